This design comes from an exercise in tuning for small area on the open sky130 flow, not from production work. Only simulation tests tie the RTL to the original design; equivalence was not proved. Runs are listed by start time; runs that overlapped did not see each other's results, and the first one shown may already differ from the original design. Not every run is shown, and edits may drop behaviour that the tests do not exercise.

--- design/flow/constraint.sdc ---
create_clock -name core_clock -period 10.0 [get_ports {clk}]
set_input_delay 2.0000 -clock core_clock [delete_from_list [all_inputs] [get_ports {clk}]]
set_output_delay 2.0000 -clock core_clock [all_outputs]
set_load 0.01 [all_outputs]
--- design/flow/design.v ---
module wht_1d #(
    parameter  WIDTH0 = 8, 
    parameter  WIDTH1 = 11, 
    parameter  WIDTH2 = 13 
)(
    input   wire                            clk,
    input   wire                            rst_n,
    input   wire    signed  [WIDTH0-1:0]    blk_i0,
    input   wire    signed  [WIDTH0-1:0]    blk_i1,
    input   wire    signed  [WIDTH0-1:0]    blk_i2,
    input   wire    signed  [WIDTH0-1:0]    blk_i3,
    input   wire    signed  [WIDTH0-1:0]    blk_i4,
    input   wire    signed  [WIDTH0-1:0]    blk_i5,
    input   wire    signed  [WIDTH0-1:0]    blk_i6,
    input   wire    signed  [WIDTH0-1:0]    blk_i7,
    input   wire    signed  [WIDTH0-1:0]    blk_i8,
    input   wire    signed  [WIDTH0-1:0]    blk_i9,
    input   wire    signed  [WIDTH0-1:0]    blk_i10,
    input   wire    signed  [WIDTH0-1:0]    blk_i11,
    input   wire    signed  [WIDTH0-1:0]    blk_i12,
    input   wire    signed  [WIDTH0-1:0]    blk_i13,
    input   wire    signed  [WIDTH0-1:0]    blk_i14,
    input   wire    signed  [WIDTH0-1:0]    blk_i15,
    input   wire                            blk_ivalid,
    output  wire            [WIDTH2-1:0]    blk_o0,
    output  wire            [WIDTH2-1:0]    blk_o1,
    output  wire            [WIDTH2-1:0]    blk_o2,
    output  wire            [WIDTH2-1:0]    blk_o3,
    output  wire            [WIDTH2-1:0]    blk_o4,
    output  wire            [WIDTH2-1:0]    blk_o5,
    output  wire            [WIDTH2-1:0]    blk_o6,
    output  wire            [WIDTH2-1:0]    blk_o7,
    output  wire            [WIDTH2-1:0]    blk_o8,
    output  wire            [WIDTH2-1:0]    blk_o9,
    output  wire            [WIDTH2-1:0]    blk_o10,
    output  wire            [WIDTH2-1:0]    blk_o11,
    output  wire            [WIDTH2-1:0]    blk_o12,
    output  wire            [WIDTH2-1:0]    blk_o13,
    output  wire            [WIDTH2-1:0]    blk_o14,
    output  wire            [WIDTH2-1:0]    blk_o15,
    output  reg                             blk_ovalid
);
    reg     signed          [WIDTH1-1:0]    cal_pix00[15:0]; 
    reg     signed          [WIDTH1-1:0]    cal_pix01[15:0]; 
    reg     signed          [WIDTH1-1:0]    cal_pix02[15:0]; 
    reg     signed          [WIDTH1-1:0]    cal_pix03[15:0]; 
    reg     signed          [WIDTH1-1:0]    cal_pix04[15:0]; 
    reg     signed          [WIDTH1-1:0]    cal_pix05[15:0]; 
    reg     signed          [WIDTH1-1:0]    cal_pix06[15:0]; 
    reg     signed          [WIDTH1-1:0]    cal_pix07[15:0];
    reg     signed          [WIDTH1-1:0]    cal_pix10[15:0]; 
    reg     signed          [WIDTH1-1:0]    cal_pix11[15:0]; 
    reg     signed          [WIDTH1-1:0]    cal_pix12[15:0]; 
    reg     signed          [WIDTH1-1:0]    cal_pix13[15:0]; 
    reg     signed          [WIDTH1-1:0]    cal_pix20[15:0]; 
    reg     signed          [WIDTH1-1:0]    cal_pix21[15:0];
    reg     signed          [WIDTH1-1:0]    cal_pix30[15:0]; 
    reg                                     blk_ivalid_s1;
    reg                                     blk_ivalid_s2;
    reg                                     blk_ivalid_s3;
    always @(posedge clk or negedge rst_n) begin:blk0
        if (!rst_n) begin
            cal_pix00[0] <= 0;
            cal_pix01[0] <= 0;
            cal_pix02[0] <= 0;
            cal_pix03[0] <= 0;
            cal_pix04[0] <= 0;
            cal_pix05[0] <= 0;
            cal_pix06[0] <= 0;
            cal_pix07[0] <= 0;
        end
        else if (blk_ivalid) begin
            cal_pix00[0] <= blk_i0 + blk_i1;
            cal_pix01[0] <= blk_i2 + blk_i3;
            cal_pix02[0] <= blk_i4 + blk_i5;
            cal_pix03[0] <= blk_i6 + blk_i7;
            cal_pix04[0] <= blk_i8 + blk_i9;
            cal_pix05[0] <= blk_i10 + blk_i11;
            cal_pix06[0] <= blk_i12 + blk_i13;
            cal_pix07[0] <= blk_i14 + blk_i15;
        end
    end
    always @(posedge clk or negedge rst_n) begin:blk1
        if (!rst_n) begin
            cal_pix00[1] <= 0;
            cal_pix01[1] <= 0;
            cal_pix02[1] <= 0;
            cal_pix03[1] <= 0;
            cal_pix04[1] <= 0;
            cal_pix05[1] <= 0;
            cal_pix06[1] <= 0;
            cal_pix07[1] <= 0;
        end
        else if (blk_ivalid) begin
            cal_pix00[1] <= blk_i0 + blk_i1;
            cal_pix01[1] <= blk_i2 + blk_i3;
            cal_pix02[1] <= blk_i4 + blk_i5;
            cal_pix03[1] <= blk_i6 + blk_i7;
            cal_pix04[1] <= (-blk_i8) + (-blk_i9);
            cal_pix05[1] <= (-blk_i10) + (-blk_i11);
            cal_pix06[1] <= (-blk_i12) + (-blk_i13);
            cal_pix07[1] <= (-blk_i14) + (-blk_i15);
        end
    end
    always @(posedge clk or negedge rst_n) begin:blk2
        if (!rst_n) begin
            cal_pix00[2] <= 0;
            cal_pix01[2] <= 0;
            cal_pix02[2] <= 0;
            cal_pix03[2] <= 0;
            cal_pix04[2] <= 0;
            cal_pix05[2] <= 0;
            cal_pix06[2] <= 0;
            cal_pix07[2] <= 0;
        end
        else if (blk_ivalid) begin
            cal_pix00[2] <= blk_i0 + blk_i1;
            cal_pix01[2] <= blk_i2 + blk_i3;
            cal_pix02[2] <= (-blk_i4) + (-blk_i5);
            cal_pix03[2] <= (-blk_i6) + (-blk_i7);
            cal_pix04[2] <= blk_i8 + blk_i9;
            cal_pix05[2] <= blk_i10 + blk_i11;
            cal_pix06[2] <= (-blk_i12) + (-blk_i13);
            cal_pix07[2] <= (-blk_i14) + (-blk_i15);
        end
    end
    always @(posedge clk or negedge rst_n) begin:blk3
        if (!rst_n) begin
            cal_pix00[3] <= 0;
            cal_pix01[3] <= 0;
            cal_pix02[3] <= 0;
            cal_pix03[3] <= 0;
            cal_pix04[3] <= 0;
            cal_pix05[3] <= 0;
            cal_pix06[3] <= 0;
            cal_pix07[3] <= 0;
        end
        else if (blk_ivalid) begin
            cal_pix00[3] <= blk_i0 + blk_i1;
            cal_pix01[3] <= blk_i2 + blk_i3;
            cal_pix02[3] <= (-blk_i4) + (-blk_i5);
            cal_pix03[3] <= (-blk_i6) + (-blk_i7);
            cal_pix04[3] <= (-blk_i8) + (-blk_i9);
            cal_pix05[3] <= (-blk_i10) + (-blk_i11);
            cal_pix06[3] <= blk_i12 + blk_i13;
            cal_pix07[3] <= blk_i14 + blk_i15;
        end
    end
    always @(posedge clk or negedge rst_n) begin:blk4
        if (!rst_n) begin
            cal_pix00[4] <= 0;
            cal_pix01[4] <= 0;
            cal_pix02[4] <= 0;
            cal_pix03[4] <= 0;
            cal_pix04[4] <= 0;
            cal_pix05[4] <= 0;
            cal_pix06[4] <= 0;
            cal_pix07[4] <= 0;
        end
        else if (blk_ivalid) begin
            cal_pix00[4] <= blk_i0 + blk_i1;
            cal_pix01[4] <= (-blk_i2) + (-blk_i3);
            cal_pix02[4] <= blk_i4 + blk_i5;
            cal_pix03[4] <= (-blk_i6) + (-blk_i7);
            cal_pix04[4] <= blk_i8 + blk_i9;
            cal_pix05[4] <= (-blk_i10) + (-blk_i11);
            cal_pix06[4] <= blk_i12 + blk_i13;
            cal_pix07[4] <= (-blk_i14) + (-blk_i15);
        end
    end
    always @(posedge clk or negedge rst_n) begin:blk5
        if (!rst_n) begin
            cal_pix00[5] <= 0;
            cal_pix01[5] <= 0;
            cal_pix02[5] <= 0;
            cal_pix03[5] <= 0;
            cal_pix04[5] <= 0;
            cal_pix05[5] <= 0;
            cal_pix06[5] <= 0;
            cal_pix07[5] <= 0;
        end
        else if (blk_ivalid) begin
            cal_pix00[5] <= blk_i0 + blk_i1;
            cal_pix01[5] <= (-blk_i2) + (-blk_i3);
            cal_pix02[5] <= blk_i4 + blk_i5;
            cal_pix03[5] <= (-blk_i6) + (-blk_i7);
            cal_pix04[5] <= (-blk_i8) + (-blk_i9);
            cal_pix05[5] <= blk_i10 + blk_i11;
            cal_pix06[5] <= (-blk_i12) + (-blk_i13);
            cal_pix07[5] <= blk_i14 + blk_i15;
        end
    end
    always @(posedge clk or negedge rst_n) begin:blk6
        if (!rst_n) begin
            cal_pix00[6] <= 0;
            cal_pix01[6] <= 0;
            cal_pix02[6] <= 0;
            cal_pix03[6] <= 0;
            cal_pix04[6] <= 0;
            cal_pix05[6] <= 0;
            cal_pix06[6] <= 0;
            cal_pix07[6] <= 0;
        end
        else if (blk_ivalid) begin
            cal_pix00[6] <= blk_i0 + blk_i1;
            cal_pix01[6] <= (-blk_i2) + (-blk_i3);
            cal_pix02[6] <= (-blk_i4) + (-blk_i5);
            cal_pix03[6] <= blk_i6 + blk_i7;
            cal_pix04[6] <= blk_i8 + blk_i9;
            cal_pix05[6] <= (-blk_i10) + (-blk_i11);
            cal_pix06[6] <= (-blk_i12) + (-blk_i13);
            cal_pix07[6] <= blk_i14 + blk_i15;
        end
    end
    always @(posedge clk or negedge rst_n) begin:blk7
        if (!rst_n) begin
            cal_pix00[7] <= 0;
            cal_pix01[7] <= 0;
            cal_pix02[7] <= 0;
            cal_pix03[7] <= 0;
            cal_pix04[7] <= 0;
            cal_pix05[7] <= 0;
            cal_pix06[7] <= 0;
            cal_pix07[7] <= 0;
        end
        else if (blk_ivalid) begin
            cal_pix00[7] <= blk_i0 + blk_i1;
            cal_pix01[7] <= (-blk_i2) + (-blk_i3);
            cal_pix02[7] <= (-blk_i4) + (-blk_i5);
            cal_pix03[7] <= blk_i6 + blk_i7;
            cal_pix04[7] <= (-blk_i8) + (-blk_i9);
            cal_pix05[7] <= blk_i10 + blk_i11;
            cal_pix06[7] <= blk_i12 + blk_i13;
            cal_pix07[7] <= (-blk_i14) + (-blk_i15);
        end
    end
    always @(posedge clk or negedge rst_n) begin:blk8
        if (!rst_n) begin
            cal_pix00[8] <= 0;
            cal_pix01[8] <= 0;
            cal_pix02[8] <= 0;
            cal_pix03[8] <= 0;
            cal_pix04[8] <= 0;
            cal_pix05[8] <= 0;
            cal_pix06[8] <= 0;
            cal_pix07[8] <= 0;
        end
        else if (blk_ivalid) begin
            cal_pix00[8] <= blk_i0 + (-blk_i1);
            cal_pix01[8] <= blk_i2 + (-blk_i3);
            cal_pix02[8] <= blk_i4 + (-blk_i5);
            cal_pix03[8] <= blk_i6 + (-blk_i7);
            cal_pix04[8] <= blk_i8 + (-blk_i9);
            cal_pix05[8] <= blk_i10 + (-blk_i11);
            cal_pix06[8] <= blk_i12 + (-blk_i13);
            cal_pix07[8] <= blk_i14 + (-blk_i15);
        end
    end
    always @(posedge clk or negedge rst_n) begin:blk9
        if (!rst_n) begin
            cal_pix00[9] <= 0;
            cal_pix01[9] <= 0;
            cal_pix02[9] <= 0;
            cal_pix03[9] <= 0;
            cal_pix04[9] <= 0;
            cal_pix05[9] <= 0;
            cal_pix06[9] <= 0;
            cal_pix07[9] <= 0;
        end
        else if (blk_ivalid) begin
            cal_pix00[9] <= blk_i0 + (-blk_i1);
            cal_pix01[9] <= blk_i2 + (-blk_i3);
            cal_pix02[9] <= blk_i4 + (-blk_i5);
            cal_pix03[9] <= blk_i6 + (-blk_i7);
            cal_pix04[9] <= (-blk_i8) + blk_i9;
            cal_pix05[9] <= (-blk_i10) + blk_i11;
            cal_pix06[9] <= (-blk_i12) + blk_i13;
            cal_pix07[9] <= (-blk_i14) + blk_i15;
        end
    end
    always @(posedge clk or negedge rst_n) begin:blk10
        if (!rst_n) begin
            cal_pix00[10] <= 0;
            cal_pix01[10] <= 0;
            cal_pix02[10] <= 0;
            cal_pix03[10] <= 0;
            cal_pix04[10] <= 0;
            cal_pix05[10] <= 0;
            cal_pix06[10] <= 0;
            cal_pix07[10] <= 0;
        end
        else if (blk_ivalid) begin
            cal_pix00[10] <= blk_i0 + (-blk_i1);
            cal_pix01[10] <= blk_i2 + (-blk_i3);
            cal_pix02[10] <= (-blk_i4) + blk_i5;
            cal_pix03[10] <= (-blk_i6) + blk_i7;
            cal_pix04[10] <= blk_i8 + (-blk_i9);
            cal_pix05[10] <= blk_i10 + (-blk_i11);
            cal_pix06[10] <= (-blk_i12) + blk_i13;
            cal_pix07[10] <= (-blk_i14) + blk_i15;
        end
    end
    always @(posedge clk or negedge rst_n) begin:blk11
        if (!rst_n) begin
            cal_pix00[11] <= 0;
            cal_pix01[11] <= 0;
            cal_pix02[11] <= 0;
            cal_pix03[11] <= 0;
            cal_pix04[11] <= 0;
            cal_pix05[11] <= 0;
            cal_pix06[11] <= 0;
            cal_pix07[11] <= 0;
        end
        else if (blk_ivalid) begin
            cal_pix00[11] <= blk_i0 + (-blk_i1);
            cal_pix01[11] <= blk_i2 + (-blk_i3);
            cal_pix02[11] <= (-blk_i4) + blk_i5;
            cal_pix03[11] <= (-blk_i6) + blk_i7;
            cal_pix04[11] <= (-blk_i8) + blk_i9;
            cal_pix05[11] <= (-blk_i10) + blk_i11;
            cal_pix06[11] <= blk_i12 + (-blk_i13);
            cal_pix07[11] <= blk_i14 + (-blk_i15);
        end
    end
    always @(posedge clk or negedge rst_n) begin:blk12
        if (!rst_n) begin
            cal_pix00[12] <= 0;
            cal_pix01[12] <= 0;
            cal_pix02[12] <= 0;
            cal_pix03[12] <= 0;
            cal_pix04[12] <= 0;
            cal_pix05[12] <= 0;
            cal_pix06[12] <= 0;
            cal_pix07[12] <= 0;
        end
        else if (blk_ivalid) begin
            cal_pix00[12] <= blk_i0 + (-blk_i1);
            cal_pix01[12] <= (-blk_i2) + blk_i3;
            cal_pix02[12] <= blk_i4 + (-blk_i5);
            cal_pix03[12] <= (-blk_i6) + blk_i7;
            cal_pix04[12] <= blk_i8 + (-blk_i9);
            cal_pix05[12] <= (-blk_i10) + blk_i11;
            cal_pix06[12] <= blk_i12 + (-blk_i13);
            cal_pix07[12] <= (-blk_i14) + blk_i15;
        end
    end
    always @(posedge clk or negedge rst_n) begin:blk13
        if (!rst_n) begin
            cal_pix00[13] <= 0;
            cal_pix01[13] <= 0;
            cal_pix02[13] <= 0;
            cal_pix03[13] <= 0;
            cal_pix04[13] <= 0;
            cal_pix05[13] <= 0;
            cal_pix06[13] <= 0;
            cal_pix07[13] <= 0;
        end
        else if (blk_ivalid) begin
            cal_pix00[13] <= blk_i0 + (-blk_i1);
            cal_pix01[13] <= (-blk_i2) + blk_i3;
            cal_pix02[13] <= blk_i4 + (-blk_i5);
            cal_pix03[13] <= (-blk_i6) + blk_i7;
            cal_pix04[13] <= (-blk_i8) + blk_i9;
            cal_pix05[13] <= blk_i10 + (-blk_i11);
            cal_pix06[13] <= (-blk_i12) + blk_i13;
            cal_pix07[13] <= blk_i14 + (-blk_i15);
        end
    end
    always @(posedge clk or negedge rst_n) begin:blk14
        if (!rst_n) begin
            cal_pix00[14] <= 0;
            cal_pix01[14] <= 0;
            cal_pix02[14] <= 0;
            cal_pix03[14] <= 0;
            cal_pix04[14] <= 0;
            cal_pix05[14] <= 0;
            cal_pix06[14] <= 0;
            cal_pix07[14] <= 0;
        end
        else if (blk_ivalid) begin
            cal_pix00[14] <= blk_i0 + (-blk_i1);
            cal_pix01[14] <= (-blk_i2) + blk_i3;
            cal_pix02[14] <= (-blk_i4) + blk_i5;
            cal_pix03[14] <= blk_i6 + (-blk_i7);
            cal_pix04[14] <= blk_i8 + (-blk_i9);
            cal_pix05[14] <= (-blk_i10) + blk_i11;
            cal_pix06[14] <= (-blk_i12) + blk_i13;
            cal_pix07[14] <= blk_i14 + (-blk_i15);
        end
    end
    always @(posedge clk or negedge rst_n) begin:blk15
        if (!rst_n) begin
            cal_pix00[15] <= 0;
            cal_pix01[15] <= 0;
            cal_pix02[15] <= 0;
            cal_pix03[15] <= 0;
            cal_pix04[15] <= 0;
            cal_pix05[15] <= 0;
            cal_pix06[15] <= 0;
            cal_pix07[15] <= 0;
        end
        else if (blk_ivalid) begin
            cal_pix00[15] <= blk_i0 + (-blk_i1);
            cal_pix01[15] <= (-blk_i2) + blk_i3;
            cal_pix02[15] <= (-blk_i4) + blk_i5;
            cal_pix03[15] <= blk_i6 + (-blk_i7);
            cal_pix04[15] <= (-blk_i8) + blk_i9;
            cal_pix05[15] <= blk_i10 + (-blk_i11);
            cal_pix06[15] <= blk_i12 + (-blk_i13);
            cal_pix07[15] <= (-blk_i14) + blk_i15;
        end
    end
    always @(posedge clk or negedge rst_n) begin
        if (!rst_n) begin
            blk_ivalid_s1 <= 0;
            blk_ivalid_s2 <= 0;
            blk_ivalid_s3 <= 0;
        end
        else begin
            blk_ivalid_s1 <= blk_ivalid;
            blk_ivalid_s2 <= blk_ivalid_s1;
            blk_ivalid_s3 <= blk_ivalid_s2;
        end
    end
    generate
        genvar i;
        for (i=0; i<16; i=i+1) begin:gen_calpix
            always @(posedge clk or negedge rst_n) begin
                if (!rst_n) begin
                    cal_pix10[i] <= 0;
                    cal_pix11[i] <= 0;
                    cal_pix12[i] <= 0;
                    cal_pix13[i] <= 0;
                end
                else if (blk_ivalid_s1) begin
                    cal_pix10[i] <= cal_pix00[i] + cal_pix01[i];
                    cal_pix11[i] <= cal_pix02[i] + cal_pix03[i];
                    cal_pix12[i] <= cal_pix04[i] + cal_pix05[i];
                    cal_pix13[i] <= cal_pix06[i] + cal_pix07[i];
                end
            end
            always @(posedge clk or negedge rst_n) begin
                if (!rst_n) begin
                    cal_pix20[i] <= 0;
                    cal_pix21[i] <= 0;
                end
                else if (blk_ivalid_s2) begin
                    cal_pix20[i] <= cal_pix10[i] + cal_pix11[i];
                    cal_pix21[i] <= cal_pix12[i] + cal_pix13[i];
                end
            end
            always @(posedge clk or negedge rst_n) begin
                if (!rst_n) begin
                    cal_pix30[i] <= 0;
                end
                else if (blk_ivalid_s3) begin
                    cal_pix30[i] <= cal_pix20[i] + cal_pix21[i];
                end
            end
        end
    endgenerate
    assign blk_o0 = cal_pix30[0];
    assign blk_o1 = cal_pix30[1];
    assign blk_o2 = cal_pix30[2];
    assign blk_o3 = cal_pix30[3];
    assign blk_o4 = cal_pix30[4];
    assign blk_o5 = cal_pix30[5];
    assign blk_o6 = cal_pix30[6];
    assign blk_o7 = cal_pix30[7];
    assign blk_o8 = cal_pix30[8];
    assign blk_o9 = cal_pix30[9];
    assign blk_o10 = cal_pix30[10];
    assign blk_o11 = cal_pix30[11];
    assign blk_o12 = cal_pix30[12];
    assign blk_o13 = cal_pix30[13];
    assign blk_o14 = cal_pix30[14];
    assign blk_o15 = cal_pix30[15];
    always @(posedge clk or negedge rst_n) begin
        if (!rst_n) begin
            blk_ovalid <= 0;
        end
        else begin
            blk_ovalid <= blk_ivalid_s3;
        end
    end
endmodule  
--- design/flow/config.mk ---
export PLATFORM = sky130hd
export DESIGN_NAME = wht_1d
export DESIGN_NICKNAME = wht_1d
export VERILOG_FILES = /design/flow/design.v
export SDC_FILE = /design/flow/constraint.sdc
export NUM_CORES = 8
export LEC_CHECK = 0
export CAP_MARGIN = 20
export CORE_MARGIN = 2
export CORE_UTILIZATION = 50
export PLACE_DENSITY = 0.65
export SLEW_MARGIN = 20
--- design/flow/run.sh ---
#!/bin/bash
# synth_recipe.tcl (not shown) runs the flow's synth.tcl, then flattens the netlist and writes it again
# the make line also repeats each setting of config.mk as NAME=value (left out here)
make -C /OpenROAD-flow-scripts/flow DESIGN_CONFIG=/design/flow/config.mk WORK_HOME=/design/flow/orfs CLKGATE_MAP_FILE= SYNTH_SCRIPT=/design/flow/synth_recipe.tcl finish
==> metrics.cfg, run 1 <==
[die]
num_rows = 147
start_util = 0.502
dieHeight_um = 405
die-area_mm2 = 0.164
core_area_mm2 = 0.160
io_pins = 340
die_x_um = 405

[synthesis]
ys.flop_type = dfrtp_1
syn_inst = 8607
synth_edf_count = 0
ys_seq_area_frac = 0.306
ys_async_sr_fraction = 1.00
ys_warn_count = 16
synth_cell_types = 79
synth_nets = 9755
netlist_area_mm2 = 0.0803
postSynthAreaPerCell_um2 = 9.33
synth-seq-cells = 983

[clock_network]
clock-sinks = 983
cts_resized = 0
cts_tree = yes
cts.path.max_buffers = 3
post_cts.repair.setup_buffers = 0
hold_buffers = 0
cts.clk_slew.worst_paths_ns = 0.06
htree_levels = 3
clk-insertion-delay-late_ns = 0.77
root_buffer = clkbuf_16
cts_buffers = 113

[routing]
met1_length_mm = 125
wl_met3_mm = 19.0
wl_mm = 259
drc_errors = 0
drt_iter0_markers = 5694
drt_first_pass_iters = 7
ant_nets = 0
met2WireLength_mm = 110
avgRoutedWirePerCell_um = 23.6
viasPerCell = 6.06
routed-via-count = 66600
top_layer_used = met5

[global_routing]
grt_pass1_wl_mm = 389
grt_overflow = 0
grt_max_degree = 191
grt_pass1_vias = 62400
grt_usage = 0.311
grt_antenna_before_repair = 15

[place]
dpl_cell_area_mm2 = 0.0853
io_buffers = 339
post-dp-hpwl_mm = 209
post-place-ws_ns = 4.65
place_congestion = 0.978
dp_cells = 10800

[sta]
fin_setup_tns_ns = 0
min_period_over_period = 0.460
period_needed_ns = 4.60
setup_violations = 0
fmax_ghz = 0.217
worst_pin_slew_ns = 1.07
hold_viol = 0
fin_ws_ns = 5.40
final-max-slew-violation-count = 0
fin_skew_ns = 0.0302
rsz0062_at_grt = false
max_slew_margin = 0.286

[critical_path]
end_kind = flip-flop
crit_type = in -> reg
cp_max_fo = 6
worstSetupStartpointType = input pin
critPathRequiredTime_ns = 10.63
arrival_ns = 5.23

[final_layout]
area_growth_pct = 11.3
drive_above_1_share = 0.113
final_cell_mix = dfrtp_1, ha_1, nor2_1, a21oi_1, xnor2_1
final_cell_area_mm2 = 0.0894
stdcell_count = 11000
finalNetCount = 9950
final_common_cell = dfrtp_1

[run_status]
status = no timing/DRC/antenna violations

[min_path]
hold_path.class = reg -> reg

[flow_run]
maxCapViolCount = 0

## per-layer routing
layer / vias to the layer above / global-route usage
met5: - / 0
met4: 10 / 0.0773
met3: 283 / 0.0533
met2: 2096 / 0.462
met1: 32600 / 0.465
li1: 31600 / -
## state kept, by name (all words and copies together), names as in the netlist
| signal | cells |
|---|---|
| cal_pix05 | 39 |
| blk_ivalid_s3 | 1 |
| cal_pix12 | 81 |
| cal_pix02 | 39 |
| blk_ivalid_s1 | 1 |
| cal_pix10 | 41 |
| cal_pix01 | 39 |
| cal_pix03 | 39 |
| cal_pix30 | 161 |
| cal_pix07 | 39 |
| cal_pix11 | 81 |
| cal_pix13 | 81 |
| cal_pix04 | 39 |
| cal_pix06 | 39 |
| cal_pix21 | 161 |
| blk_ivalid_s2 | 1 |
| blk_ovalid | 1 |
| cal_pix20 | 81 |
| cal_pix00 | 19 |
## synthesized netlist by cell type (188+ instances only)
library cell	number	area share
o21ai_0	594	0.037
nand2_1	288	0.013
dfrtp_1	983	0.31
a31oi_1	188	0.015
ha_1	919	0.14
xnor2_1	615	0.067
nor3_1	211	0.013
a21oi_1	620	0.039
nor2_1	727	0.034
a21o_1	224	0.021
clkbuf_1	188	0.0088
mux2_2	592	0.083
inv_1	472	0.022
## area by class of cell
cell class                      count  area [µm²]
Fill cell                       14400       70600
Tap cell                         2086        2610
Clock inverter                     63         848
Inverter                          475        1790
Multi-Input combinational cell   6865       52600
Clock buffer                      148        3150
Sequential cell                   983       24600
Timing Repair Buffer              364        3720
Antenna cell                        5        12.5
## final timing paths
check / from / end / slack [ns] / depth (start not counted)
hold reg to reg: cal_pix30[3][1] / cal_pix30[3][1] / 0.48 / 2
max in group asynchronous: rst_n / blk_ivalid_s3 / 6.44 / 4
setup reg to reg: cal_pix10[10][0] / cal_pix20[11][6] / 6.10 / 9
setup / recovery: blk_i9[3] / cal_pix04[3][9] / 5.40 / 11
hold / removal: cal_pix30[3][1] / cal_pix30[3][1] / 0.48 / 2
min in group asynchronous: rst_n / cal_pix01[3][7] / 1.27 / 1
## cell families (layout without fill, tap and decap cells)
kind of cell	count (synthesis)	count (layout)	share of synthesized area
compound gates	2448	2448	0.192
xor+xnor	754	754	0.0823
fa+ha+maj	1017	1017	0.168
buf+inv	759	1050	0.0384
flops	983	983	0.306
mux	675	675	0.0933
other cells	0	5	0
simple gates	1971	1971	0.120
## metrics by stage
stage | hold slack (ns) | util
5_1_grt | 0.495 | 0.558
3_3_place_gp | 0.462 | 0.533
6_report | 0.481 | 0.559
3_5_place_dp | 0.469 | 0.533
2_1_floorplan | 0.349 | -
4_1_cts | 0.483 | 0.558
## worst max-delay path, cell delays in order
cell and delay, ns:
clkdlybuf4s50_1 0.55, or3_1 0.46, or3_1 0.37, nor3_1 0.29, xnor2_1 0.18, ha_1 0.43, a211oi_1 0.24, o21ai_0 0.14
a31oi_1 0.23, xnor2_1 0.08, mux2_2 0.26
Power of run 1 is not shown: the default activity estimate is doubtful for this run.
## Run 2: large edit since run 1, in outline
design/flow/design.v: 486 -> 2510 lines; modules unchanged: 0
  wht_1d: edited, 486 -> 2510 lines, shown in part
==> module wht_1d as of run 2, first 37 of 2510 lines <==
module wht_1d #(
    parameter  WIDTH0 = 8,
    parameter  WIDTH1 = 11,
    parameter  WIDTH2 = 13
)(
    input   wire                            clk,
    input   wire                            rst_n,
    input   wire    signed  [WIDTH0-1:0]    blk_i0,
    input   wire    signed  [WIDTH0-1:0]    blk_i1,
    input   wire    signed  [WIDTH0-1:0]    blk_i2,
    input   wire    signed  [WIDTH0-1:0]    blk_i3,
    input   wire    signed  [WIDTH0-1:0]    blk_i4,
    input   wire    signed  [WIDTH0-1:0]    blk_i5,
    input   wire    signed  [WIDTH0-1:0]    blk_i6,
    input   wire    signed  [WIDTH0-1:0]    blk_i7,
    input   wire    signed  [WIDTH0-1:0]    blk_i8,
    input   wire    signed  [WIDTH0-1:0]    blk_i9,
    input   wire    signed  [WIDTH0-1:0]    blk_i10,
    input   wire    signed  [WIDTH0-1:0]    blk_i11,
    input   wire    signed  [WIDTH0-1:0]    blk_i12,
    input   wire    signed  [WIDTH0-1:0]    blk_i13,
    input   wire    signed  [WIDTH0-1:0]    blk_i14,
    input   wire    signed  [WIDTH0-1:0]    blk_i15,
    input   wire                            blk_ivalid,
    output  wire            [WIDTH2-1:0]    blk_o0,
    output  wire            [WIDTH2-1:0]    blk_o1,
    output  wire            [WIDTH2-1:0]    blk_o2,
    output  wire            [WIDTH2-1:0]    blk_o3,
    output  wire            [WIDTH2-1:0]    blk_o4,
    output  wire            [WIDTH2-1:0]    blk_o5,
    output  wire            [WIDTH2-1:0]    blk_o6,
    output  wire            [WIDTH2-1:0]    blk_o7,
    output  wire            [WIDTH2-1:0]    blk_o8,
    output  wire            [WIDTH2-1:0]    blk_o9,
    output  wire            [WIDTH2-1:0]    blk_o10,
    output  wire            [WIDTH2-1:0]    blk_o11,
    output  wire            [WIDTH2-1:0]    blk_o12,
==> run 2 against run 1 <==
Global-route usage decreased by 6.3 points. Synthesized cell count decreased by 64%. Largest cell class unchanged. Critical path depth increased by 11. Final area decreased by 60%. Hold slack got worse by 0.17 ns. Via count decreased by 69%. Synthesized area decreased by 62%. Sequential share of layout area increased by 1.5 points.
==> metrics.cfg, run 2 <==
[run_status]
status = no timing/DRC/antenna violations

[clock_network]
hold_buffers = 0  ; unchanged
clk-insertion-delay-late_ns = 0.60  ; -0.17 ns
cts_buffers = 47  ; -58%
cts.clk_slew.worst_paths_ns = 0.06  ; about the same
cts.path.max_buffers = 3  ; unchanged
cts_tree = yes
clock-sinks = 516  ; -48%
htree_levels = 2  ; -1
root_buffer = clkbuf_16

[die]
io_pins = 340  ; unchanged
start_util = 0.503  ; +0.000673
die_x_um = 252  ; -38%
die-area_mm2 = 0.0637  ; -61%
num_rows = 91  ; -38%
dieHeight_um = 252  ; -38%
core_area_mm2 = 0.0614  ; -62%

[synthesis]
synth_top_area_cell = dfxtp_1
syn_inst = 3136  ; -64%
ys_warn_count = 1  ; -15
synth_most_common_cell = dfxtp_1
ys_top_cells_by_count = dfxtp_1, inv_1, xnor2_1
ys_seq_area_frac = 0.336  ; +0.0293
netlist_area_mm2 = 0.0308  ; -62%
synth-seq-cells = 516  ; -48%
synth_nets = 3662  ; -62%
synth_edf_count = 0  ; unchanged
synth_cell_types = 79  ; unchanged
ys_async_sr_fraction = 0.00775  ; -0.992
synthTopCellsByArea = dfxtp_1, fa_1, ha_1
ys.flop_type = dfxtp_1
synth_top_cell_area_share = 0.332  ; +0.0260
postSynthAreaPerCell_um2 = 9.84  ; +5.4%

[place]
post-dp-hpwl_mm = 68.0  ; -68%
dpl_cell_area_mm2 = 0.0337  ; -60%
place_congestion = 0.929  ; -5.0%
io_buffers = 339  ; unchanged
post-place-ws_ns = 0.306  ; -4.34 ns

[final_layout]
num-fill-cells = 5262  ; -63%
final_cell_area_mm2 = 0.0357  ; -60%
finalNetCount = 3851  ; -61%
final_cell_mix = dfxtp_1, inv_1, clkdlybuf4s50_1, xnor2_1, ha_1
n_antenna_cell = 0  ; -5
final_common_cell = dfxtp_1
drive_above_1_share = 0.0647  ; -0.0486
area_growth_pct = 15.7

[critical_path]
crit_type = reg -> out
worstSetupStartpointType = flip-flop
path_cells = inv_1, ha_1, fa_1, fa_1, fa_1, fa_1, fa_1, fa_1, fa_1, nand2_1, nand2_1, o21ai_0, fa_1, inv_1, fa_1, fa_1, inv_1, ha_1, a21o_1, a31oi_1, xor2_2, clkdlybuf4s50_1
crit_slowest_cell = fa_1
end_kind = primary output
cp_max_fo = 4  ; -2
critPathRequiredTime_ns = 8.00  ; -2.63 ns
critPathMostFrequentCell = fa_1
max_stage_delay_ns = 0.60  ; +0.05 ns
arrival_ns = 7.74  ; +2.51 ns

[global_routing]
grt_usage = 0.248  ; -0.0626
grt_max_degree = 17  ; -91%
grt_antenna_before_repair = 0  ; -15
grt_overflow = 0  ; unchanged
grt_pass1_wl_mm = 119  ; -70%
grt_pass1_vias = 21000  ; -66%

[routing]
ant_nets = 0  ; unchanged
routed-via-count = 20900  ; -69%
drt_first_pass_iters = 7  ; unchanged
wl_mm = 79.6  ; -69%
viasPerCell = 5.05  ; -17%
drc_errors = 0  ; unchanged
avgRoutedWirePerCell_um = 19.2  ; -19%
drt_iter0_markers = 952  ; -83%

[sta]
fmax_ghz = 0.103  ; -53%
max_slew_margin = 0.330  ; +0.0439
rsz0062_at_grt = true
worst_pin_slew_ns = 0.993  ; -0.0784 ns
holdWs_ns = 0.310  ; -0.171 ns
hold_viol = 0  ; unchanged
fin_skew_ns = 0.0237  ; -0.00645 ns
min_period_over_period = 0.974  ; +0.514
setup_violations = 0  ; unchanged
fin_ws_ns = 0.256  ; -5.14 ns
period_needed_ns = 9.74  ; +5.14 ns
fin_setup_tns_ns = 0  ; unchanged
final-max-slew-violation-count = 0  ; unchanged

[min_path]
hold_path.class = reg -> reg

[flow_run]
maxCapViolCount = 0  ; unchanged

## run 2: changes by cell type in the layout (fill, tap and decap cells not counted), sizes merged, moves of 105 or more
cell | previous run | this run
o21ai | 618 | 60
dfxtp | 0 | 512
a21oi | 625 | 103
xnor2 | 616 | 290
ha | 919 | 243
nor3 | 212 | 35
dfrtp | 983 | 4
a21o | 224 | 35
o21a | 121 | 16
nor2 | 729 | 152
a211oi | 169 | 15
mux2 | 592 | 0
nand2 | 288 | 118
a31oi | 192 | 17
## run 2: cells by family (layout without fill, tap and decap cells)
group,Yosys count,count (layout),synth area share
adders and majority gates,483,483,0.226
and+or+nand+nor,515,515,0.0821
DFF,516,516,0.336
buffers and inverters,684,903,0.109
muxes,2,2,0.000649
xor gates and xnor gates,472,472,0.143
AOI/OAI and AO/OA,464,464,0.104
## run 2: worst max-delay path, delay by kind of cell, from the launching register on
family                     cells  cell delay (ns)
AOI/OAI and AO/OA              3             0.50
xor gates and xnor gates       1             0.25
adders and majority gates     12             5.11
buffers and inverters          4             0.80
DFF                            1             0.34
and+or+nand+nor                2             0.13
## run 2: final cells by class
cell class                      instances  area [µm²]  area share
Clock buffer                           62        1310      0.0368
Sequential cell                       516       10300       0.290
Clock inverter                         17         216     0.00606
Multi-Input combinational cell       1936       17500       0.491
Timing Repair Buffer                  361        3580       0.100
Tap cell                              790         988      0.0277
Inverter                              463        1740      0.0487
## run 2: through the flow
stage	util	instances
floorplan	-	3136
global placement	0.550	4059
detailed placement	0.550	4059
CTS	0.576	4139
global route	0.582	4145
finish	0.582	4145
## run 2: repair_timing
action / in CTS / in global routing
setup endpoints to repair: 21 / 45
buffers inserted: 1 / 6
resized for setup: 16 / 69
pin swaps: 1 / 8
## run 2: metal layers
metal  GRT usage  up-vias  share of wire
li1            -    10300              -
met1       0.327     9923           0.46
met2       0.409      548           0.45
met3      0.0432      104          0.053
met4      0.0889        0          0.036
met5           0        -              0
## run 2: worst paths after layout
kind                          startpoint            end  cells past startpoint  slack [ns]
max                              r4_6[0]    blk_o14[10]                     22        0.26
min                             r2_15[5]       r3_15[5]                      0        0.31
max reg2reg                blk_ivalid_s2  blk_ivalid_s3                      0        9.52
min reg2reg                     r2_15[5]       r3_15[5]                      0        0.31
max in group asynchronous          rst_n     blk_ovalid                      1        8.23
min in group asynchronous          rst_n  blk_ivalid_s2                      1        1.61
Power of run 2 is left out: the tool's default activity adds up to more than one toggle a clock period on the data nets, which glitch-free logic cannot reach.
==> run 3, diff against run 2 <==
--- a/design/flow/config.mk
+++ b/design/flow/config.mk
@@ -6,7 +6,8 @@
 export NUM_CORES = 8
 export LEC_CHECK = 0
+export ABC_AREA = 1
 export CAP_MARGIN = 20
 export CORE_MARGIN = 2
-export CORE_UTILIZATION = 50
-export PLACE_DENSITY = 0.65
+export CORE_UTILIZATION = 60
+export PLACE_DENSITY = 0.75
 export SLEW_MARGIN = 20
==> run 3 against run 2 <==
Synthesized area rose by 4.1%. Sequential share of layout area fell by 0.68 points. Global-route usage rose by 0.74 points. Flip-flop and latch count did not move. Highest routed layer unchanged. Synthesized cell count rose by 28%. Non-clock buffer count fell by 21. Via count rose by 12%. Cell count rose by 19%. Critical path depth fell by 1. Clock skew fell by 0.0075 ns. First-iteration DRC count rose by 7.8%.
==> metrics.cfg, run 3 <==
[run_status]
status = no timing/DRC/antenna violations

[routing]
routed-via-count = 23500  ; +12%
ant_nets = 0  ; unchanged
drt_iter0_markers = 1026  ; +7.8%
wl_mm = 70.0  ; -12%
drt_first_pass_iters = 8  ; +1
drc_errors = 0  ; unchanged
viasPerCell = 4.78  ; -5.4%
avgRoutedWirePerCell_um = 14.2  ; -26%

[synthesis]
ys_seq_area_frac = 0.322  ; -0.0132
synth_cell_types = 42  ; -47%
synth_most_common_cell = nand2_1
synthTopCellsByArea = dfxtp_1, nand2_1, fa_1
muxShareOfSynthArea = 0  ; -0.000649
synth-adder-area-share = 0.190  ; -0.0360
ys.flop_type = dfxtp_1
synth_edf_count = 0  ; unchanged
synth_compound_area_frac = 0.0283  ; -0.0758
synth-seq-cells = 516  ; unchanged
yosys.area_share.simple = 0.217  ; +0.135
synth_top_area_cell = dfxtp_1
ys_top_cells_by_count = nand2_1, inv_1, dfxtp_1
synth_top_cell_area_share = 0.319  ; -0.0131
synth_xor_area_frac = 0.105  ; -0.0377
netlist_area_mm2 = 0.0321  ; +4.1%
postSynthAreaPerCell_um2 = 7.98  ; -19%
ys_async_sr_fraction = 0.00775  ; unchanged
ys_warn_count = 1  ; unchanged
synth_nets = 4550  ; +24%
synth_top_family_by_area = simple AND/OR/NAND/NOR gates
syn_inst = 4024  ; +28%

[clock_network]
clk-insertion-delay-late_ns = 0.59  ; about the same
root_buffer = clkbuf_16
hold_buffers = 0  ; unchanged
cts_tree = yes
htree_levels = 2  ; unchanged
clock-sinks = 516  ; unchanged
cts.clk_slew.worst_paths_ns = 0.07  ; about the same
cts_resized = 0  ; -16
post_cts.repair.setup_buffers = 0  ; -1
cts_buffers = 48  ; +2.1%
cts.path.max_buffers = 3  ; unchanged

[sta]
period_needed_ns = 9.50  ; -0.241 ns
setup_violations = 0  ; unchanged
max_slew_margin = 0.413  ; +0.0833
hold_viol = 0  ; unchanged
final-max-slew-violation-count = 0  ; unchanged
min_period_over_period = 0.950  ; -0.0241
fmax_ghz = 0.105  ; +2.5%
worst_pin_slew_ns = 0.881  ; -0.112 ns
fin_skew_ns = 0.0163  ; -0.00746 ns
fin_setup_tns_ns = 0  ; unchanged
rsz0062_at_grt = false

[global_routing]
grt_usage = 0.255  ; +0.00737
grt_max_degree = 17  ; unchanged
grt_pass1_vias = 22800  ; +8.2%
grt_antenna_before_repair = 0  ; unchanged
grt_pass1_wl_mm = 111  ; -6.0%
grt_overflow = 0  ; unchanged

[place]
post-dp-hpwl_mm = 58.6  ; -14%
io_buffers = 339  ; unchanged
place_congestion = 0.923  ; -0.69%

[die]
start_util = 0.609  ; +0.106
io_pins = 340  ; unchanged
dieHeight_um = 235  ; -6.8%
die-area_mm2 = 0.0554  ; -13%
core_area_mm2 = 0.0528  ; -14%
die_x_um = 235  ; -6.8%
num_rows = 84  ; -7.7%

[critical_path]
crit_type = reg -> out
reg2regPathDepth = 0  ; unchanged
rr_endpoint = r4_5[4]
r2r_slack_ns = 9.49  ; -0.03 ns
worstSetupStartpointType = flip-flop
r2r_start = r3_5[4]
arrival_ns = 7.50  ; -0.24 ns
cp_max_fo = 3  ; -1
critPathRequiredTime_ns = 8.00  ; about the same
end_kind = primary output
setup.worst_path.start = r4_15[0]
crit_path_end = blk_o3[9]

[final_layout]
drive_above_1_share = 0.0682  ; +0.00350
final_cell_mix = nand2_1, inv_1, dfxtp_1, clkdlybuf4s50_1, ha_1
area_growth_pct = 13.8
n_antenna_cell = 0  ; unchanged
final_common_cell = nand2_1
finalNetCount = 4726  ; +23%

[min_path]
worst_hold_startpoint = r2_3[5]
hold_path.class = reg -> reg

[flow_run]
maxCapViolCount = 0  ; unchanged

## run 3: cell count changes after synthesis, moves of 70 or more
| cell | before | now |
|---|---|---|
| nand2_1 | 117 | 1265 |
| a21oi_1 | 103 | 23 |
| nor2_1 | 152 | 50 |
| inv_1 | 461 | 738 |
| nand2_2 | 1 | 101 |
| maj3_1 | 73 | 3 |
| xnor2_1 | 289 | 106 |
| nand3_1 | 12 | 184 |
## run 3: kinds of logic (layout without fill, tap and decap cells)
group / count (synthesis) / count (layout)
adders and majority gates: 398 / 398
buffers and inverters: 962 / 1177
and+or+nand+nor: 1666 / 1666
xor gates and xnor gates: 347 / 347
DFF: 516 / 516
AOI/OAI and AO/OA: 135 / 135
## run 3: worst min-delay path by stage
| stage | endpoint | slack [ns] | cells after the start |
|---|---|---|---|
| 2_1_floorplan | r2_0[0] | 0.31 | 0 |
| 3_3_place_gp | r4_0[5] | 0.31 | 0 |
| 3_5_place_dp | r2_0[5] | 0.31 | 0 |
| 4_1_cts | r3_3[5] | 0.32 | 0 |
| 5_1_grt | r3_3[5] | 0.32 | 0 |
| 6_report | r3_3[5] | 0.32 | 0 |
## run 3: layer usage
layer / wire (µm) / track usage
met4: 2210 / 0.0840
met3: 3700 / 0.0335
met2: 32900 / 0.442
met1: 31200 / 0.331
met5: 0 / 0
## run 3: critical path: stages, from the launching register on
cell and delay, ns:
dfxtp_1 0.35, ha_1 0.14, inv_1 0.04, fa_1 0.38, fa_1 0.40, fa_1 0.42, fa_1 0.41, fa_1 0.47
fa_1 0.42, fa_1 0.60, inv_1 0.10, ha_1 0.33, inv_1 0.06, nand2_1 0.06, nand2_1 0.10, maj3_1 0.40
fa_1 0.52, fa_1 0.62, inv_1 0.08, ha_1 0.31, xor2_1 0.14, clkdlybuf4s50_1 0.55
## run 3: area by class of cell
cell class,instances,area (µm²)
Multi-Input combinational cell,2546,17400
Fill cell,4251,16200
Sequential cell,516,10300
Timing Repair Buffer,340,3400
Inverter,748,2810
Clock buffer,63,1390
Tap cell,688,861
Clock inverter,26,375
## run 3: metrics by stage
step	utilization	hold slack (ns)	area [µm²]	setup WS, ns	std cells
final	0.693	0.316	36500	0.497	4927
after global routing	0.693	0.319	36500	0.268	4927
after CTS	0.693	0.316	36500	0.494	4927
after detailed placement	0.659	0.312	34800	1.17	4838
after global placement	0.659	0.310	34800	1.23	4838
after floorplan	-	0.310	32100	2.10	4024
Power of run 3 is left out for the same reason.
## Run 4: large edit since run 3, in outline
design/flow/design.v: 2510 -> 1992 lines; modules unchanged: 0
  wht_1d: edited, 2510 -> 1982 lines, shown in part
  wht_fa: new, 10 lines
==> module wht_1d, changes in run 4, first 26 of 1730 lines <==
@@ -1294,1201 +1294,673 @@
     assign a0_0_s0 = r4_0[0] ^ r4_1[0];
     assign a0_0_c1 = r4_0[0] & r4_1[0];
-    assign a0_0_s1 = r4_0[1] ^ r4_1[1] ^ a0_0_c1;
-    assign a0_0_c2 = (r4_0[1] & r4_1[1]) | (r4_0[1] & a0_0_c1) | (r4_1[1] & a0_0_c1);
-    assign a0_0_s2 = r4_0[2] ^ r4_1[2] ^ a0_0_c2;
-    assign a0_0_c3 = (r4_0[2] & r4_1[2]) | (r4_0[2] & a0_0_c2) | (r4_1[2] & a0_0_c2);
-    assign a0_0_s3 = r4_0[3] ^ r4_1[3] ^ a0_0_c3;
-    assign a0_0_c4 = (r4_0[3] & r4_1[3]) | (r4_0[3] & a0_0_c3) | (r4_1[3] & a0_0_c3);
-    assign a0_0_s4 = r4_0[4] ^ r4_1[4] ^ a0_0_c4;
-    assign a0_0_c5 = (r4_0[4] & r4_1[4]) | (r4_0[4] & a0_0_c4) | (r4_1[4] & a0_0_c4);
-    assign a0_0_s5 = r4_0[5] ^ r4_1[5] ^ a0_0_c5;
-    assign a0_0_c6 = (r4_0[5] & r4_1[5]) | (r4_0[5] & a0_0_c5) | (r4_1[5] & a0_0_c5);
-    assign a0_0_s6 = r4_0[6] ^ r4_1[6] ^ a0_0_c6;
-    assign a0_0_c7 = (r4_0[6] & r4_1[6]) | (r4_0[6] & a0_0_c6) | (r4_1[6] & a0_0_c6);
-    assign a0_0_s7 = ~r4_0[7] ^ ~r4_1[7] ^ a0_0_c7;
-    assign a0_0_c8 = (~r4_0[7] & ~r4_1[7]) | (~r4_0[7] & a0_0_c7) | (~r4_1[7] & a0_0_c7);
+    wht_fa u_a0_0_1 (.a(r4_0[1]), .b(r4_1[1]), .c(a0_0_c1), .s(a0_0_s1), .co(a0_0_c2));
+    wht_fa u_a0_0_2 (.a(r4_0[2]), .b(r4_1[2]), .c(a0_0_c2), .s(a0_0_s2), .co(a0_0_c3));
+    wht_fa u_a0_0_3 (.a(r4_0[3]), .b(r4_1[3]), .c(a0_0_c3), .s(a0_0_s3), .co(a0_0_c4));
+    wht_fa u_a0_0_4 (.a(r4_0[4]), .b(r4_1[4]), .c(a0_0_c4), .s(a0_0_s4), .co(a0_0_c5));
+    wht_fa u_a0_0_5 (.a(r4_0[5]), .b(r4_1[5]), .c(a0_0_c5), .s(a0_0_s5), .co(a0_0_c6));
+    wht_fa u_a0_0_6 (.a(r4_0[6]), .b(r4_1[6]), .c(a0_0_c6), .s(a0_0_s6), .co(a0_0_c7));
+    wht_fa u_a0_0_7 (.a(~r4_0[7]), .b(~r4_1[7]), .c(a0_0_c7), .s(a0_0_s7), .co(a0_0_c8));
     assign d0_0_s0 = r4_0[0] ^ r4_1[0];
     assign d0_0_c1 = r4_0[0] | ~r4_1[0];
==> module wht_fa as of run 4 <==
module wht_fa (
    input   wire    a,
    input   wire    b,
    input   wire    c,
    output  wire    s,
    output  wire    co
);
    assign s  = a ^ b ^ c;
    assign co = (a & b) | (a & c) | (b & c);
endmodule
--- a/design/flow/config.mk
+++ b/design/flow/config.mk
@@ -6,8 +6,8 @@
 export NUM_CORES = 8
 export LEC_CHECK = 0
-export ABC_AREA = 1
 export CAP_MARGIN = 20
 export CORE_MARGIN = 2
-export CORE_UTILIZATION = 60
-export PLACE_DENSITY = 0.75
+export CORE_UTILIZATION = 50
+export PLACE_DENSITY = 0.65
 export SLEW_MARGIN = 20
+export SYNTH_HIERARCHICAL = 1
==> run 4 against run 3 <==
Still clean on timing, DRC and antenna. Sequential share of layout area grew 7.8 points. Fmax down 1.7%. Final area down 22%. Routed wire length is 31% lower. Critical path depth decreased by 3. Non-clock buffer count is 1 lower. Hold slack worse by 0.0048 ns. Flip-flop and latch count did not move. Worst setup slack lost 0.17 ns. Global-route usage decreased by 5.3 points. Critical endpoint is now blk_o13[10].
==> metrics.cfg, run 4 <==
[run_status]
status = no timing/DRC/antenna violations

[sta]
final-max-slew-violation-count = 0  ; unchanged
max_slew_margin = 0.621  ; +0.208
setup_violations = 0  ; unchanged
fmax_ghz = 0.103  ; -1.7%
rsz0062_at_grt = false
min_period_over_period = 0.967  ; +0.0167
worst_pin_slew_ns = 0.569  ; -0.312 ns
fin_skew_ns = 0.0156  ; -0.000657 ns
fin_setup_tns_ns = 0  ; unchanged
period_needed_ns = 9.67  ; +0.167 ns
hold_viol = 0  ; unchanged

[synthesis]
ys_seq_area_frac = 0.424  ; +0.102
ys_top_cells_by_count = fa_1, dfxtp_1, inv_1
ys_warn_count = 7  ; +6
synth_compound_area_frac = 0  ; -0.0283
syn_inst = 1608  ; -60%
synth-seq-cells = 516  ; unchanged
synth_nets = 2297  ; -50%
synthTopCellsByArea = fa_1, dfxtp_1, buf_4
synth_top_cell_area_share = 0.433  ; +0.114
synth_edf_count = 0  ; unchanged
netlist_area_mm2 = 0.0244  ; -24%
ys.flop_type = dfxtp_1
postSynthAreaPerCell_um2 = 15.2  ; +90%
synth_top_family_by_area = adder cells
synth_xor_area_frac = 0.0152  ; -0.0898
synth_top_area_cell = fa_1
synth_cell_types = 8  ; -81%
synth-adder-area-share = 0.449  ; +0.258
synth_most_common_cell = fa_1
muxShareOfSynthArea = 0  ; unchanged
ys_async_sr_fraction = 0.00775  ; unchanged
yosys.area_share.simple = 0  ; -0.217

[die]
die_x_um = 225  ; -4.4%
start_util = 0.509  ; -0.0998
die-area_mm2 = 0.0506  ; -8.7%
io_pins = 340  ; unchanged
num_rows = 80  ; -4.8%
core_area_mm2 = 0.0479  ; -9.1%
dieHeight_um = 225  ; -4.4%

[clock_network]
htree_levels = 2  ; unchanged
clk-insertion-delay-late_ns = 0.57  ; -0.02 ns
cts.clk_slew.worst_paths_ns = 0.07  ; about the same
hold_buffers = 0  ; unchanged
cts_buffers = 48  ; unchanged
cts_resized = 0  ; unchanged
cts_tree = yes
clock-sinks = 516  ; unchanged
cts.path.max_buffers = 3  ; unchanged
root_buffer = clkbuf_16
post_cts.repair.setup_buffers = 0  ; unchanged

[final_layout]
drive_above_1_share = 0.0400  ; -0.0282
area_growth_pct = 17.3
num-fill-cells = 3724  ; -12%
n_antenna_cell = 0  ; unchanged
seqCellArea_mm2 = 0.0103  ; unchanged
final_common_cell = fa_1
finalNetCount = 2478  ; -48%
final_cell_mix = fa_1, dfxtp_1, clkdlybuf4s50_1, inv_1, clkbuf_16
multiInputGateArea_mm2 = 0.0113  ; -35%

[routing]
drc_errors = 0  ; unchanged
routed-via-count = 10600  ; -55%
wl_mm = 48.1  ; -31%
drt_first_pass_iters = 4  ; -4
ant_nets = 0  ; unchanged
avgRoutedWirePerCell_um = 19.7  ; +39%
drt_iter0_markers = 372  ; -64%
viasPerCell = 4.36  ; -8.7%

[global_routing]
grt_antenna_before_repair = 0  ; unchanged
grt_pass1_vias = 12800  ; -44%
grt_usage = 0.203  ; -0.0527
grt_overflow = 0  ; unchanged
grt_pass1_wl_mm = 73.8  ; -34%
grt_max_degree = 17  ; unchanged

[critical_path]
cp_max_fo = 3  ; unchanged
end_kind = primary output
crit_type = reg -> out
critPathRequiredTime_ns = 8.00  ; about the same
worstSetupStartpointType = flip-flop
arrival_ns = 7.67  ; +0.17 ns

[flow_run]
maxCapViolCount = 0  ; unchanged

[place]
post-dp-hpwl_mm = 43.5  ; -26%
io_buffers = 339  ; unchanged
place_congestion = 0.871  ; -5.6%

[min_path]
hold_path.class = reg -> reg

run 4: layout make-up:
class | instances | share of cell area
Clock inverter | 20 | 0.0104
Tap cell | 615 | 0.0269
Clock buffer | 65 | 0.0463
Timing Repair Buffer | 339 | 0.119
Inverter | 310 | 0.0407
Multi-Input combinational cell | 574 | 0.395
Sequential cell | 516 | 0.362
run 4: worst paths after layout:
path,from,endpoint,slack (ns),cells after the start
hold / removal,r3_9[7],r4_9[7],0.31,0
max in group asynchronous,rst_n,blk_ivalid_s2,8.20,1
setup / recovery,r4_2[0],blk_o13[10],0.33,18
hold reg to reg,r3_9[7],r4_9[7],0.31,0
min in group asynchronous,rst_n,blk_ivalid_s3,1.64,1
setup reg to reg,blk_ivalid_s1,blk_ivalid_s2,9.52,0
run 4: metrics by stage:
| step | cell area (µm²) | util | setup WS [ns] | hold slack [ns] | cells |
|---|---|---|---|---|---|
| after floorplan | 24400 | - | 1.90 | 0.310 | 1608 |
| after global placement | 27000 | 0.563 | 0.887 | 0.311 | 2354 |
| after detailed placement | 27000 | 0.563 | 0.795 | 0.312 | 2354 |
| after CTS | 28600 | 0.597 | 0.187 | 0.308 | 2439 |
| after global routing | 28600 | 0.597 | 0.0197 | 0.320 | 2439 |
| final | 28600 | 0.597 | 0.330 | 0.311 | 2439 |
run 4: critical path, stage by stage, from the launching register on:
cell	delay (ns)
dfxtp_1	0.31
inv_1	0.05
ha_1	0.14
inv_1	0.05
fa_1	0.60
inv_1	0.09
fa_1	0.44
fa_1	0.42
fa_1	0.54
fa_1	0.61
fa_1	0.53
fa_1	0.43
fa_1	0.41
fa_1	0.43
fa_1	0.41
fa_1	0.39
fa_1	0.38
xnor3_1	0.30
clkdlybuf4s50_1	0.57
run 4: Yosys stat by module, one instance, submodules excluded:
| module | times used | flip-flops and latches | cells | cell area [µm²] |
|---|---|---|---|---|
| wht_fa | 528 | 0 | 1 | 20.0 |
| wht_1d | 1 | 516 | 1080 | 13800 |
run 4: metal layers:
metal / share of wire / wire length, µm / GRT usage
met5: 0 / 0 / 0
met4: 0.015 / 721 / 0.0436
met3: 0.071 / 3410 / 0.0485
met2: 0.52 / 25200 / 0.362
met1: 0.39 / 18800 / 0.250
run 4: logic make-up after synthesis:
logic type  count (synthesis)
xor+xnor                   16
fa+ha+maj                 558
buf+inv                   518
flops                     516
Power of run 4 is left out for the same reason.
==> run 5, diff against run 4 <==
--- a/design/flow/config.mk
+++ b/design/flow/config.mk
@@ -8,6 +8,7 @@
 export CAP_MARGIN = 20
 export CORE_MARGIN = 2
-export CORE_UTILIZATION = 50
-export PLACE_DENSITY = 0.65
+export CORE_UTILIZATION = 60
+export CTS_BUF_LIST = sky130_fd_sc_hd__clkbuf_4 sky130_fd_sc_hd__clkbuf_8
+export PLACE_DENSITY = 0.7
 export SLEW_MARGIN = 20
 export SYNTH_HIERARCHICAL = 1
==> run 5 against run 4 <==
Still clean on timing, DRC and antenna. Clock skew up 0.013 ns. Hold slack improved by 0.0022 ns. Final area decreased by 0.33%. Die area down 16%. Synthesized area is the same. Sequential share of layout area increased by 0.12 points. Cell count decreased by 1.9%. Via count grew 1.1%. Global-route usage increased by 3.7 points. Critical path type unchanged. Highest routed layer is now met5.
==> metrics.cfg, run 5 <==
[run_status]
status = no timing/DRC/antenna violations

[clock_network]
post_cts.repair.setup_buffers = 0  ; unchanged
root_buffer = clkbuf_8
htree_levels = 3  ; +1
cts.path.max_buffers = 3  ; unchanged
cts_buffers = 77  ; +60%
cts_tree = yes
cts.clk_slew.worst_paths_ns = 0.07  ; about the same
clock-sinks = 516  ; unchanged
clk-insertion-delay-late_ns = 0.61  ; +0.04 ns

[sta]
period_needed_ns = 9.68  ; +0.00965 ns
rsz0062_at_grt = false
fmax_ghz = 0.103  ; about the same
setup_violations = 0  ; unchanged
fin_ws_ns = 0.320  ; -0.00965 ns
fin_skew_ns = 0.0281  ; +0.0125 ns
worst_pin_slew_ns = 0.546  ; -0.0224 ns
hold_viol = 0  ; unchanged
min_period_over_period = 0.968  ; about the same
fin_setup_tns_ns = 0  ; unchanged
max_slew_margin = 0.636  ; +0.0150
final-max-slew-violation-count = 0  ; unchanged

[final_layout]
drive_above_1_share = 0.0696  ; +0.0296
final_cell_mix = fa_1, dfxtp_1, clkdlybuf4s50_1, inv_1, clkbuf_8
num-fill-cells = 2741  ; -26%
final_common_cell = fa_1
seqCellArea_mm2 = 0.0103  ; unchanged
area_growth_pct = 16.9
finalNetCount = 2507  ; +1.2%
multiInputGateArea_mm2 = 0.0113  ; about the same
n_antenna_cell = 0  ; unchanged

[critical_path]
path_cells = inv_1, ha_1, inv_1, fa_1, fa_1, fa_1, inv_1, fa_1, inv_1, fa_1, fa_1, fa_1, fa_1, fa_1, fa_1, fa_1, fa_1, xnor3_1, clkdlybuf4s50_1
cp_max_fo = 3  ; unchanged
r2r_slack_ns = 9.50  ; -0.02 ns
rr_endpoint = r4_10[0]
critPathMostFrequentCell = fa_1
critPathRequiredTime_ns = 8.00  ; about the same
end_kind = primary output
crit_slowest_cell = fa_1
worstSetupStartpointType = flip-flop
crit_type = reg -> out
reg2regPathDepth = 0  ; unchanged
r2r_start = r3_10[0]
arrival_ns = 7.68  ; about the same
max_stage_delay_ns = 0.60  ; about the same

[synthesis]
postSynthAreaPerCell_um2 = 15.2  ; unchanged
syn_inst = 1608  ; unchanged
synth_cell_types = 8  ; unchanged
synth_nets = 2297  ; unchanged
netlist_area_mm2 = 0.0244  ; unchanged
synthTopCellsByArea = fa_1, dfxtp_1, buf_4
ys.flop_type = dfxtp_1
ys_seq_area_frac = 0.424  ; unchanged
yosys.area_share.simple = 0  ; unchanged
synth_top_cell_area_share = 0.433  ; unchanged
synth_top_area_cell = fa_1
synth_edf_count = 0  ; unchanged
ys_async_sr_fraction = 0.00775  ; unchanged
ys_top_cells_by_count = fa_1, dfxtp_1, inv_1
muxShareOfSynthArea = 0  ; unchanged
synth-adder-area-share = 0.449  ; unchanged
synth_xor_area_frac = 0.0152  ; unchanged
ys_warn_count = 7  ; unchanged
synth_most_common_cell = fa_1
synth_compound_area_frac = 0  ; unchanged
synth-seq-cells = 516  ; unchanged
synth_top_family_by_area = adder cells

[place]
place_congestion = 0.954  ; +9.6%
io_buffers = 339  ; unchanged
post-dp-hpwl_mm = 42.1  ; -3.2%
post-place-ws_ns = 0.888  ; +0.0927 ns

[die]
dieHeight_um = 206  ; -8.6%
die-area_mm2 = 0.0423  ; -16%
die_x_um = 206  ; -8.6%
num_rows = 73  ; -8.8%
start_util = 0.611  ; +0.102
io_pins = 340  ; unchanged
core_area_mm2 = 0.0399  ; -17%

[global_routing]
grt_pass1_vias = 12700  ; -0.31%
grt_overflow = 0  ; unchanged
grt_usage = 0.239  ; +0.0366
grt_pass1_wl_mm = 71.6  ; -3.0%
grt_antenna_before_repair = 1  ; +1
grt_max_degree = 17  ; unchanged

[flow_run]
maxCapViolCount = 0  ; unchanged

[routing]
drt_first_pass_iters = 4  ; unchanged
wl_mm = 47.1  ; -2.3%
routed-via-count = 10700  ; +1.1%
drt_iter0_markers = 411  ; +10%
avgRoutedWirePerCell_um = 19.7  ; -0.39%
viasPerCell = 4.49  ; +3.0%
ant_nets = 0  ; unchanged
drc_errors = 0  ; unchanged

[min_path]
hold_path_depth = 0  ; unchanged
min_to = r3_15[2]
worst_hold_startpoint = r2_15[2]
hold_path.class = reg -> reg

[run 5: cell counts after synthesis]
Identical to the previous run, type by type.
[run 5: per-layer routing]
| layer | track usage | part of all wire | routed length (µm) | vias to the layer above |
|---|---|---|---|---|
| li1 | - | - | - | 4826 |
| met1 | 0.299 | 0.40 | 18900 | 5548 |
| met2 | 0.413 | 0.51 | 24200 | 315 |
| met3 | 0.0634 | 0.063 | 2950 | 56 |
| met4 | 0.0658 | 0.021 | 1000 | 2 |
| met5 | 0 | 0.00017 | 8 | - |
[run 5: what timing repair did]
item,4_1_cts,5_1_grt
endpoints found under the hold margin,0,0
endpoints found under the setup margin,0,2
hold buffers,0,0
gates resized for setup,0,1
[run 5: layout make-up]
class,count,area share
multi-input cells,574,0.397
clock buffers,117,0.0521
inverters,310,0.0408
repair buffers,339,0.119
flip-flops and latches,516,0.363
clock inverters,12,0.00540
well taps,525,0.0230
[run 5: worst max-delay path: cells and delay by family, from the launching register on]
family                     cells  cell delay (ns)
xor gates and xnor gates       1             0.25
adders and majority gates     13             5.62
buffers and inverters          5             0.85
DFF                            1             0.35
[run 5: logic make-up (layout without fill, tap and decap cells)]
family,Yosys count,in the layout
adder cells (fa/ha/maj),558,558
buffers and inverters,518,778
flip-flops,516,516
XOR/XNOR,16,16
[run 5: Yosys stat by module (local to each module, per instance)]
| module | area, µm² | flops+latches |
|---|---|---|
| wht_fa | 20.0 | 0 |
| wht_1d | 13800 | 516 |
[run 5: how the worst max path moves through the flow]
| stage | start | endpoint | slack (ns) | cells past startpoint |
|---|---|---|---|---|
| after floorplan | r4_12[0] | blk_o11[10] | 1.90 | 19 |
| after global placement | r4_14[0] | blk_o7[10] | 0.92 | 18 |
| after detailed placement | r4_6[0] | blk_o15[11] | 0.89 | 19 |
| after CTS | r4_14[0] | blk_o7[12] | 0.20 | 18 |
| after global routing | r4_14[0] | blk_o15[12] | 0.03 | 20 |
| final | r4_12[0] | blk_o11[11] | 0.32 | 19 |
[run 5: per-stage QoR]
stage	hold WS (ns)	util	instance area (µm²)	std cells
detailed placement	0.312	0.673	26900	2264
global placement	0.310	0.673	26900	2264
global route	0.324	0.715	28500	2393
finish	0.313	0.715	28500	2393
floorplan	0.310	-	24400	1608
CTS	0.316	0.714	28500	2393
Power of run 5 is left out for the same reason.
==> run 6: too many edits to list; what changed since run 5 <==
design/flow/design.v: 1992 -> 1857 lines; modules unchanged: 1
  wht_1d: edited, 1982 -> 1817 lines, shown in part
  wht_ha: new, 9 lines
  wht_orn: new, 7 lines
  wht_xor: new, 7 lines
  wht_xnor: new, 7 lines
==> module wht_1d as of run 6, first 37 of 1817 lines <==
module wht_1d #(
    parameter  WIDTH0 = 8,
    parameter  WIDTH1 = 11,
    parameter  WIDTH2 = 13
)(
    input   wire                            clk,
    input   wire                            rst_n,
    input   wire    signed  [WIDTH0-1:0]    blk_i0,
    input   wire    signed  [WIDTH0-1:0]    blk_i1,
    input   wire    signed  [WIDTH0-1:0]    blk_i2,
    input   wire    signed  [WIDTH0-1:0]    blk_i3,
    input   wire    signed  [WIDTH0-1:0]    blk_i4,
    input   wire    signed  [WIDTH0-1:0]    blk_i5,
    input   wire    signed  [WIDTH0-1:0]    blk_i6,
    input   wire    signed  [WIDTH0-1:0]    blk_i7,
    input   wire    signed  [WIDTH0-1:0]    blk_i8,
    input   wire    signed  [WIDTH0-1:0]    blk_i9,
    input   wire    signed  [WIDTH0-1:0]    blk_i10,
    input   wire    signed  [WIDTH0-1:0]    blk_i11,
    input   wire    signed  [WIDTH0-1:0]    blk_i12,
    input   wire    signed  [WIDTH0-1:0]    blk_i13,
    input   wire    signed  [WIDTH0-1:0]    blk_i14,
    input   wire    signed  [WIDTH0-1:0]    blk_i15,
    input   wire                            blk_ivalid,
    output  wire            [WIDTH2-1:0]    blk_o0,
    output  wire            [WIDTH2-1:0]    blk_o1,
    output  wire            [WIDTH2-1:0]    blk_o2,
    output  wire            [WIDTH2-1:0]    blk_o3,
    output  wire            [WIDTH2-1:0]    blk_o4,
    output  wire            [WIDTH2-1:0]    blk_o5,
    output  wire            [WIDTH2-1:0]    blk_o6,
    output  wire            [WIDTH2-1:0]    blk_o7,
    output  wire            [WIDTH2-1:0]    blk_o8,
    output  wire            [WIDTH2-1:0]    blk_o9,
    output  wire            [WIDTH2-1:0]    blk_o10,
    output  wire            [WIDTH2-1:0]    blk_o11,
    output  wire            [WIDTH2-1:0]    blk_o12,
==> module wht_ha as of run 6 <==
module wht_ha (
    input   wire    a,
    input   wire    b,
    output  wire    s,
    output  wire    c
);
    assign s = a ^ b;
    assign c = a & b;
endmodule
==> module wht_orn as of run 6 <==
module wht_orn (
    input   wire    a,
    input   wire    b,
    output  wire    y
);
    assign y = a | ~b;
endmodule
==> module wht_xor as of run 6 <==
module wht_xor (
    input   wire    a,
    input   wire    b,
    output  wire    y
);
    assign y = a ^ b;
endmodule
==> module wht_xnor as of run 6 <==
module wht_xnor (
    input   wire    a,
    input   wire    b,
    output  wire    y
);
    assign y = ~(a ^ b);
endmodule
removed: design/flow/run.sh
==> design/flow/flow/run.sh (new file) <==
#!/bin/bash
# The standard ORFS layout (standard.sh), with two changes:
#  - port buffers are sky130_fd_sc_hd__buf_1 instead of the default delay buffer;
#  - the clock tree uses clkbuf_4 leaf clusters of up to 11 flip-flops and no dummy loads.
# make's full output goes to flow.log here; ORFS keeps each step's log under orfs/logs/.
set -euo pipefail
export BUFFER_PORTS_ARGS="-buffer_cell sky130_fd_sc_hd__buf_1"
export CTS_ARGS="-sink_clustering_enable -repair_clock_nets -dont_use_dummy_load -buf_list sky130_fd_sc_hd__clkbuf_4 -sink_clustering_size 11 -sink_clustering_max_diameter 60"
bash standard.sh > flow.log 2>&1
==> design/flow/standard.sh (new file) <==
#!/bin/bash
# synth_recipe.tcl (not shown) runs the flow's synth.tcl, then flattens the netlist and writes it again
# the make line also repeats each setting of config.mk as NAME=value (left out here)
make -C /OpenROAD-flow-scripts/flow DESIGN_CONFIG=/design/flow/config.mk WORK_HOME=/design/flow/orfs CLKGATE_MAP_FILE= SYNTH_SCRIPT=/design/flow/synth_recipe.tcl "${@:-finish}"
--- a/design/flow/config.mk
+++ b/design/flow/config.mk
@@ -8,7 +8,6 @@
 export CAP_MARGIN = 20
 export CORE_MARGIN = 2
-export CORE_UTILIZATION = 60
-export CTS_BUF_LIST = sky130_fd_sc_hd__clkbuf_4 sky130_fd_sc_hd__clkbuf_8
-export PLACE_DENSITY = 0.7
+export CORE_UTILIZATION = 50
+export PLACE_DENSITY = 0.65
 export SLEW_MARGIN = 20
 export SYNTH_HIERARCHICAL = 1
==> run 6 against run 5 <==
Synthesized area is 1.6% lower. Fmax up 0.39%. Cell count down 0.50%. First-iteration DRC count grew 7.8%. Count of clock-buffer cells in the layout is 61 lower. Worst setup slack improved by 0.038 ns. Global-route usage down 3.8 points. Clock skew rose by 0.026 ns. Register-to-register slack worse by 0.02 ns. Synthesized cell count is 1.9% lower. Via count down 2.8%. Hold slack got worse by 0.037 ns. Highest routed layer unchanged.
==> metrics.cfg, run 6 <==
[clock_network]
cts_resized = 0  ; unchanged
root_buffer = clkbuf_4
htree_levels = 2  ; -1
cts.path.max_buffers = 3  ; unchanged
cts_buffers = 56  ; -27%
post_cts.repair.setup_buffers = 0  ; unchanged
clock-sinks = 516  ; unchanged
hold_buffers = 0  ; unchanged
clk-insertion-delay-late_ns = 0.79  ; +0.18 ns
cts_tree = yes
cts.clk_slew.worst_paths_ns = 0.10  ; +0.03 ns

[critical_path]
cp_max_fo = 3  ; unchanged
r2r_slack_ns = 9.48  ; -0.02 ns
reg2regPathDepth = 0  ; unchanged
rr_endpoint = r4_8[0]
crit_type = reg -> out
end_kind = primary output
critPathRequiredTime_ns = 8.00  ; about the same
setup.worst_path.start = r4_15[0]
r2r_start = r3_8[0]
worstSetupStartpointType = flip-flop
arrival_ns = 7.64  ; -0.04 ns

[die]
start_util = 0.505  ; -0.106
die-area_mm2 = 0.0498  ; +18%
die_x_um = 223  ; +8.5%
dieHeight_um = 223  ; +8.5%
core_area_mm2 = 0.0475  ; +19%
num_rows = 80  ; +9.6%
io_pins = 340  ; unchanged

[sta]
max_slew_margin = 0.577  ; -0.0592
rsz0062_at_grt = false
fin_skew_ns = 0.0540  ; +0.0259 ns
final-max-slew-violation-count = 0  ; unchanged
fin_ws_ns = 0.358  ; +0.0375 ns
setup_violations = 0  ; unchanged
fmax_ghz = 0.104  ; +0.39%
hold_viol = 0  ; unchanged
worst_pin_slew_ns = 0.635  ; +0.0888 ns
min_period_over_period = 0.964  ; -0.00375
period_needed_ns = 9.64  ; -0.0375 ns
holdWs_ns = 0.276  ; -0.0371 ns
fin_setup_tns_ns = 0  ; unchanged

[final_layout]
num-fill-cells = 4001  ; +46%
final_cell_mix = fa_1, dfxtp_1, buf_1, inv_1, clkbuf_4
stdcell_count = 2381  ; -0.50%
finalNetCount = 2441  ; -2.6%
final_common_cell = fa_1
drive_above_1_share = 0.0317  ; -0.0379
area_growth_pct = 3.76

[synthesis]
ys_seq_area_frac = 0.431  ; +0.00701
synth_compound_area_frac = 0  ; unchanged
synth_edf_count = 0  ; unchanged
synth_top_area_cell = fa_1
postSynthAreaPerCell_um2 = 15.2  ; +0.24%
syn_inst = 1578  ; -1.9%
ys.flop_type = dfxtp_1
synth-adder-area-share = 0.448  ; about the same
ys_top_cells_by_count = fa_1, dfxtp_1, inv_1
ys_warn_count = 7  ; unchanged
muxShareOfSynthArea = 0  ; unchanged
synthTopCellsByArea = fa_1, dfxtp_1, buf_4
synth_most_common_cell = fa_1
synth_nets = 2252  ; -2.0%
yosys.area_share.simple = 0.00391  ; +0.00391
synth_top_cell_area_share = 0.441  ; +0.00716
synth_top_family_by_area = adder cells
netlist_area_mm2 = 0.0240  ; -1.6%
ys_async_sr_fraction = 0.00775  ; unchanged
synth_xor_area_frac = 0.00876  ; -0.00642
synth_cell_types = 9  ; +1
synth-seq-cells = 516  ; unchanged

[routing]
drt_first_pass_iters = 4  ; unchanged
drc_errors = 0  ; unchanged
viasPerCell = 4.39  ; -2.3%
avgRoutedWirePerCell_um = 19.9  ; +1.2%
drt_iter0_markers = 443  ; +7.8%
ant_nets = 0  ; unchanged
wl_mm = 47.4  ; +0.74%
routed-via-count = 10400  ; -2.8%

[place]
post-dp-hpwl_mm = 43.3  ; +2.7%
io_buffers = 339  ; unchanged
dp_cells = 2324  ; +2.7%
post-place-ws_ns = 1.16  ; +0.276 ns
place_congestion = 0.891  ; -6.6%

[min_path]
worst_hold_startpoint = r1_4[7]
min_to = r2_4[7]
hold_path.class = reg -> reg
hold_path_depth = 0  ; unchanged

[global_routing]
grt_antenna_before_repair = 2  ; +1
grt_usage = 0.201  ; -0.0381
grt_overflow = 0  ; unchanged
grt_max_degree = 17  ; unchanged
grt_pass1_wl_mm = 71.8  ; +0.30%
grt_pass1_vias = 12300  ; -3.1%

[run_status]
status = no timing/DRC/antenna violations

[flow_run]
maxCapViolCount = 0  ; unchanged

## run 6: changes by cell type after synthesis, sizes merged
cell | previous run | this run
nand2b | 0 | 15
xor2 | 0 | 16
ha | 30 | 15
inv | 310 | 272
xnor2 | 0 | 8
xnor3 | 8 | 0
xor3 | 8 | 0
## run 6: through the flow
step                area (µm²)  utilization
floorplan                24000            -
global placement         24500        0.515
detailed placement       24500        0.515
CTS                      24900        0.524
global route             24900        0.524
finish                   24900        0.524
## run 6: how the worst max path moves through the flow
stage,end,slack [ns]
finish,blk_o7[12],0.36
global route,blk_o7[11],0.03
CTS,blk_o7[11],0.22
detailed placement,blk_o7[11],1.16
global placement,blk_o7[12],1.21
floorplan,blk_o7[10],1.91
## run 6: cell families (layout without fill, tap and decap cells)
family | after synthesis | count (layout)
XOR/XNOR | 24 | 24
adder cells (fa/ha/maj) | 543 | 543
buffers and inverters | 480 | 667
flip-flops | 516 | 516
other | 0 | 1
AND/OR/NAND/NOR | 15 | 15
## run 6: per-module statistics from Yosys (local to each module, per instance)
module,flops+latches,cells inside,cell area [µm²],times used
wht_1d,516,996,12900,1
wht_orn,0,1,6.26,15
wht_ha,0,1,12.5,15
wht_xnor,0,1,8.76,8
wht_fa,0,1,20.0,528
wht_xor,0,1,8.76,16
## run 6: critical path: stages (launching register included)
cell and delay (ns):
dfxtp_1 0.34, ha_1 0.20, fa_1 0.39, fa_1 0.63
inv_1 0.09, fa_1 0.57, inv_1 0.07, fa_1 0.62
inv_1 0.09, fa_1 0.46, fa_1 0.42, fa_1 0.42
fa_1 0.42, fa_1 0.40, fa_1 0.40, fa_1 0.39
fa_1 0.39, xnor2_1 0.36, buf_1 0.20
## run 6: layer usage
metal	up-vias	track usage	wire, µm
met5	-	0	17
met4	2	0.0554	801
met3	50	0.0421	2800
met2	293	0.354	24500
met1	5424	0.253	19300
li1	4678	-	-
## run 6: area by class of cell
| type | count | area [µm²] | area share |
|---|---|---|---|
| clock buffers | 56 | 420 | 0.0169 |
| diodes | 1 | 2.50 | 0.000101 |
| well taps | 615 | 769 | 0.0309 |
| multi-input cells | 582 | 11100 | 0.444 |
| repair buffers | 339 | 1270 | 0.0511 |
| flip-flops and latches | 516 | 10300 | 0.416 |
| inverters | 272 | 1020 | 0.0410 |
Power of run 6 is left out for the same reason.
==> run 7, diff against run 6 <==
--- a/design/flow/flow/run.sh
+++ b/design/flow/flow/run.sh
@@ -6,4 +6,4 @@
 set -euo pipefail
 export BUFFER_PORTS_ARGS="-buffer_cell sky130_fd_sc_hd__buf_1"
-export CTS_ARGS="-sink_clustering_enable -repair_clock_nets -dont_use_dummy_load -buf_list sky130_fd_sc_hd__clkbuf_4 -sink_clustering_size 11 -sink_clustering_max_diameter 60"
+export CTS_ARGS="-sink_clustering_enable -repair_clock_nets -dont_use_dummy_load -buf_list sky130_fd_sc_hd__clkbuf_4 -sink_clustering_size 11 -sink_clustering_max_diameter 50"
 bash standard.sh > flow.log 2>&1
--- a/design/flow/config.mk
+++ b/design/flow/config.mk
@@ -8,6 +8,6 @@
 export CAP_MARGIN = 20
 export CORE_MARGIN = 2
-export CORE_UTILIZATION = 50
-export PLACE_DENSITY = 0.65
+export CORE_UTILIZATION = 65
+export PLACE_DENSITY = 0.8
 export SLEW_MARGIN = 20
 export SYNTH_HIERARCHICAL = 1
==> run 7 against run 6 <==
Cell count down 6.2%. Critical endpoint unchanged. Clock skew up 0.0068 ns. Still clean. Critical path type unchanged. Count of clock-buffer cells in the layout down 2. Synthesized cell count unchanged. Global-route usage up 4.8 points. Largest cell class unchanged.
==> metrics.cfg, run 7 <==
[synthesis]
synth_nets = 2252  ; unchanged
netlist_area_mm2 = 0.0240  ; unchanged
ys.flop_type = dfxtp_1
synthTopCellsByArea = fa_1, dfxtp_1, buf_4
ys_seq_area_frac = 0.431  ; unchanged
postSynthAreaPerCell_um2 = 15.2  ; unchanged
synth_top_cell_area_share = 0.441  ; unchanged
ys_warn_count = 7  ; unchanged
ys_async_sr_fraction = 0.00775  ; unchanged
synth_top_area_cell = fa_1
synth_most_common_cell = fa_1
ys_top_cells_by_count = fa_1, dfxtp_1, inv_1
syn_inst = 1578  ; unchanged
synth-seq-cells = 516  ; unchanged
synth_edf_count = 0  ; unchanged
synth_cell_types = 9  ; unchanged

[sta]
hold_viol = 0  ; unchanged
final-max-slew-violation-count = 0  ; unchanged
fin_skew_ns = 0.0607  ; +0.00676 ns
max_slew_margin = 0.590  ; +0.0134
period_needed_ns = 9.52  ; -0.119 ns
fmax_ghz = 0.105  ; +1.2%
worst_pin_slew_ns = 0.615  ; -0.0201 ns
rsz0062_at_grt = false
setup_violations = 0  ; unchanged
fin_ws_ns = 0.477  ; +0.119 ns
min_period_over_period = 0.952  ; -0.0119
fin_setup_tns_ns = 0  ; unchanged

[critical_path]
reg2regPathDepth = 0  ; unchanged
rr_endpoint = blk_ivalid_s2
worstSetupStartpointType = flip-flop
cp_max_fo = 3  ; unchanged
end_kind = primary output
crit_path_end = blk_o7[12]
arrival_ns = 7.52  ; -0.12 ns
setup.worst_path.start = r4_14[0]
r2r_slack_ns = 9.52  ; +0.04 ns
critPathRequiredTime_ns = 8.00  ; about the same
crit_type = reg -> out
r2r_start = blk_ivalid_s1

[place]
place_congestion = 0.944  ; +5.9%
post-dp-hpwl_mm = 40.4  ; -6.6%
dp_cells = 2177  ; -6.3%
post-place-ws_ns = 1.19  ; +0.0252 ns
io_buffers = 339  ; unchanged
dpl_cell_area_mm2 = 0.0243  ; -0.75%

[min_path]
hold_path_depth = 0  ; unchanged
hold_path.class = reg -> reg

[die]
die_x_um = 196  ; -12%
io_pins = 340  ; unchanged
die-area_mm2 = 0.0385  ; -23%
core_area_mm2 = 0.0365  ; -23%
start_util = 0.657  ; +0.152
dieHeight_um = 196  ; -12%
num_rows = 70  ; -13%

[clock_network]
clock-sinks = 516  ; unchanged
cts.clk_slew.worst_paths_ns = 0.11  ; about the same
hold_buffers = 0  ; unchanged
cts.path.max_buffers = 3  ; unchanged
cts_buffers = 54  ; -3.6%
post_cts.repair.setup_buffers = 0  ; unchanged
root_buffer = clkbuf_4
cts_tree = yes
cts_resized = 0  ; unchanged
htree_levels = 2  ; unchanged
clk-insertion-delay-late_ns = 0.73  ; -0.06 ns

[final_layout]
area_growth_pct = 2.95
finalNetCount = 2439  ; -0.082%
final_cell_area_mm2 = 0.0247  ; -0.79%
stdcell_count = 2233  ; -6.2%
final_cell_mix = fa_1, dfxtp_1, buf_1, inv_1, clkbuf_4
drive_above_1_share = 0.0306  ; -0.00110
final_common_cell = fa_1

[flow_run]
maxCapViolCount = 0  ; unchanged

[routing]
routed-via-count = 10600  ; +1.2%
drt_iter0_markers = 327  ; -26%
drc_errors = 0  ; unchanged
avgRoutedWirePerCell_um = 19.9  ; -0.23%
ant_nets = 0  ; unchanged
drt_first_pass_iters = 4  ; unchanged
viasPerCell = 4.73  ; +7.9%
wl_mm = 44.4  ; -6.4%

[global_routing]
grt_antenna_before_repair = 2  ; unchanged
grt_max_degree = 17  ; unchanged
grt_overflow = 0  ; unchanged
grt_pass1_vias = 12700  ; +2.6%
grt_pass1_wl_mm = 69.4  ; -3.3%
grt_usage = 0.249  ; +0.0481

[run_status]
status = no timing/DRC/antenna violations

==> run 7: per-layer routing <==
metal,vias up,track usage,wire length (µm)
met5,-,0,0
met4,0,0.0704,1060
met3,63,0.0535,2660
met2,356,0.443,23400
met1,5472,0.311,17300
li1,4679,-,-
==> run 7: critical path: stages (launching register included) <==
cell,delay [ns]
dfxtp_1,0.33
ha_1,0.21
fa_1,0.58
inv_1,0.08
fa_1,0.58
inv_1,0.09
fa_1,0.42
fa_1,0.59
inv_1,0.08
fa_1,0.44
fa_1,0.44
fa_1,0.43
fa_1,0.41
fa_1,0.40
fa_1,0.41
fa_1,0.42
fa_1,0.39
xnor2_1,0.29
buf_1,0.19
==> run 7: logic make-up after synthesis <==
kind of cell,synth area share
simple gates,0.00391
buf+inv,0.108
flops,0.431
xor+xnor,0.00876
fa+ha+maj,0.448
==> run 7: modules after synthesis, one instance, submodules excluded <==
module    flops+latches  copies in the design
wht_fa                0                   528
wht_xnor              0                     8
wht_1d              516                     1
wht_ha                0                    15
wht_orn               0                    15
wht_xor               0                    16
==> run 7: cell type report <==
type | instances | area (µm²)
multi-input cells | 582 | 11100
clock buffers | 54 | 405
repair buffers | 339 | 1270
diodes | 2 | 5.00
fillers | 2578 | 11800
flip-flops and latches | 516 | 10300
inverters | 272 | 1020
well taps | 468 | 586
==> run 7: worst min path at each step <==
stage              from       end  slack [ns]
6_report        r2_9[0]   r3_9[0]        0.26
5_1_grt         r2_9[0]   r3_9[0]        0.26
4_1_cts         r2_9[0]   r3_9[0]        0.26
3_5_place_dp    r3_1[0]   r4_1[0]        0.31
3_3_place_gp   r1_15[0]  r2_15[0]        0.31
2_1_floorplan   r1_0[0]   r2_0[0]        0.31
==> run 7: through the flow <==
| stage | utilization | hold WS, ns |
|---|---|---|
| after floorplan | - | 0.310 |
| after global placement | 0.665 | 0.311 |
| after detailed placement | 0.665 | 0.312 |
| after CTS | 0.676 | 0.264 |
| after global routing | 0.676 | 0.258 |
| final | 0.676 | 0.255 |
Power of run 7 is left out for the same reason.
==> run 8, diff against run 7 <==
==> design/flow/run.sh (new file) <==
#!/bin/bash
# synth_recipe.tcl (not shown) runs the flow's synth.tcl, then flattens the netlist and writes it again
# the make line also repeats each setting of config.mk as NAME=value (left out here)
make -C /OpenROAD-flow-scripts/flow DESIGN_CONFIG=/design/flow/config.mk WORK_HOME=/design/flow/orfs CLKGATE_MAP_FILE= SYNTH_SCRIPT=/design/flow/synth_recipe.tcl finish
--- a/design/flow/config.mk
+++ b/design/flow/config.mk
@@ -9,4 +9,7 @@
 export CORE_MARGIN = 2
 export CORE_UTILIZATION = 65
+export CTS_BUF_LIST = sky130_fd_sc_hd__clkbuf_4
+export CTS_CLUSTER_DIAMETER = 50
+export CTS_CLUSTER_SIZE = 11
 export PLACE_DENSITY = 0.8
 export SLEW_MARGIN = 20
removed: design/flow/flow/run.sh
removed: design/flow/standard.sh
==> run 8 against run 7 <==
Still clean. Worst setup slack lost 0.20 ns. Highest routed layer unchanged. Hold slack improved by 0.052 ns. Register-to-register slack about the same. Count of clock-buffer cells in the layout rose by 8. Sequential share of layout area down 3.9 points. Global-route usage rose by 0.54 points. Synthesized area unchanged. Fmax shrank 2.1%. Routed wire length grew 2.9%. Core utilization rose by 6.9 points. Via count unchanged. First-iteration DRC count grew 3.4%.
==> metrics.cfg, run 8 <==
[run_status]
status = no timing/DRC/antenna violations

[final_layout]
finalNetCount = 2441  ; +0.082%
stdcell_count = 2250  ; +0.76%
area_growth_pct = 13.5
drive_above_1_share = 0.0719  ; +0.0413
final_common_cell = dfxtp_1
final_cell_mix = dfxtp_1, fa_1, clkdlybuf4s50_1, inv_1, clkbuf_4

[place]
post-dp-hpwl_mm = 41.2  ; +2.0%
dp_cells = 2177  ; unchanged
io_buffers = 339  ; unchanged
post-place-ws_ns = 0.861  ; -0.329 ns
place_congestion = 0.899  ; -4.7%

[clock_network]
cts.path.max_buffers = 3  ; unchanged
root_buffer = clkbuf_4
cts_buffers = 56  ; +3.7%
cts_tree = yes
htree_levels = 2  ; unchanged
clock-sinks = 516  ; unchanged
cts.clk_slew.worst_paths_ns = 0.12  ; about the same
clk-insertion-delay-late_ns = 0.77  ; +0.04 ns

[synthesis]
ys_async_sr_fraction = 0.00775  ; unchanged
yosys.area_share.simple = 0.00391  ; unchanged
synth_top_cell_area_share = 0.441  ; unchanged
synth_top_family_by_area = adder cells
ys_seq_area_frac = 0.431  ; unchanged
synthTopCellsByArea = fa_1, dfxtp_1, buf_4
syn_inst = 1578  ; unchanged
ys.flop_type = dfxtp_1
muxShareOfSynthArea = 0  ; unchanged
netlist_area_mm2 = 0.0240  ; unchanged
synth-adder-area-share = 0.448  ; unchanged
postSynthAreaPerCell_um2 = 15.2  ; unchanged
ys_warn_count = 7  ; unchanged
synth_edf_count = 0  ; unchanged
synth_compound_area_frac = 0  ; unchanged
synth_cell_types = 9  ; unchanged
synth-seq-cells = 516  ; unchanged
synth_most_common_cell = fa_1
synth_nets = 2252  ; unchanged
ys_top_cells_by_count = fa_1, dfxtp_1, inv_1
synth_xor_area_frac = 0.00876  ; unchanged
synth_top_area_cell = fa_1

[sta]
fin_ws_ns = 0.275  ; -0.202 ns
fmax_ghz = 0.103  ; -2.1%
worst_pin_slew_ns = 0.550  ; -0.0649 ns
holdWs_ns = 0.307  ; +0.0520 ns
max_slew_margin = 0.633  ; +0.0433
fin_skew_ns = 0.0332  ; -0.0276 ns
final-max-slew-violation-count = 0  ; unchanged
period_needed_ns = 9.73  ; +0.202 ns
hold_viol = 0  ; unchanged
min_period_over_period = 0.973  ; +0.0202
setup_violations = 0  ; unchanged

[critical_path]
crit_path_end = blk_o10[12]
critPathRequiredTime_ns = 8.00  ; about the same
r2r_slack_ns = 9.51  ; about the same
setup.worst_path.start = r4_4[0]
r2r_start = blk_ivalid_s3
reg2regPathDepth = 0  ; unchanged
worstSetupStartpointType = flip-flop
cp_max_fo = 3  ; unchanged
rr_endpoint = blk_ovalid
crit_type = reg -> out
arrival_ns = 7.73  ; +0.21 ns
end_kind = primary output

[global_routing]
grt_overflow = 0  ; unchanged
grt_max_degree = 17  ; unchanged
grt_pass1_vias = 12700  ; +0.37%
grt_antenna_before_repair = 2  ; unchanged
grt_pass1_wl_mm = 70.8  ; +2.0%
grt_usage = 0.254  ; +0.00536

[flow_run]
maxCapViolCount = 0  ; unchanged

[min_path]
hold_path.class = reg -> reg

[routing]
avgRoutedWirePerCell_um = 20.3  ; +2.1%
wl_mm = 45.6  ; +2.9%
drc_errors = 0  ; unchanged
routed-via-count = 10600  ; unchanged
viasPerCell = 4.70  ; -0.76%
ant_nets = 0  ; unchanged
drt_iter0_markers = 338  ; +3.4%
drt_first_pass_iters = 6  ; +2

[die]
core_area_mm2 = 0.0365  ; unchanged
die-area_mm2 = 0.0385  ; unchanged
dieHeight_um = 196  ; unchanged
start_util = 0.657  ; unchanged
num_rows = 70  ; unchanged
die_x_um = 196  ; unchanged
io_pins = 340  ; unchanged

==> run 8: cell counts after synthesis <==
No cell type changed its count.
==> run 8: cell type report <==
class                           count  area [µm²]
Inverter                          272        1020
Multi-Input combinational cell    582       11300
Sequential cell                   516       10400
Antenna cell                        2        5.00
Fill cell                        2322        9300
Timing Repair Buffer              339        3440
Tap cell                          468         586
Clock inverter                      9        87.6
Clock buffer                       62         465
==> run 8: cells by family (layout without fill, tap and decap cells) <==
group                      after synthesis  count (layout)
adders and majority gates              543             543
and+or+nand+nor                         15              15
DFF                                    516             516
other                                    0               2
xor gates and xnor gates                24              24
buffers and inverters                  480             682
==> run 8: layer usage <==
| layer | track usage | routed length [µm] | part of all wire | vias up |
|---|---|---|---|---|
| li1 | - | - | - | 4693 |
| met1 | 0.318 | 18000 | 0.39 | 5486 |
| met2 | 0.450 | 24100 | 0.53 | 336 |
| met3 | 0.0557 | 2460 | 0.054 | 55 |
| met4 | 0.0746 | 1030 | 0.023 | 0 |
| met5 | 0 | 0 | 0 | - |
==> run 8: timing repair <==
| item | CTS | global route |
|---|---|---|
| pin swaps | 0 | 2 |
| hold buffers | 0 | 0 |
| endpoints found under the setup margin | 7 | 46 |
| resized for setup | 3 | 72 |
| setup buffers | 0 | 0 |
==> run 8: per-stage QoR <==
stage	util	cell area [µm²]	TNS (ns)
finish	0.745	27200	0
global route	0.745	27200	-0.0380
global placement	0.723	26400	0
floorplan	-	24000	0
detailed placement	0.723	26400	0
CTS	0.739	27000	0
==> run 8: per-module statistics from Yosys, one instance, submodules excluded <==
module | cell area (µm²) | times used
wht_xor | 8.76 | 16
wht_orn | 6.26 | 15
wht_ha | 12.5 | 15
wht_fa | 20.0 | 528
wht_xnor | 8.76 | 8
wht_1d | 12900 | 1
==> run 8: worst min path at each step <==
stage          slack [ns]  endpoint     start  cells past startpoint
3_3_place_gp         0.31  r2_12[0]  r1_12[0]                      0
2_1_floorplan        0.31   r2_0[0]   r1_0[0]                      0
6_report             0.31  r2_14[3]  r1_14[3]                      0
5_1_grt              0.30   r4_0[5]   r3_0[5]                      0
4_1_cts              0.31   r4_0[5]   r3_0[5]                      0
3_5_place_dp         0.31   r3_7[0]   r2_7[0]                      0
==> run 8: worst max-delay path, cell delays in order, from the launching register on <==
cell             delay [ns]
dfxtp_1                0.34
nand2b_1               0.16
fa_1                   0.52
fa_1                   0.63
inv_1                  0.08
fa_1                   0.58
fa_1                   0.48
fa_1                   0.40
fa_1                   0.45
fa_1                   0.43
fa_1                   0.43
fa_1                   0.42
fa_1                   0.42
fa_1                   0.39
fa_1                   0.38
xor2_1                 0.24
clkdlybuf4s50_1        0.59
Power of run 8 is left out for the same reason.

[what the ideal ports hide]
The results above use ideal ports. As a check the final layouts listed here were re-extracted and re-timed, cells and wires unchanged.
Step 1, drivers: a clkbuf_16 drives clk and a buf_2 each remaining input, both assumed.
Step 2 moves the port delays by t, midway between the first and last clock arrival at a register: inputs arrive t later, outputs are due t later. That takes back most of the time a late clock gives input paths.
a / b / c = ideal / step 1 / step 2; a / b = the first two.
run | shift t [ns] | setup WS [ns] | hold slack, ns | clock arrival spread, ns | worst slew at a driven data input, ns
run 1 | 0.834 | 5.399 / 5.459 / 4.625 | 0.481 / 0.481 / 0.481 | 0.032 / 0.032 | 0.05
run 2 | 0.646 | 0.256 / 0.195 / 0.841 | 0.310 / 0.310 / 0.310 | 0.029 / 0.028 | 0.08
run 3 | 0.650 | 0.497 / 0.437 / 1.087 | 0.316 / 0.316 / 0.316 | 0.031 / 0.030 | 0.06
run 4 | 0.613 | 0.330 / 0.272 / 0.885 | 0.311 / 0.311 / 0.311 | 0.018 / 0.019 | 0.05
run 5 | 0.647 | 0.320 / 0.268 / 0.915 | 0.313 / 0.313 / 0.313 | 0.034 / 0.034 | 0.06
run 6 | 0.811 | 0.358 / 0.301 / 1.112 | 0.276 / 0.276 / 0.276 | 0.077 / 0.076 | 0.04
run 7 | 0.770 | 0.477 / 0.428 / 1.199 | 0.255 / 0.255 / 0.255 | 0.097 / 0.097 | 0.04
run 8 | 0.808 | 0.274 / 0.224 / 1.032 | 0.307 / 0.307 / 0.307 | 0.061 / 0.061 | 0.07
After both steps every run listed still meets setup and hold. For run 1, which loses most, drivers alone change the setup slack by +0.060 ns; drivers and shift together by -0.774 ns.
